This is an optimization exercise on Yosys and OpenROAD, whose aim is small area, not a production implementation. Where RTL was checked, it was by simulation tests only, not by an equivalence proof against the original. Order is by start time. A run may have started before the one above it ended, and the first run may already hold edits. Not every run is shown, and edits may drop behaviour that the tests do not exercise. Function not checked in run 1: the RTL went through the layout flow alone.

===== design/flow/config.mk =====
export PLATFORM = sky130hd
export DESIGN_NAME = advanced_trace_filter
export DESIGN_NICKNAME = advanced_trace_filter
export VERILOG_FILES = /design/flow/design.v
export SDC_FILE = /design/flow/constraint.sdc
export NUM_CORES = 4
export LEC_CHECK = 0
export CAP_MARGIN = 20
export CORE_MARGIN = 2
export CORE_UTILIZATION = 40
export SLEW_MARGIN = 20

===== design/flow/constraint.sdc =====
create_clock -name core_clock -period 12.0 [get_ports {clk}]
set_input_delay 2.4000 -clock core_clock [delete_from_list [all_inputs] [get_ports {clk}]]
set_output_delay 2.4000 -clock core_clock [all_outputs]
set_load 0.01 [all_outputs]

===== design/flow/design.v =====
`timescale 1ns/10ps
module pos_bit_count #(
    parameter DATA_WIDTH = 1024,
    parameter DATA_WIDTH_LOG2 = 10  
) (
    input clk,
    input rst_n,
    input [DATA_WIDTH-1:0] data_in,
    output reg [DATA_WIDTH_LOG2:0] pos_bit_count
);
    reg [DATA_WIDTH_LOG2:0] temp;
    always @(posedge clk) begin
        if(!rst_n) begin
            pos_bit_count <= 0;
        end
        else begin
            temp = 0;
            for (integer i = 0; i < DATA_WIDTH; i=i+1) begin
                temp = temp + data_in[i];
            end
            pos_bit_count <= temp;
        end
    end
endmodule
`timescale 1ns/10ps
module advanced_trace_filter #(
    parameter DETERMINISTIC_DATA_WIDTH = 256,
    parameter NUM_OF_SEEDS = 4, 
    parameter RANGES_PER_SEED = 4,
    parameter SEEDS_ADDR_WIDTH = 2,
    parameter RANGES_ADDR_WIDTH = 2,
    parameter BIT_COUNTS_WIDTH = 11  
) (
    input wire clk,
    input wire rst_n,
    input wire en,
    input wire [DETERMINISTIC_DATA_WIDTH-1:0] data_pkt_deterministic,
    input wire [DETERMINISTIC_DATA_WIDTH-1:0] seed_input,
    input wire [DETERMINISTIC_DATA_WIDTH-1:0] seed_mask_input,
    input wire [SEEDS_ADDR_WIDTH-1:0] seed_address,
    input wire seed_write_enable,
    input wire [BIT_COUNTS_WIDTH-1:0] lower_bound_input,
    input wire [BIT_COUNTS_WIDTH-1:0] upper_bound_input,
    input wire [RANGES_ADDR_WIDTH-1:0] range_address,
    input wire range_write_enable,
    output reg drop_pkt,
    output reg keep_pkt,
    output wire [BIT_COUNTS_WIDTH-1:0] result_bit_counts_0_probe,
    output wire [BIT_COUNTS_WIDTH-1:0] lower_bound_0_0_probe,
    output wire [BIT_COUNTS_WIDTH-1:0] upper_bound_0_0_probe,
    output wire [NUM_OF_SEEDS*BIT_COUNTS_WIDTH-1:0] bit_counts  
);
    reg [DETERMINISTIC_DATA_WIDTH-1:0] seeds [NUM_OF_SEEDS-1:0];
    reg [DETERMINISTIC_DATA_WIDTH-1:0] seed_masks [NUM_OF_SEEDS-1:0];
    reg [BIT_COUNTS_WIDTH-1:0] lower_bounds [NUM_OF_SEEDS-1:0] [RANGES_PER_SEED-1:0];
    reg [BIT_COUNTS_WIDTH-1:0] upper_bounds [NUM_OF_SEEDS-1:0] [RANGES_PER_SEED-1:0];
    wire [BIT_COUNTS_WIDTH-1:0] result_bit_counts [NUM_OF_SEEDS-1:0];
    assign result_bit_counts_0_probe = result_bit_counts[0];
    assign lower_bound_0_0_probe = lower_bounds[0][0];
    assign upper_bound_0_0_probe = upper_bounds[0][0];
    for (genvar i = 0; i < NUM_OF_SEEDS; i++) begin : g_seed
        assign bit_counts[i*BIT_COUNTS_WIDTH +: BIT_COUNTS_WIDTH] = result_bit_counts[i];
        pos_bit_count #(
            .DATA_WIDTH(DETERMINISTIC_DATA_WIDTH)
        ) pos_bit_count_inst (
            .clk(clk),
            .rst_n(rst_n),
            .data_in(~(data_pkt_deterministic ^ seeds[i]) & seed_masks[i]),  
            .pos_bit_count(result_bit_counts[i])
        );
    end
    always @(posedge clk) begin
        if (rst_n == 1'b0) begin
            for (int i = 0; i < NUM_OF_SEEDS; i++) begin
                seeds[i] <= '0;
                seed_masks[i] <= '0;
            end
        end else begin
            if (seed_write_enable) begin
                seeds[seed_address] <= seed_input;
                seed_masks[seed_address] <= seed_mask_input;
            end
        end
    end
    always @(posedge clk) begin
        if (rst_n == 1'b0) begin
            for (int i = 0; i < NUM_OF_SEEDS; i++) begin
                for (int j = 0; j < RANGES_PER_SEED; j++) begin
                    lower_bounds[i][j] <= '1;
                    upper_bounds[i][j] <= '0;
                end
            end
        end else begin
            if (range_write_enable) begin
                lower_bounds[seed_address][range_address] <= lower_bound_input;
                upper_bounds[seed_address][range_address] <= upper_bound_input;
            end
        end
    end
    reg temp_keep;
    always @(posedge clk) begin
        if (rst_n == 1'b0) begin
            drop_pkt <= 1'b1;
            keep_pkt <= 1'b0;
        end else begin
            if (~en) begin
                drop_pkt <= 1'b1;
                keep_pkt <= 1'b0;
            end else begin
                temp_keep = 0;
                for (int i = 0; i < NUM_OF_SEEDS; i++) begin
                    for (int j = 0; j < RANGES_PER_SEED; j++) begin
                        if (result_bit_counts[i] >= lower_bounds[i][j] && result_bit_counts[i] <= upper_bounds[i][j]) begin
                            temp_keep = 1;
                        end
                    end
                end
                keep_pkt <= temp_keep;
                drop_pkt <= ~temp_keep;
            end
        end
    end
endmodule

===== design/flow/run.sh =====
#!/bin/bash
# synth_recipe.tcl (not shown) runs the flow's synth.tcl, then flattens the netlist and writes it again
# the make line also repeats each setting of config.mk as NAME=value (left out here)
make -C /OpenROAD-flow-scripts/flow DESIGN_CONFIG=/design/flow/config.mk WORK_HOME=/design/flow/orfs CLKGATE_MAP_FILE= SYNTH_SCRIPT=/design/flow/synth_recipe.tcl finish

==> results of run 1 <==
sequential cells by signal, summed over array words and instances, names as in the netlist:
signal and count:
upper_bounds 176, g_seed.pos_bit_count_inst.pos_bit_count 36, keep_pkt 1, seeds 1024
seed_masks 1024, lower_bounds 176, drop_pkt 1
synth_stat cells, types with 5 or more instances:
| master | n |
|---|---|
| a211oi_1 | 19 |
| a2111oi_0 | 16 |
| nor2_1 | 1591 |
| nor4_1 | 6 |
| buf_2 | 77 |
| xor2_1 | 8 |
| o21a_1 | 24 |
| a211o_1 | 7 |
| fa_1 | 968 |
| nand3_1 | 25 |
| a21oi_1 | 80 |
| and2_1 | 632 |
| dfxtp_1 | 38 |
| xnor2_1 | 1036 |
| ha_1 | 448 |
| clkbuf_1 | 492 |
| nand2b_1 | 17 |
| o21ai_0 | 60 |
| nand4_1 | 26 |
| o211ai_1 | 6 |
| o2111ai_1 | 7 |
| o21ai_1 | 21 |
| and3_1 | 35 |
| nor3_1 | 26 |
| inv_1 | 1760 |
| or3_1 | 178 |
| and4_1 | 5 |
| nand2_1 | 1108 |
| a21o_1 | 34 |
| edfxtp_1 | 2400 |
| o21bai_1 | 13 |
| buf_4 | 19 |
| nor2b_1 | 23 |
routing by layer:
layer | global-route usage [%] | vias to the layer above | part of all wire, %
met3 | 5.31 | 685 | 9.1
met5 | 0 | - | 0.12
met1 | 34.2 | 42000 | 40
met4 | 10.2 | 80 | 4.3
met2 | 41.2 | 3401 | 47
li1 | - | 36800 | -
worst paths after layout:
path,endpoint,depth (start not counted)
worst min register to register,drop_pkt,2
worst min-delay path,drop_pkt,2
worst max register to register,g_seed[1].pos_bit_count_inst.pos_bit_count[8],31
worst max-delay path,g_seed[1].pos_bit_count_inst.pos_bit_count[8],32
cell families after synthesis:
logic type	synth area share [%]
AND/OR/NAND/NOR	12.1
flip-flops	54.3
adder cells (fa/ha/maj)	18.6
buffers and inverters	6.70
XOR/XNOR	6.81
other	0.00279
AO/OA/AOI/OAI	1.51
critical path, delay by kind of cell:
family / cells / cell delay (ps)
AO/OA/AOI/OAI: 5 / 760
XOR/XNOR: 1 / 140
adder cells (fa/ha/maj): 13 / 6710
buffers and inverters: 9 / 1190
AND/OR/NAND/NOR: 4 / 410
area by class of cell:
cell class                 count  area [um^2]
clock buffer                 364         7640
antenna                       67          168
clock inverter               144         1440
timing repair buffer         986         9760
inverter                    1760         6610
tap                         4387         5490
multi-input combinational   6462        52500
fill                       29800       177000
sequential                  2438        72800
through the flow:
step	cell area [um^2]	instances	hold slack [ps]	setup WS, ps	utilization [%]
floorplan	134000	11300	615	-2760	-
global placement	147000	16000	816	334	44.1
detailed placement	147000	16000	833	334	44.1
CTS	156000	16500	833	1280	46.8
global route	156000	16600	886	892	46.9
finish	156000	16600	817	1180	46.9
==> out/qor.csv, run 1 <==
metric,value,unit
worst setup path start,data_pkt_deterministic[196],
RSZ-0062 raised after global routing,no,
Finish-stage setup viols,0,
status,finished clean,
Post-CTS Resized,0,
Final #Nets,14100,
Worst Path Max Fanout,4,
"commonest non-fill, non-tap cells in the layout","edfxtp_1, inv_1, nor2_1",
R2R setup slack,2900,ps
Clock Path Buffers,4,
cts bufs inserted,285,
max cap viols,0,
DRC errors left,0,
hold violation count in the final report,0,
initial antenna violation count,152,
"most common cell after layout, fill and taps aside",edfxtp_1,
IO Pins,878,
Die ar.,0.340,mm^2
FF-to-FF Start,seeds[1][196],
slowest cell on the critical path,fa_1,
Tightest Pin Transition,1140,ps
clock-pin slew on the worst setup and hold paths,60,ps
CP arrival,11610,ps
DIE WIDTH,583,um
first-pass GRT wire length,620000,um
Mapped Area,0.134,mm^2
Clock H-tree levels,5,
core area,0.334,mm^2
Tot GR Track Use,25.7,%
wire per inst,26.5,um
Synth cell types,52,
final clock skew,60.3,ps
CTS root buf,clkbuf_16,
residual overflow from global routing,0,
ys flop type,edfxtp_1,
Initial DRC Count,8282,
setup_tns,0,ps
dpl hpwl,329000,um
later-pin clock latency in the skew report,920,ps
pin count of the biggest net entering global routing,150,
layout cell share with drive strength beyond 1,4.44,%
crit path capture type,register,
startpoint type of the worst setup path,input port,
post-synthesis sequential area ratio,54.3,%
GP Congestion,0.933,
# port buffers,867,
synth warn,2,
CTS tree,done,
Routed WL,440000,um
asr flop ratio synth,0,%
Final min period,10820,ps
DR vias/cell,5.00,
top cell type's share of synthesized area,53.7,%
vias in the first global route,86300,
clock sink count,2438,
Syn Inst Count,11200,
Worst path most repeated cell,fa_1,
Slew HR,23.7,%
Synth area leaders,"edfxtp_1, fa_1, xnor2_1",
Tightest Hold Check Type,reg -> reg,
CP required,12790,ps
vias post-DR,83100,
fin crit share,90.2,%
number of synthesized flops with an enable pin,2400,
"FF+latch count, synth",2438,
post-route ant nets,0,
starting density of the core,40.2,%
post-CTS setup buffer count,0,
CP peak stage delay,650,ps
Final Max Slew Viols,0,
area grow syn2layout,16.6,%
chip height,583,um
WS Path Type,in -> reg,
Avg Inst Size Synth,11.9,um^2
"area leader, netlist",edfxtp_1,
CTS hold repair buffers,0,
drt pass-1 iters,6,
cell row count,212,
Max Fclk,92.4,MHz
hold wc startpoint,lower_bounds[3][10],
Power of run 1 is not shown: default switching activity piles up to over one toggle a cycle in this logic, so the estimate is an artifact.
==> run 2: changes to the inputs <==
==> design/flow/design.v (replaced) <==
`timescale 1ns/10ps
module pos_bit_count (
    input  wire [255:0] gn,
    output wire [8:0]   cnt
);
    wire s1;
    wire c2;
    wire s3;
    wire c4;
    wire s5;
    wire c6;
    wire s7;
    wire c8;
    wire s9;
    wire c10;
    wire s11;
    wire c12;
    wire s13;
    wire c14;
    wire s15;
    wire c16;
    wire s17;
    wire c18;
    wire s19;
    wire c20;
    wire s21;
    wire c22;
    wire s23;
    wire c24;
    wire s25;
    wire c26;
    wire s27;
    wire c28;
    wire s29;
    wire c30;
    wire s31;
    wire c32;
    wire s33;
    wire c34;
    wire s35;
    wire c36;
    wire s37;
    wire c38;
    wire s39;
    wire c40;
    wire s41;
    wire c42;
    wire s43;
    wire c44;
    wire s45;
    wire c46;
    wire s47;
    wire c48;
    wire s49;
    wire c50;
    wire s51;
    wire c52;
    wire s53;
    wire c54;
    wire s55;
    wire c56;
    wire s57;
    wire c58;
    wire s59;
    wire c60;
    wire s61;
    wire c62;
    wire s63;
    wire c64;
    wire s65;
    wire c66;
    wire s67;
    wire c68;
    wire s69;
    wire c70;
    wire s71;
    wire c72;
    wire s73;
    wire c74;
    wire s75;
    wire c76;
    wire s77;
    wire c78;
    wire s79;
    wire c80;
    wire s81;
    wire c82;
    wire s83;
    wire c84;
    wire s85;
    wire c86;
    wire s87;
    wire c88;
    wire s89;
    wire c90;
    wire s91;
    wire c92;
    wire s93;
    wire c94;
    wire s95;
    wire c96;
    wire s97;
    wire c98;
    wire s99;
    wire c100;
    wire s101;
    wire c102;
    wire s103;
    wire c104;
    wire s105;
    wire c106;
    wire s107;
    wire c108;
    wire s109;
    wire c110;
    wire s111;
    wire c112;
    wire s113;
    wire c114;
    wire s115;
    wire c116;
    wire s117;
    wire c118;
    wire s119;
    wire c120;
    wire s121;
    wire c122;
    wire s123;
    wire c124;
    wire s125;
    wire c126;
    wire s127;
    wire c128;
    wire s129;
    wire c130;
    wire s131;
    wire c132;
    wire s133;
    wire c134;
    wire s135;
    wire c136;
    wire s137;
    wire c138;
    wire s139;
    wire c140;
    wire s141;
    wire c142;
    wire s143;
    wire c144;
    wire s145;
    wire c146;
    wire s147;
    wire c148;
    wire s149;
    wire c150;
    wire s151;
    wire c152;
    wire s153;
    wire c154;
    wire s155;
    wire c156;
    wire s157;
    wire c158;
    wire s159;
    wire c160;
    wire s161;
    wire c162;
    wire s163;
    wire c164;
    wire s165;
    wire c166;
    wire s167;
    wire c168;
    wire s169;
    wire c170;
    wire s171;
    wire c172;
    wire s173;
    wire c174;
    wire s175;
    wire c176;
    wire s177;
    wire c178;
    wire s179;
    wire c180;
    wire s181;
    wire c182;
    wire s183;
    wire c184;
    wire s185;
    wire c186;
    wire s187;
    wire c188;
    wire s189;
    wire c190;
    wire s191;
    wire c192;
    wire s193;
    wire c194;
    wire s195;
    wire c196;
    wire s197;
    wire c198;
    wire s199;
    wire c200;
    wire s201;
    wire c202;
    wire s203;
    wire c204;
    wire s205;
    wire c206;
    wire s207;
    wire c208;
    wire s209;
    wire c210;
    wire s211;
    wire c212;
    wire s213;
    wire c214;
    wire s215;
    wire c216;
    wire s217;
    wire c218;
    wire s219;
    wire c220;
    wire s221;
    wire c222;
    wire s223;
    wire c224;
    wire s225;
    wire c226;
    wire s227;
    wire c228;
    wire s229;
    wire c230;
    wire s231;
    wire c232;
    wire s233;
    wire c234;
    wire s235;
    wire c236;
    wire s237;
    wire c238;
    wire s239;
    wire c240;
    wire s241;
    wire c242;
    wire s243;
    wire c244;
    wire s245;
    wire c246;
    wire s247;
    wire c248;
    wire s249;
    wire c250;
    wire s251;
    wire c252;
    wire s253;
    wire c254;
    wire h255;
    wire k256;
    wire s257;
    wire c258;
    wire s259;
    wire c260;
    wire s261;
    wire c262;
    wire s263;
    wire c264;
    wire s265;
    wire c266;
    wire s267;
    wire c268;
    wire s269;
    wire c270;
    wire s271;
    wire c272;
    wire s273;
    wire c274;
    wire s275;
    wire c276;
    wire s277;
    wire c278;
    wire s279;
    wire c280;
    wire s281;
    wire c282;
    wire s283;
    wire c284;
    wire s285;
    wire c286;
    wire s287;
    wire c288;
    wire s289;
    wire c290;
    wire s291;
    wire c292;
    wire s293;
    wire c294;
    wire s295;
    wire c296;
    wire s297;
    wire c298;
    wire s299;
    wire c300;
    wire s301;
    wire c302;
    wire s303;
    wire c304;
    wire s305;
    wire c306;
    wire s307;
    wire c308;
    wire s309;
    wire c310;
    wire s311;
    wire c312;
    wire s313;
    wire c314;
    wire s315;
    wire c316;
    wire s317;
    wire c318;
    wire s319;
    wire c320;
    wire s321;
    wire c322;
    wire s323;
    wire c324;
    wire s325;
    wire c326;
    wire s327;
    wire c328;
    wire s329;
    wire c330;
    wire s331;
    wire c332;
    wire s333;
    wire c334;
    wire s335;
    wire c336;
    wire s337;
    wire c338;
    wire s339;
    wire c340;
    wire s341;
    wire c342;
    wire s343;
    wire c344;
    wire s345;
    wire c346;
    wire s347;
    wire c348;
    wire s349;
    wire c350;
    wire s351;
    wire c352;
    wire s353;
    wire c354;
    wire s355;
    wire c356;
    wire s357;
    wire c358;
    wire s359;
    wire c360;
    wire s361;
    wire c362;
    wire s363;
    wire c364;
    wire s365;
    wire c366;
    wire s367;
    wire c368;
    wire s369;
    wire c370;
    wire s371;
    wire c372;
    wire s373;
    wire c374;
    wire s375;
    wire c376;
    wire s377;
    wire c378;
    wire s379;
    wire c380;
    wire s381;
    wire c382;
    wire h383;
    wire k384;
    wire s385;
    wire c386;
    wire s387;
    wire c388;
    wire s389;
    wire c390;
    wire s391;
    wire c392;
    wire s393;
    wire c394;
    wire s395;
    wire c396;
    wire s397;
    wire c398;
    wire s399;
    wire c400;
    wire s401;
    wire c402;
    wire s403;
    wire c404;
    wire s405;
    wire c406;
    wire s407;
    wire c408;
    wire s409;
    wire c410;
    wire s411;
    wire c412;
    wire s413;
    wire c414;
    wire s415;
    wire c416;
    wire s417;
    wire c418;
    wire s419;
    wire c420;
    wire s421;
    wire c422;
    wire s423;
    wire c424;
    wire s425;
    wire c426;
    wire s427;
    wire c428;
    wire s429;
    wire c430;
    wire s431;
    wire c432;
    wire s433;
    wire c434;
    wire s435;
    wire c436;
    wire s437;
    wire c438;
    wire s439;
    wire c440;
    wire s441;
    wire c442;
    wire s443;
    wire c444;
    wire s445;
    wire c446;
    wire h447;
    wire k448;
    wire s449;
    wire c450;
    wire s451;
    wire c452;
    wire s453;
    wire c454;
    wire s455;
    wire c456;
    wire s457;
    wire c458;
    wire s459;
    wire c460;
    wire s461;
    wire c462;
    wire s463;
    wire c464;
    wire s465;
    wire c466;
    wire s467;
    wire c468;
    wire s469;
    wire c470;
    wire s471;
    wire c472;
    wire s473;
    wire c474;
    wire s475;
    wire c476;
    wire s477;
    wire c478;
    wire h479;
    wire k480;
    wire s481;
    wire c482;
    wire s483;
    wire c484;
    wire s485;
    wire c486;
    wire s487;
    wire c488;
    wire s489;
    wire c490;
    wire s491;
    wire c492;
    wire s493;
    wire c494;
    wire h495;
    wire k496;
    wire s497;
    wire c498;
    wire s499;
    wire c500;
    wire s501;
    wire c502;
    wire h503;
    wire k504;
    wire s505;
    wire c506;
    wire h507;
    wire k508;
    wire h509;
    wire k510;
    atf_fa u_s1 (.a(gn[0]), .b(gn[1]), .c(gn[2]), .s(s1), .co(c2));
    atf_fa u_s3 (.a(gn[3]), .b(gn[4]), .c(gn[5]), .s(s3), .co(c4));
    atf_fa u_s5 (.a(gn[6]), .b(gn[7]), .c(gn[8]), .s(s5), .co(c6));
    atf_fa u_s7 (.a(gn[9]), .b(gn[10]), .c(gn[11]), .s(s7), .co(c8));
    atf_fa u_s9 (.a(gn[12]), .b(gn[13]), .c(gn[14]), .s(s9), .co(c10));
    atf_fa u_s11 (.a(gn[15]), .b(gn[16]), .c(gn[17]), .s(s11), .co(c12));
    atf_fa u_s13 (.a(gn[18]), .b(gn[19]), .c(gn[20]), .s(s13), .co(c14));
    atf_fa u_s15 (.a(gn[21]), .b(gn[22]), .c(gn[23]), .s(s15), .co(c16));
    atf_fa u_s17 (.a(gn[24]), .b(gn[25]), .c(gn[26]), .s(s17), .co(c18));
    atf_fa u_s19 (.a(gn[27]), .b(gn[28]), .c(gn[29]), .s(s19), .co(c20));
    atf_fa u_s21 (.a(gn[30]), .b(gn[31]), .c(gn[32]), .s(s21), .co(c22));
    atf_fa u_s23 (.a(gn[33]), .b(gn[34]), .c(gn[35]), .s(s23), .co(c24));
    atf_fa u_s25 (.a(gn[36]), .b(gn[37]), .c(gn[38]), .s(s25), .co(c26));
    atf_fa u_s27 (.a(gn[39]), .b(gn[40]), .c(gn[41]), .s(s27), .co(c28));
    atf_fa u_s29 (.a(gn[42]), .b(gn[43]), .c(gn[44]), .s(s29), .co(c30));
    atf_fa u_s31 (.a(gn[45]), .b(gn[46]), .c(gn[47]), .s(s31), .co(c32));
    atf_fa u_s33 (.a(gn[48]), .b(gn[49]), .c(gn[50]), .s(s33), .co(c34));
    atf_fa u_s35 (.a(gn[51]), .b(gn[52]), .c(gn[53]), .s(s35), .co(c36));
    atf_fa u_s37 (.a(gn[54]), .b(gn[55]), .c(gn[56]), .s(s37), .co(c38));
    atf_fa u_s39 (.a(gn[57]), .b(gn[58]), .c(gn[59]), .s(s39), .co(c40));
    atf_fa u_s41 (.a(gn[60]), .b(gn[61]), .c(gn[62]), .s(s41), .co(c42));
    atf_fa u_s43 (.a(gn[63]), .b(gn[64]), .c(gn[65]), .s(s43), .co(c44));
    atf_fa u_s45 (.a(gn[66]), .b(gn[67]), .c(gn[68]), .s(s45), .co(c46));
    atf_fa u_s47 (.a(gn[69]), .b(gn[70]), .c(gn[71]), .s(s47), .co(c48));
    atf_fa u_s49 (.a(gn[72]), .b(gn[73]), .c(gn[74]), .s(s49), .co(c50));
    atf_fa u_s51 (.a(gn[75]), .b(gn[76]), .c(gn[77]), .s(s51), .co(c52));
    atf_fa u_s53 (.a(gn[78]), .b(gn[79]), .c(gn[80]), .s(s53), .co(c54));
    atf_fa u_s55 (.a(gn[81]), .b(gn[82]), .c(gn[83]), .s(s55), .co(c56));
    atf_fa u_s57 (.a(gn[84]), .b(gn[85]), .c(gn[86]), .s(s57), .co(c58));
    atf_fa u_s59 (.a(gn[87]), .b(gn[88]), .c(gn[89]), .s(s59), .co(c60));
    atf_fa u_s61 (.a(gn[90]), .b(gn[91]), .c(gn[92]), .s(s61), .co(c62));
    atf_fa u_s63 (.a(gn[93]), .b(gn[94]), .c(gn[95]), .s(s63), .co(c64));
    atf_fa u_s65 (.a(gn[96]), .b(gn[97]), .c(gn[98]), .s(s65), .co(c66));
    atf_fa u_s67 (.a(gn[99]), .b(gn[100]), .c(gn[101]), .s(s67), .co(c68));
    atf_fa u_s69 (.a(gn[102]), .b(gn[103]), .c(gn[104]), .s(s69), .co(c70));
    atf_fa u_s71 (.a(gn[105]), .b(gn[106]), .c(gn[107]), .s(s71), .co(c72));
    atf_fa u_s73 (.a(gn[108]), .b(gn[109]), .c(gn[110]), .s(s73), .co(c74));
    atf_fa u_s75 (.a(gn[111]), .b(gn[112]), .c(gn[113]), .s(s75), .co(c76));
    atf_fa u_s77 (.a(gn[114]), .b(gn[115]), .c(gn[116]), .s(s77), .co(c78));
    atf_fa u_s79 (.a(gn[117]), .b(gn[118]), .c(gn[119]), .s(s79), .co(c80));
    atf_fa u_s81 (.a(gn[120]), .b(gn[121]), .c(gn[122]), .s(s81), .co(c82));
    atf_fa u_s83 (.a(gn[123]), .b(gn[124]), .c(gn[125]), .s(s83), .co(c84));
    atf_fa u_s85 (.a(gn[126]), .b(gn[127]), .c(gn[128]), .s(s85), .co(c86));
    atf_fa u_s87 (.a(gn[129]), .b(gn[130]), .c(gn[131]), .s(s87), .co(c88));
    atf_fa u_s89 (.a(gn[132]), .b(gn[133]), .c(gn[134]), .s(s89), .co(c90));
    atf_fa u_s91 (.a(gn[135]), .b(gn[136]), .c(gn[137]), .s(s91), .co(c92));
    atf_fa u_s93 (.a(gn[138]), .b(gn[139]), .c(gn[140]), .s(s93), .co(c94));
    atf_fa u_s95 (.a(gn[141]), .b(gn[142]), .c(gn[143]), .s(s95), .co(c96));
    atf_fa u_s97 (.a(gn[144]), .b(gn[145]), .c(gn[146]), .s(s97), .co(c98));
    atf_fa u_s99 (.a(gn[147]), .b(gn[148]), .c(gn[149]), .s(s99), .co(c100));
    atf_fa u_s101 (.a(gn[150]), .b(gn[151]), .c(gn[152]), .s(s101), .co(c102));
    atf_fa u_s103 (.a(gn[153]), .b(gn[154]), .c(gn[155]), .s(s103), .co(c104));
    atf_fa u_s105 (.a(gn[156]), .b(gn[157]), .c(gn[158]), .s(s105), .co(c106));
    atf_fa u_s107 (.a(gn[159]), .b(gn[160]), .c(gn[161]), .s(s107), .co(c108));
    atf_fa u_s109 (.a(gn[162]), .b(gn[163]), .c(gn[164]), .s(s109), .co(c110));
    atf_fa u_s111 (.a(gn[165]), .b(gn[166]), .c(gn[167]), .s(s111), .co(c112));
    atf_fa u_s113 (.a(gn[168]), .b(gn[169]), .c(gn[170]), .s(s113), .co(c114));
    atf_fa u_s115 (.a(gn[171]), .b(gn[172]), .c(gn[173]), .s(s115), .co(c116));
    atf_fa u_s117 (.a(gn[174]), .b(gn[175]), .c(gn[176]), .s(s117), .co(c118));
    atf_fa u_s119 (.a(gn[177]), .b(gn[178]), .c(gn[179]), .s(s119), .co(c120));
    atf_fa u_s121 (.a(gn[180]), .b(gn[181]), .c(gn[182]), .s(s121), .co(c122));
    atf_fa u_s123 (.a(gn[183]), .b(gn[184]), .c(gn[185]), .s(s123), .co(c124));
    atf_fa u_s125 (.a(gn[186]), .b(gn[187]), .c(gn[188]), .s(s125), .co(c126));
    atf_fa u_s127 (.a(gn[189]), .b(gn[190]), .c(gn[191]), .s(s127), .co(c128));
    atf_fa u_s129 (.a(gn[192]), .b(gn[193]), .c(gn[194]), .s(s129), .co(c130));
    atf_fa u_s131 (.a(gn[195]), .b(gn[196]), .c(gn[197]), .s(s131), .co(c132));
    atf_fa u_s133 (.a(gn[198]), .b(gn[199]), .c(gn[200]), .s(s133), .co(c134));
    atf_fa u_s135 (.a(gn[201]), .b(gn[202]), .c(gn[203]), .s(s135), .co(c136));
    atf_fa u_s137 (.a(gn[204]), .b(gn[205]), .c(gn[206]), .s(s137), .co(c138));
    atf_fa u_s139 (.a(gn[207]), .b(gn[208]), .c(gn[209]), .s(s139), .co(c140));
    atf_fa u_s141 (.a(gn[210]), .b(gn[211]), .c(gn[212]), .s(s141), .co(c142));
    atf_fa u_s143 (.a(gn[213]), .b(gn[214]), .c(gn[215]), .s(s143), .co(c144));
    atf_fa u_s145 (.a(gn[216]), .b(gn[217]), .c(gn[218]), .s(s145), .co(c146));
    atf_fa u_s147 (.a(gn[219]), .b(gn[220]), .c(gn[221]), .s(s147), .co(c148));
    atf_fa u_s149 (.a(gn[222]), .b(gn[223]), .c(gn[224]), .s(s149), .co(c150));
    atf_fa u_s151 (.a(gn[225]), .b(gn[226]), .c(gn[227]), .s(s151), .co(c152));
    atf_fa u_s153 (.a(gn[228]), .b(gn[229]), .c(gn[230]), .s(s153), .co(c154));
    atf_fa u_s155 (.a(gn[231]), .b(gn[232]), .c(gn[233]), .s(s155), .co(c156));
    atf_fa u_s157 (.a(gn[234]), .b(gn[235]), .c(gn[236]), .s(s157), .co(c158));
    atf_fa u_s159 (.a(gn[237]), .b(gn[238]), .c(gn[239]), .s(s159), .co(c160));
    atf_fa u_s161 (.a(gn[240]), .b(gn[241]), .c(gn[242]), .s(s161), .co(c162));
    atf_fa u_s163 (.a(gn[243]), .b(gn[244]), .c(gn[245]), .s(s163), .co(c164));
    atf_fa u_s165 (.a(gn[246]), .b(gn[247]), .c(gn[248]), .s(s165), .co(c166));
    atf_fa u_s167 (.a(gn[249]), .b(gn[250]), .c(gn[251]), .s(s167), .co(c168));
    atf_fa u_s169 (.a(gn[252]), .b(gn[253]), .c(gn[254]), .s(s169), .co(c170));
    atf_fa u_s171 (.a(gn[255]), .b(s1), .c(s3), .s(s171), .co(c172));
    atf_fa u_s173 (.a(s5), .b(s7), .c(s9), .s(s173), .co(c174));
    atf_fa u_s175 (.a(s11), .b(s13), .c(s15), .s(s175), .co(c176));
    atf_fa u_s177 (.a(s17), .b(s19), .c(s21), .s(s177), .co(c178));
    atf_fa u_s179 (.a(s23), .b(s25), .c(s27), .s(s179), .co(c180));
    atf_fa u_s181 (.a(s29), .b(s31), .c(s33), .s(s181), .co(c182));
    atf_fa u_s183 (.a(s35), .b(s37), .c(s39), .s(s183), .co(c184));
    atf_fa u_s185 (.a(s41), .b(s43), .c(s45), .s(s185), .co(c186));
    atf_fa u_s187 (.a(s47), .b(s49), .c(s51), .s(s187), .co(c188));
    atf_fa u_s189 (.a(s53), .b(s55), .c(s57), .s(s189), .co(c190));
    atf_fa u_s191 (.a(s59), .b(s61), .c(s63), .s(s191), .co(c192));
    atf_fa u_s193 (.a(s65), .b(s67), .c(s69), .s(s193), .co(c194));
    atf_fa u_s195 (.a(s71), .b(s73), .c(s75), .s(s195), .co(c196));
    atf_fa u_s197 (.a(s77), .b(s79), .c(s81), .s(s197), .co(c198));
    atf_fa u_s199 (.a(s83), .b(s85), .c(s87), .s(s199), .co(c200));
    atf_fa u_s201 (.a(s89), .b(s91), .c(s93), .s(s201), .co(c202));
    atf_fa u_s203 (.a(s95), .b(s97), .c(s99), .s(s203), .co(c204));
    atf_fa u_s205 (.a(s101), .b(s103), .c(s105), .s(s205), .co(c206));
    atf_fa u_s207 (.a(s107), .b(s109), .c(s111), .s(s207), .co(c208));
    atf_fa u_s209 (.a(s113), .b(s115), .c(s117), .s(s209), .co(c210));
    atf_fa u_s211 (.a(s119), .b(s121), .c(s123), .s(s211), .co(c212));
    atf_fa u_s213 (.a(s125), .b(s127), .c(s129), .s(s213), .co(c214));
    atf_fa u_s215 (.a(s131), .b(s133), .c(s135), .s(s215), .co(c216));
    atf_fa u_s217 (.a(s137), .b(s139), .c(s141), .s(s217), .co(c218));
    atf_fa u_s219 (.a(s143), .b(s145), .c(s147), .s(s219), .co(c220));
    atf_fa u_s221 (.a(s149), .b(s151), .c(s153), .s(s221), .co(c222));
    atf_fa u_s223 (.a(s155), .b(s157), .c(s159), .s(s223), .co(c224));
    atf_fa u_s225 (.a(s161), .b(s163), .c(s165), .s(s225), .co(c226));
    atf_fa u_s227 (.a(s167), .b(s169), .c(s171), .s(s227), .co(c228));
    atf_fa u_s229 (.a(s173), .b(s175), .c(s177), .s(s229), .co(c230));
    atf_fa u_s231 (.a(s179), .b(s181), .c(s183), .s(s231), .co(c232));
    atf_fa u_s233 (.a(s185), .b(s187), .c(s189), .s(s233), .co(c234));
    atf_fa u_s235 (.a(s191), .b(s193), .c(s195), .s(s235), .co(c236));
    atf_fa u_s237 (.a(s197), .b(s199), .c(s201), .s(s237), .co(c238));
    atf_fa u_s239 (.a(s203), .b(s205), .c(s207), .s(s239), .co(c240));
    atf_fa u_s241 (.a(s209), .b(s211), .c(s213), .s(s241), .co(c242));
    atf_fa u_s243 (.a(s215), .b(s217), .c(s219), .s(s243), .co(c244));
    atf_fa u_s245 (.a(s221), .b(s223), .c(s225), .s(s245), .co(c246));
    atf_fa u_s247 (.a(s227), .b(s229), .c(s231), .s(s247), .co(c248));
    atf_fa u_s249 (.a(s233), .b(s235), .c(s237), .s(s249), .co(c250));
    atf_fa u_s251 (.a(s239), .b(s241), .c(s243), .s(s251), .co(c252));
    atf_fa u_s253 (.a(s245), .b(s247), .c(s249), .s(s253), .co(c254));
    assign h255 = s251 ^ s253;
    assign k256 = s251 & s253;
    atf_fa u_s257 (.a(c2), .b(c4), .c(c6), .s(s257), .co(c258));
    atf_fa u_s259 (.a(c8), .b(c10), .c(c12), .s(s259), .co(c260));
    atf_fa u_s261 (.a(c14), .b(c16), .c(c18), .s(s261), .co(c262));
    atf_fa u_s263 (.a(c20), .b(c22), .c(c24), .s(s263), .co(c264));
    atf_fa u_s265 (.a(c26), .b(c28), .c(c30), .s(s265), .co(c266));
    atf_fa u_s267 (.a(c32), .b(c34), .c(c36), .s(s267), .co(c268));
    atf_fa u_s269 (.a(c38), .b(c40), .c(c42), .s(s269), .co(c270));
    atf_fa u_s271 (.a(c44), .b(c46), .c(c48), .s(s271), .co(c272));
    atf_fa u_s273 (.a(c50), .b(c52), .c(c54), .s(s273), .co(c274));
    atf_fa u_s275 (.a(c56), .b(c58), .c(c60), .s(s275), .co(c276));
    atf_fa u_s277 (.a(c62), .b(c64), .c(c66), .s(s277), .co(c278));
    atf_fa u_s279 (.a(c68), .b(c70), .c(c72), .s(s279), .co(c280));
    atf_fa u_s281 (.a(c74), .b(c76), .c(c78), .s(s281), .co(c282));
    atf_fa u_s283 (.a(c80), .b(c82), .c(c84), .s(s283), .co(c284));
    atf_fa u_s285 (.a(c86), .b(c88), .c(c90), .s(s285), .co(c286));
    atf_fa u_s287 (.a(c92), .b(c94), .c(c96), .s(s287), .co(c288));
    atf_fa u_s289 (.a(c98), .b(c100), .c(c102), .s(s289), .co(c290));
    atf_fa u_s291 (.a(c104), .b(c106), .c(c108), .s(s291), .co(c292));
    atf_fa u_s293 (.a(c110), .b(c112), .c(c114), .s(s293), .co(c294));
    atf_fa u_s295 (.a(c116), .b(c118), .c(c120), .s(s295), .co(c296));
    atf_fa u_s297 (.a(c122), .b(c124), .c(c126), .s(s297), .co(c298));
    atf_fa u_s299 (.a(c128), .b(c130), .c(c132), .s(s299), .co(c300));
    atf_fa u_s301 (.a(c134), .b(c136), .c(c138), .s(s301), .co(c302));
    atf_fa u_s303 (.a(c140), .b(c142), .c(c144), .s(s303), .co(c304));
    atf_fa u_s305 (.a(c146), .b(c148), .c(c150), .s(s305), .co(c306));
    atf_fa u_s307 (.a(c152), .b(c154), .c(c156), .s(s307), .co(c308));
    atf_fa u_s309 (.a(c158), .b(c160), .c(c162), .s(s309), .co(c310));
    atf_fa u_s311 (.a(c164), .b(c166), .c(c168), .s(s311), .co(c312));
    atf_fa u_s313 (.a(c170), .b(c172), .c(c174), .s(s313), .co(c314));
    atf_fa u_s315 (.a(c176), .b(c178), .c(c180), .s(s315), .co(c316));
    atf_fa u_s317 (.a(c182), .b(c184), .c(c186), .s(s317), .co(c318));
    atf_fa u_s319 (.a(c188), .b(c190), .c(c192), .s(s319), .co(c320));
    atf_fa u_s321 (.a(c194), .b(c196), .c(c198), .s(s321), .co(c322));
    atf_fa u_s323 (.a(c200), .b(c202), .c(c204), .s(s323), .co(c324));
    atf_fa u_s325 (.a(c206), .b(c208), .c(c210), .s(s325), .co(c326));
    atf_fa u_s327 (.a(c212), .b(c214), .c(c216), .s(s327), .co(c328));
    atf_fa u_s329 (.a(c218), .b(c220), .c(c222), .s(s329), .co(c330));
    atf_fa u_s331 (.a(c224), .b(c226), .c(s257), .s(s331), .co(c332));
    atf_fa u_s333 (.a(s259), .b(s261), .c(s263), .s(s333), .co(c334));
    atf_fa u_s335 (.a(s265), .b(s267), .c(s269), .s(s335), .co(c336));
    atf_fa u_s337 (.a(s271), .b(s273), .c(s275), .s(s337), .co(c338));
    atf_fa u_s339 (.a(s277), .b(s279), .c(s281), .s(s339), .co(c340));
    atf_fa u_s341 (.a(s283), .b(s285), .c(s287), .s(s341), .co(c342));
    atf_fa u_s343 (.a(s289), .b(s291), .c(s293), .s(s343), .co(c344));
    atf_fa u_s345 (.a(s295), .b(s297), .c(s299), .s(s345), .co(c346));
    atf_fa u_s347 (.a(s301), .b(s303), .c(s305), .s(s347), .co(c348));
    atf_fa u_s349 (.a(s307), .b(s309), .c(s311), .s(s349), .co(c350));
    atf_fa u_s351 (.a(c228), .b(c230), .c(c232), .s(s351), .co(c352));
    atf_fa u_s353 (.a(c234), .b(c236), .c(c238), .s(s353), .co(c354));
    atf_fa u_s355 (.a(c240), .b(c242), .c(c244), .s(s355), .co(c356));
    atf_fa u_s357 (.a(c246), .b(s313), .c(s315), .s(s357), .co(c358));
    atf_fa u_s359 (.a(s317), .b(s319), .c(s321), .s(s359), .co(c360));
    atf_fa u_s361 (.a(s323), .b(s325), .c(s327), .s(s361), .co(c362));
    atf_fa u_s363 (.a(s329), .b(s331), .c(s333), .s(s363), .co(c364));
    atf_fa u_s365 (.a(s335), .b(s337), .c(s339), .s(s365), .co(c366));
    atf_fa u_s367 (.a(s341), .b(s343), .c(s345), .s(s367), .co(c368));
    atf_fa u_s369 (.a(s347), .b(s349), .c(c248), .s(s369), .co(c370));
    atf_fa u_s371 (.a(c250), .b(c252), .c(s351), .s(s371), .co(c372));
    atf_fa u_s373 (.a(s353), .b(s355), .c(s357), .s(s373), .co(c374));
    atf_fa u_s375 (.a(s359), .b(s361), .c(s363), .s(s375), .co(c376));
    atf_fa u_s377 (.a(s365), .b(s367), .c(c254), .s(s377), .co(c378));
    atf_fa u_s379 (.a(s369), .b(s371), .c(s373), .s(s379), .co(c380));
    atf_fa u_s381 (.a(s375), .b(k256), .c(s377), .s(s381), .co(c382));
    assign h383 = s379 ^ s381;
    assign k384 = s379 & s381;
    atf_fa u_s385 (.a(c258), .b(c260), .c(c262), .s(s385), .co(c386));
    atf_fa u_s387 (.a(c264), .b(c266), .c(c268), .s(s387), .co(c388));
    atf_fa u_s389 (.a(c270), .b(c272), .c(c274), .s(s389), .co(c390));
    atf_fa u_s391 (.a(c276), .b(c278), .c(c280), .s(s391), .co(c392));
    atf_fa u_s393 (.a(c282), .b(c284), .c(c286), .s(s393), .co(c394));
    atf_fa u_s395 (.a(c288), .b(c290), .c(c292), .s(s395), .co(c396));
    atf_fa u_s397 (.a(c294), .b(c296), .c(c298), .s(s397), .co(c398));
    atf_fa u_s399 (.a(c300), .b(c302), .c(c304), .s(s399), .co(c400));
    atf_fa u_s401 (.a(c306), .b(c308), .c(c310), .s(s401), .co(c402));
    atf_fa u_s403 (.a(c312), .b(c314), .c(c316), .s(s403), .co(c404));
    atf_fa u_s405 (.a(c318), .b(c320), .c(c322), .s(s405), .co(c406));
    atf_fa u_s407 (.a(c324), .b(c326), .c(c328), .s(s407), .co(c408));
    atf_fa u_s409 (.a(c330), .b(c332), .c(c334), .s(s409), .co(c410));
    atf_fa u_s411 (.a(c336), .b(c338), .c(c340), .s(s411), .co(c412));
    atf_fa u_s413 (.a(c342), .b(c344), .c(c346), .s(s413), .co(c414));
    atf_fa u_s415 (.a(c348), .b(c350), .c(s385), .s(s415), .co(c416));
    atf_fa u_s417 (.a(s387), .b(s389), .c(s391), .s(s417), .co(c418));
    atf_fa u_s419 (.a(s393), .b(s395), .c(s397), .s(s419), .co(c420));
    atf_fa u_s421 (.a(s399), .b(s401), .c(c352), .s(s421), .co(c422));
    atf_fa u_s423 (.a(c354), .b(c356), .c(c358), .s(s423), .co(c424));
    atf_fa u_s425 (.a(c360), .b(c362), .c(c364), .s(s425), .co(c426));
    atf_fa u_s427 (.a(c366), .b(c368), .c(s403), .s(s427), .co(c428));
    atf_fa u_s429 (.a(s405), .b(s407), .c(s409), .s(s429), .co(c430));
    atf_fa u_s431 (.a(s411), .b(s413), .c(s415), .s(s431), .co(c432));
    atf_fa u_s433 (.a(s417), .b(s419), .c(c370), .s(s433), .co(c434));
    atf_fa u_s435 (.a(c372), .b(c374), .c(c376), .s(s435), .co(c436));
    atf_fa u_s437 (.a(s421), .b(s423), .c(s425), .s(s437), .co(c438));
    atf_fa u_s439 (.a(s427), .b(s429), .c(s431), .s(s439), .co(c440));
    atf_fa u_s441 (.a(c378), .b(c380), .c(s433), .s(s441), .co(c442));
    atf_fa u_s443 (.a(s435), .b(s437), .c(s439), .s(s443), .co(c444));
    atf_fa u_s445 (.a(c382), .b(s441), .c(s443), .s(s445), .co(c446));
    assign h447 = k384 ^ s445;
    assign k448 = k384 & s445;
    atf_fa u_s449 (.a(c386), .b(c388), .c(c390), .s(s449), .co(c450));
    atf_fa u_s451 (.a(c392), .b(c394), .c(c396), .s(s451), .co(c452));
    atf_fa u_s453 (.a(c398), .b(c400), .c(c402), .s(s453), .co(c454));
    atf_fa u_s455 (.a(c404), .b(c406), .c(c408), .s(s455), .co(c456));
    atf_fa u_s457 (.a(c410), .b(c412), .c(c414), .s(s457), .co(c458));
    atf_fa u_s459 (.a(c416), .b(c418), .c(c420), .s(s459), .co(c460));
    atf_fa u_s461 (.a(s449), .b(s451), .c(s453), .s(s461), .co(c462));
    atf_fa u_s463 (.a(c422), .b(c424), .c(c426), .s(s463), .co(c464));
    atf_fa u_s465 (.a(c428), .b(c430), .c(c432), .s(s465), .co(c466));
    atf_fa u_s467 (.a(s455), .b(s457), .c(s459), .s(s467), .co(c468));
    atf_fa u_s469 (.a(s461), .b(c434), .c(c436), .s(s469), .co(c470));
    atf_fa u_s471 (.a(c438), .b(c440), .c(s463), .s(s471), .co(c472));
    atf_fa u_s473 (.a(s465), .b(s467), .c(c442), .s(s473), .co(c474));
    atf_fa u_s475 (.a(c444), .b(s469), .c(s471), .s(s475), .co(c476));
    atf_fa u_s477 (.a(c446), .b(s473), .c(s475), .s(s477), .co(c478));
    assign h479 = k448 ^ s477;
    assign k480 = k448 & s477;
    atf_fa u_s481 (.a(c450), .b(c452), .c(c454), .s(s481), .co(c482));
    atf_fa u_s483 (.a(c456), .b(c458), .c(c460), .s(s483), .co(c484));
    atf_fa u_s485 (.a(c462), .b(s481), .c(c464), .s(s485), .co(c486));
    atf_fa u_s487 (.a(c466), .b(c468), .c(s483), .s(s487), .co(c488));
    atf_fa u_s489 (.a(c470), .b(c472), .c(s485), .s(s489), .co(c490));
    atf_fa u_s491 (.a(s487), .b(c474), .c(c476), .s(s491), .co(c492));
    atf_fa u_s493 (.a(s489), .b(c478), .c(s491), .s(s493), .co(c494));
    assign h495 = k480 ^ s493;
    assign k496 = k480 & s493;
    atf_fa u_s497 (.a(c482), .b(c484), .c(c486), .s(s497), .co(c498));
    atf_fa u_s499 (.a(c488), .b(c490), .c(s497), .s(s499), .co(c500));
    atf_fa u_s501 (.a(c492), .b(s499), .c(c494), .s(s501), .co(c502));
    assign h503 = k496 ^ s501;
    assign k504 = k496 & s501;
    atf_fa u_s505 (.a(c498), .b(c500), .c(c502), .s(s505), .co(c506));
    assign h507 = k504 ^ s505;
    assign k508 = k504 & s505;
    assign h509 = c506 ^ k508;
    assign k510 = c506 & k508;
    assign cnt[0] = h255;
    assign cnt[1] = h383;
    assign cnt[2] = h447;
    assign cnt[3] = h479;
    assign cnt[4] = h495;
    assign cnt[5] = h503;
    assign cnt[6] = h507;
    assign cnt[7] = h509;
    assign cnt[8] = k510;
endmodule
module atf_fa (
    input  wire a,
    input  wire b,
    input  wire c,
    output wire s,
    output wire co
);
    assign s = a ^ b ^ c;
    assign co = (a & b) | (a & c) | (b & c);
endmodule
`timescale 1ns/10ps
module advanced_trace_filter #(
    parameter DETERMINISTIC_DATA_WIDTH = 256,
    parameter NUM_OF_SEEDS = 4,
    parameter RANGES_PER_SEED = 4,
    parameter SEEDS_ADDR_WIDTH = 2,
    parameter RANGES_ADDR_WIDTH = 2,
    parameter BIT_COUNTS_WIDTH = 11
) (
    input wire clk,
    input wire rst_n,
    input wire en,
    input wire [DETERMINISTIC_DATA_WIDTH-1:0] data_pkt_deterministic,
    input wire [DETERMINISTIC_DATA_WIDTH-1:0] seed_input,
    input wire [DETERMINISTIC_DATA_WIDTH-1:0] seed_mask_input,
    input wire [SEEDS_ADDR_WIDTH-1:0] seed_address,
    input wire seed_write_enable,
    input wire [BIT_COUNTS_WIDTH-1:0] lower_bound_input,
    input wire [BIT_COUNTS_WIDTH-1:0] upper_bound_input,
    input wire [RANGES_ADDR_WIDTH-1:0] range_address,
    input wire range_write_enable,
    output wire drop_pkt,
    output wire keep_pkt,
    output wire [BIT_COUNTS_WIDTH-1:0] result_bit_counts_0_probe,
    output wire [BIT_COUNTS_WIDTH-1:0] lower_bound_0_0_probe,
    output wire [BIT_COUNTS_WIDTH-1:0] upper_bound_0_0_probe,
    output wire [NUM_OF_SEEDS*BIT_COUNTS_WIDTH-1:0] bit_counts
);
    localparam W = 256;
    localparam NS = 4;
    localparam NR = 4;
    reg [W-1:0] match_one_n [NS-1:0];    
    reg [W-1:0] match_zero_n [NS-1:0];   
    reg [NS-1:0] seed_valid;           
    wire [W-1:0] enc_one_n = ~(seed_input & seed_mask_input);
    wire [W-1:0] enc_zero_n = ~(~seed_input & seed_mask_input);
    always @(posedge clk) begin
        for (int i = 0; i < NS; i++) begin
            if (seed_write_enable && seed_address == i) begin
                match_one_n[i] <= enc_one_n;
                match_zero_n[i] <= enc_zero_n;
            end
        end
    end
    always @(posedge clk) begin
        if (!rst_n) begin
            seed_valid <= '0;
        end else if (seed_write_enable) begin
            seed_valid[seed_address] <= 1'b1;
        end
    end
    reg [8:0] counts [NS-1:0];
    for (genvar i = 0; i < NS; i++) begin : g_seed
        wire [W-1:0] agree;
        wire [8:0] pc;
        for (genvar k = 0; k < W; k++) begin : g_bit
            assign agree[k] = ~(data_pkt_deterministic[k] ? match_one_n[i][k] : match_zero_n[i][k]);
        end
        pos_bit_count pos_bit_count_inst (
            .gn(agree),
            .cnt(pc)
        );
        always @(posedge clk) begin
            counts[i] <= (rst_n && seed_valid[i]) ? pc : 9'd0;
        end
        assign bit_counts[i*BIT_COUNTS_WIDTH +: BIT_COUNTS_WIDTH] = {2'b00, counts[i]};
    end
    assign result_bit_counts_0_probe = {2'b00, counts[0]};
    reg [10:0] lower_0_0;
    reg [10:0] upper_0_0;
    reg [8:0] lower_sat [1:NS*NR-1];
    reg [8:0] upper_sat [1:NS*NR-1];
    wire [8:0] lower_in_sat = (|lower_bound_input[10:9]) ? 9'h1ff : lower_bound_input[8:0];
    wire [8:0] upper_in_sat = (|upper_bound_input[10:9]) ? 9'h1ff : upper_bound_input[8:0];
    wire [3:0] range_index = {seed_address, range_address};
    wire [10:0] lower_load = rst_n ? lower_bound_input : 11'h7ff;
    wire [10:0] upper_load = rst_n ? upper_bound_input : 11'h000;
    wire [8:0] lower_sat_load = rst_n ? lower_in_sat : 9'h1ff;
    wire [8:0] upper_sat_load = rst_n ? upper_in_sat : 9'h000;
    wire [NS*NR-1:0] range_load;
    for (genvar k = 0; k < NS*NR; k++) begin : g_rload
        assign range_load[k] = !rst_n || (range_write_enable && range_index == k);
    end
    always @(posedge clk) begin
        if (range_load[0]) begin
            lower_0_0 <= lower_load;
            upper_0_0 <= upper_load;
        end
    end
    always @(posedge clk) begin
        for (int k = 1; k < NS*NR; k++) begin
            if (range_load[k]) begin
                lower_sat[k] <= lower_sat_load;
                upper_sat[k] <= upper_sat_load;
            end
        end
    end
    assign lower_bound_0_0_probe = lower_0_0;
    assign upper_bound_0_0_probe = upper_0_0;
    function automatic ge9;
        input [8:0] a;
        input [8:0] b;
        integer n;
        begin
            ge9 = 1'b1;
            for (n = 0; n < 9; n = n + 1) ge9 = (a[n] ^ b[n]) ? a[n] : ge9;
        end
    endfunction
    reg hit;
    always @(*) begin
        hit = ~|lower_0_0[10:9] && ge9(counts[0], lower_0_0[8:0]) &&
              (|upper_0_0[10:9] || ge9(upper_0_0[8:0], counts[0]));
        for (int k = 1; k < NS*NR; k++) begin
            if (ge9(counts[k/NR], lower_sat[k]) && ge9(upper_sat[k], counts[k/NR]))
                hit = 1'b1;
        end
    end
    reg keep;
    always @(posedge clk) begin
        keep <= rst_n && en && hit;
    end
    assign keep_pkt = keep;
    assign drop_pkt = ~keep;
endmodule
--- a/design/flow/config.mk
+++ b/design/flow/config.mk
@@ -9,3 +9,5 @@
 export CORE_MARGIN = 2
 export CORE_UTILIZATION = 40
 export SLEW_MARGIN = 20
+export SYNTH_HIERARCHICAL = 1
+export SYNTH_MINIMUM_KEEP_SIZE = 0
==> out/qor.csv, run 2 <==
metric,value,unit,change
clock-pin slew on the worst setup and hold paths,60,ps,about the same
most frequent cell after synthesis,edfxtp_1,,unchanged
DR vias/cell,5.18,,was 5.00
synth warn,12,,was 2
clock sink count,2381,,was 2438
fin crit share,78.0,%,was 90.2%
"area leader, netlist",edfxtp_1,,unchanged
core area,0.276,mm^2,was 0.334 mm^2
later-pin clock latency in the skew report,920,ps,about the same
max cap viols,0,,unchanged
R2R setup slack,4460,ps,was 2900 ps
setup_tns,0,ps,unchanged
hold wc startpoint,seed_valid[1],,was lower_bounds[3][10]
Avg Inst Size Synth,18.3,um^2,was 11.9 um^2
Min-Delay Endpoint,counts[1][7],,was drop_pkt
worst setup margin,2640,ps,was 1180 ps
CP Cell Sequence,"clkdlybuf4s50_1, mux2i_1, fa_1, fa_1, fa_1, fa_1, fa_1, fa_1, fa_1, fa_1, fa_1, fa_1, fa_1, fa_1, ha_1, ha_1, and3_1",,
CTS root buf,clkbuf_16,,unchanged
Syn Inst Count,6054,,was 11200
CTS tree,done,,unchanged
Post-synth top cells,"edfxtp_1, mux2i_1, fa_1",,"was edfxtp_1, inv_1, nor2_1"
Clock H-tree levels,4,,was 5
vias post-DR,56100,,was 83100
"commonest non-fill, non-tap cells in the layout","edfxtp_1, mux2i_1, fa_1",,"was edfxtp_1, inv_1, nor2_1"
Final #Nets,8699,,was 14100
Tightest Hold Check Type,reg -> reg,,unchanged
slowest cell on the critical path,fa_1,,unchanged
DRC errors left,0,,unchanged
Slew HR,22.4,%,was 23.7%
WS Path Type,in -> reg,,unchanged
cell family with most CP delay,adder cells,,unchanged
RSZ-0062 raised after global routing,no,,unchanged
layout cell share with drive strength beyond 1,6.31,%,was 4.44%
startpoint type of the worst setup path,input port,,unchanged
Final Max Slew Viols,0,,unchanged
area grow syn2layout,18.4,%,was 16.6%
Die ar.,0.281,mm^2,was 0.340 mm^2
post-route insts no fill,10800,,was 16600
Routed WL,330000,um,was 440000 um
first-pass GRT wire length,450000,um,was 620000 um
post-route ant nets,0,,unchanged
chip height,530,um,was 583 um
Finish-stage setup viols,0,,unchanged
CP arrival,10150,ps,was 11610 ps
IO Pins,878,,unchanged
Clock Path Buffers,4,,unchanged
wire per inst,30.5,um,was 26.5 um
cell row count,193,,was 212
"FF+latch count, synth",2381,,was 2438
Worst path most repeated cell,fa_1,,unchanged
DIE WIDTH,530,um,was 583 um
initial antenna violation count,120,,was 152
depth of the worst register-to-register path,16,,was 31
dpl hpwl,264000,um,was 329000 um
Initial DRC Count,5558,,was 8282
Post-CTS Resized,0,,unchanged
crit path capture type,register,,unchanged
pin count of the biggest net entering global routing,155,,was 150
"most common cell after layout, fill and taps aside",edfxtp_1,,unchanged
Tot GR Track Use,23.4,%,was 25.7%
cts bufs inserted,248,,was 285
Max Fclk,107,MHz,was 92.4 MHz
starting density of the core,40.1,%,was 40.2%
asr flop ratio synth,0,%,unchanged
status,finished clean,,unchanged
GP Congestion,0.894,,was 0.933
post-synthesis sequential area ratio,64.3,%,was 54.3%
worst hold path depth,1,,was 2
final clock skew,80.6,ps,was 60.3 ps
hold violation count in the final report,0,,unchanged
Tightest Pin Transition,1160,ps,was 1140 ps
worst r2r dst,counts[0][7],,was g_seed[1].pos_bit_count_inst.pos_bit_count[8]
top cell type's share of synthesized area,63.5,%,was 53.7%
Mapped Area,0.111,mm^2,was 0.134 mm^2
Largest regs,"match_one_n: 1024 flops, match_zero_n: 1024 flops",,"was seed_masks: 1024 flops, seeds: 1024 flops"
CTS hold repair buffers,0,,unchanged
Synth area leaders,"edfxtp_1, fa_1, mux2i_1",,"was edfxtp_1, fa_1, xnor2_1"
CP required,12790,ps,about the same
Final min period,9360,ps,was 10820 ps
number of synthesized flops with an enable pin,2340,,was 2400
ys flop type,edfxtp_1,,unchanged
fin util,47.5,%,was 46.9%
CP peak stage delay,740,ps,was 650 ps
Synth cell types,82,,was 52
dpl ws,1770,ps,was 334 ps
# port buffers,867,,unchanged
Cells after DPL,10300,,was 16000
post-CTS setup buffer count,0,,unchanged
drt pass-1 iters,8,,was 6
Buf/Inv on CP,1,,was 9
FF-to-FF Start,match_one_n[0][52],,was seeds[1][196]
Worst Path Max Fanout,4,,unchanged
residual overflow from global routing,0,,unchanged
vias in the first global route,58300,,was 86300
[run 2: cell types whose count changed after synthesis, sizes merged, moves of 83 or more]
cell / before / now
or3: 178 / 24
and2: 632 / 11
nand2b: 17 / 322
ha: 448 / 32
maj3: 0 / 83
mux2i: 0 / 1025
inv: 1760 / 75
clkbuf: 492 / 277
xnor2: 1036 / 0
nand2: 1108 / 303
nor2: 1591 / 41
[run 2: per-module statistics from Yosys (local to each module, per instance)]
module | cells inside | flops+latches | area, um^2 | copies in the design
atf_fa | 1 | 0 | 20.0 | 988
advanced_trace_filter | 4998 | 2381 | 90200 | 1
pos_bit_count | 17 | 0 | 168 | 4
[run 2: worst max path at each step]
stage	from	endpoint	slack (ps)	cells after the start
floorplan	seed_write_enable	match_one_n[3][0]	-4430	2
global route	data_pkt_deterministic[54]	counts[0][7]	2540	17
CTS	data_pkt_deterministic[206]	counts[0][7]	2750	17
global placement	data_pkt_deterministic[55]	counts[0][7]	1740	17
detailed placement	data_pkt_deterministic[206]	counts[0][7]	1770	17
finish	data_pkt_deterministic[54]	counts[0][7]	2640	17
[run 2: per-layer routing]
| metal | wire length (um) | vias up | GRT usage [%] | share of wire [%] |
|---|---|---|---|---|
| li1 | - | 23900 | - | - |
| met1 | 134000 | 29300 | 31.5 | 41 |
| met2 | 158000 | 2281 | 37.9 | 48 |
| met3 | 26100 | 515 | 5.17 | 7.9 |
| met4 | 10600 | 68 | 7.68 | 3.2 |
| met5 | 431 | - | 0 | 0.13 |
[run 2: cell type report]
class	instances	area [um^2]
Fill cell	23100	145000
Sequential cell	2381	71100
Multi-Input combinational cell	3263	37900
Timing Repair Buffer	901	9060
Clock buffer	295	6400
Tap cell	3705	4640
Clock inverter	155	1520
Inverter	85	319
Antenna cell	43	108
[run 2: metrics by stage]
stage / hold slack [ps] / instance area [um^2]
floorplan: 526 / 111000
global placement: 573 / 123000
detailed placement: 568 / 123000
CTS: 572 / 131000
global route: 591 / 131000
finish: 574 / 131000
[run 2: worst register-to-register path, cell delays in order (launching register included)]
cell and delay, ps:
edfxtp_1 360, mux2i_1 270, fa_1 500, fa_1 590, fa_1 530, fa_1 740, fa_1 510, fa_1 440
fa_1 490, fa_1 440, fa_1 460, fa_1 420, fa_1 390, fa_1 510, ha_1 240, ha_1 270
and3_1 190
[run 2: cell families (layout without fill, tap and decap cells)]
logic type               count (synthesis)  in the layout  synth area share, %
AO/OA/AOI/OAI                          258            258                 1.68
adder cells (fa/ha/maj)               1103           1103                 19.0
buffers and inverters                  419           1436                 1.61
flip-flops                            2381           2381                 64.3
multiplexers                          1025           1025                 9.28
other                                    1             53              0.00339
AND/OR/NAND/NOR                        867            867                 4.14
Power of run 2 is not shown: the default activity estimate is doubtful for this run.
==> run 3: changes to the inputs <==
--- a/design/flow/design.v
+++ b/design/flow/design.v
@@ -866,15 +866,15 @@
     assign result_bit_counts_0_probe = {2'b00, counts[0]};
     reg [10:0] lower_0_0;
     reg [10:0] upper_0_0;
-    reg [8:0] lower_sat [1:NS*NR-1];
-    reg [8:0] upper_sat [1:NS*NR-1];
-    wire [8:0] lower_in_sat = (|lower_bound_input[10:9]) ? 9'h1ff : lower_bound_input[8:0];
-    wire [8:0] upper_in_sat = (|upper_bound_input[10:9]) ? 9'h1ff : upper_bound_input[8:0];
+    reg [8:0] lower_n [1:NS*NR-1];
+    reg [8:0] upper_n [1:NS*NR-1];
+    wire [8:0] lower_in_n = (|lower_bound_input[10:9]) ? 9'h000 : ~lower_bound_input[8:0];
+    wire [8:0] upper_in_n = (|upper_bound_input[10:9]) ? 9'h000 : ~upper_bound_input[8:0];
     wire [3:0] range_index = {seed_address, range_address};
     wire [10:0] lower_load = rst_n ? lower_bound_input : 11'h7ff;
     wire [10:0] upper_load = rst_n ? upper_bound_input : 11'h000;
-    wire [8:0] lower_sat_load = rst_n ? lower_in_sat : 9'h1ff;
-    wire [8:0] upper_sat_load = rst_n ? upper_in_sat : 9'h000;
+    wire [8:0] lower_n_load = rst_n ? lower_in_n : 9'h000;
+    wire [8:0] upper_n_load = rst_n ? upper_in_n : 9'h1ff;
     wire [NS*NR-1:0] range_load;
     for (genvar k = 0; k < NS*NR; k++) begin : g_rload
         assign range_load[k] = !rst_n || (range_write_enable && range_index == k);
@@ -888,31 +888,44 @@
     always @(posedge clk) begin
         for (int k = 1; k < NS*NR; k++) begin
             if (range_load[k]) begin
-                lower_sat[k] <= lower_sat_load;
-                upper_sat[k] <= upper_sat_load;
+                lower_n[k] <= lower_n_load;
+                upper_n[k] <= upper_n_load;
             end
         end
     end
     assign lower_bound_0_0_probe = lower_0_0;
     assign upper_bound_0_0_probe = upper_0_0;
-    function automatic ge9;
-        input [8:0] a;
-        input [8:0] b;
-        integer n;
-        begin
-            ge9 = 1'b1;
-            for (n = 0; n < 9; n = n + 1) ge9 = (a[n] ^ b[n]) ? a[n] : ge9;
+    wire [NS*NR-1:0] in_range;
+    for (genvar k = 0; k < NS*NR; k++) begin : g_cmp
+        wire [8:0] c = counts[k/NR];
+        wire [8:0] ln;
+        wire [8:0] un;
+        wire [9:0] ge_c;
+        wire [9:0] gt_c;
+        wire lower_ok;
+        wire upper_ok;
+        if (k == 0) begin : g_exact
+            assign ln = ~lower_0_0[8:0];
+            assign un = ~upper_0_0[8:0];
+            assign lower_ok = ~|lower_0_0[10:9] & ge_c[9];
+            assign upper_ok = |upper_0_0[10:9] | ~gt_c[9];
+        end else begin : g_sat
+            assign ln = lower_n[k];
+            assign un = upper_n[k];
+            assign lower_ok = ge_c[9];
+            assign upper_ok = ~gt_c[9];
         end
-    endfunction
-    reg hit;
-    always @(*) begin
-        hit = ~|lower_0_0[10:9] && ge9(counts[0], lower_0_0[8:0]) &&
-              (|upper_0_0[10:9] || ge9(upper_0_0[8:0], counts[0]));
-        for (int k = 1; k < NS*NR; k++) begin
-            if (ge9(counts[k/NR], lower_sat[k]) && ge9(upper_sat[k], counts[k/NR]))
-                hit = 1'b1;
+        assign ge_c[0] = 1'b1;
+        assign gt_c[0] = 1'b0;
+        assign ge_c[1] = c[0] | ln[0];
+        assign gt_c[1] = c[0] & un[0];
+        for (genvar n = 1; n < 9; n++) begin : g_bit
+            atf_maj3 u_ge (.a(c[n]), .b(ln[n]), .c(ge_c[n]), .y(ge_c[n+1]));
+            atf_maj3 u_gt (.a(c[n]), .b(un[n]), .c(gt_c[n]), .y(gt_c[n+1]));
         end
+        assign in_range[k] = lower_ok & upper_ok;
     end
+    wire hit = |in_range;
     reg keep;
     always @(posedge clk) begin
         keep <= rst_n && en && hit;
@@ -920,3 +933,11 @@
     assign keep_pkt = keep;
     assign drop_pkt = ~keep;
 endmodule
+module atf_maj3 (
+    input  wire a,
+    input  wire b,
+    input  wire c,
+    output wire y
+);
+    assign y = (a & b) | (a & c) | (b & c);
+endmodule
==> design/flow/flow/run.sh (new file) <==
#!/bin/bash
# Layout flow: the standard flow (standard.sh, unchanged synthesis) with
# two layout settings changed:
#  - input and output ports are buffered with the smallest buffer
#    (sky130_fd_sc_hd__buf_1) instead of the default delay buffer;
#  - clock tree synthesis builds the tree from sky130_fd_sc_hd__clkbuf_2 and
#    adds no dummy loads.
# standard.sh's output goes to standard.log; ORFS keeps each step's log in orfs/logs/.
export BUFFER_PORTS_ARGS="-buffer_cell sky130_fd_sc_hd__buf_1"
export CTS_ARGS="-sink_clustering_enable -repair_clock_nets -dont_use_dummy_load -buf_list sky130_fd_sc_hd__clkbuf_2"
bash standard.sh > standard.log 2>&1
==> design/flow/standard.sh (new file) <==
#!/bin/bash
# synth_recipe.tcl (not shown) runs the flow's synth.tcl, then flattens the netlist and writes it again
# the make line also repeats each setting of config.mk as NAME=value (left out here)
make -C /OpenROAD-flow-scripts/flow DESIGN_CONFIG=/design/flow/config.mk WORK_HOME=/design/flow/orfs CLKGATE_MAP_FILE= SYNTH_SCRIPT=/design/flow/synth_recipe.tcl "${@:-finish}"
removed: design/flow/run.sh
==> out/qor.csv, run 3 <==
metric,value,unit,change
Worst path depth,17,,unchanged
cts bufs inserted,616,,was 248
first-pass GRT wire length,440000,um,was 450000 um
fin crit share,67.3,%,was 78.0%
hold violation count in the final report,0,,unchanged
Max Fclk,124,MHz,was 107 MHz
CTS root buf,clkbuf_2,,was clkbuf_16
clock-pin slew on the worst setup and hold paths,100,ps,was 60 ps
Worst Path Max Fanout,4,,unchanged
starting density of the core,40.1,%,about the same
FF-to-FF Start,match_one_n[2][17],,was match_one_n[0][52]
number of synthesized flops with an enable pin,2340,,unchanged
CP Cell Sequence,"buf_1, mux2i_1, fa_1, fa_1, fa_1, fa_1, fa_1, fa_1, fa_1, fa_1, fa_1, fa_1, fa_1, fa_1, ha_1, ha_1, and3_1",,"was clkdlybuf4s50_1, mux2i_1, fa_1, fa_1, fa_1, fa_1, fa_1, fa_1, fa_1, fa_1, fa_1, fa_1, fa_1, fa_1, ha_1, ha_1, and3_1"
vias in the first global route,58200,,was 58300
initial antenna violation count,216,,was 120
final clock skew,295,ps,was 80.6 ps
dpl hpwl,257000,um,was 264000 um
setup_tns,0,ps,unchanged
Final min period,8080,ps,was 9360 ps
ys flop type,edfxtp_1,,unchanged
CP arrival,9760,ps,was 10150 ps
Clock H-tree levels,6,,was 4
max cap viols,0,,unchanged
area grow syn2layout,9.27,%,was 18.4%
fin util,43.8,%,was 47.5%
startpoint type of the worst setup path,input port,,unchanged
DR vias/cell,5.15,,was 5.18
Tot GR Track Use,23.1,%,was 23.4%
complex-gate fraction of the synthesized area,0.154,%,was 1.68%
"FF+latch count, synth",2381,,unchanged
Filler cells,24100,,was 23100
Synth cell types,34,,was 82
RSZ-0062 raised after global routing,no,,unchanged
core area,0.273,mm^2,was 0.276 mm^2
pin count of the biggest net entering global routing,141,,was 155
Post-Synth XOR/XNOR Area,0,%,unchanged
"most common cell after layout, fill and taps aside",edfxtp_1,,unchanged
Largest regs,"match_one_n: 1024 flops, match_zero_n: 1024 flops",,unchanged
multiplexer area fraction after synthesis,9.36,%,was 9.28%
Routed WL,322000,um,was 330000 um
CP endpoint,counts[2][7],,was counts[0][7]
chip height,527,um,was 530 um
drt pass-1 iters,5,,was 8
Avg Inst Size Synth,19.2,um^2,was 18.3 um^2
cell row count,192,,was 193
GP Congestion,0.888,,was 0.894
Worst path most repeated cell,fa_1,,unchanged
depth of the worst register-to-register path,16,,unchanged
Die ar.,0.278,mm^2,was 0.281 mm^2
highest routed layer,met5,,unchanged
Synth Area in Simple Gates,3.04,%,was 4.14%
combinational family with the most area after synthesis,adder cells,,unchanged
residual overflow from global routing,0,,unchanged
slowest cell on the critical path,fa_1,,unchanged
post-synthesis sequential area ratio,64.9,%,was 64.3%
met3 wire length,27000,um,was 26100 um
worst r2r dst,counts[2][7],,was counts[0][7]
post-CTS setup buffer count,0,,unchanged
Slew HR,22.6,%,was 22.4%
synth warn,12,,unchanged
top cell type's share of synthesized area,64.2,%,was 63.5%
Initial DRC Count,4657,,was 5558
CTS hold repair buffers,0,,unchanged
most frequent cell after synthesis,edfxtp_1,,unchanged
Buf/Inv on CP,1,,unchanged
R2R setup slack,4270,ps,was 4460 ps
Final Max Slew Viols,0,,unchanged
"commonest non-fill, non-tap cells in the layout","edfxtp_1, mux2i_1, fa_1",,unchanged
Post-CTS Resized,0,,unchanged
asr flop ratio synth,0,%,unchanged
wl on met1,129000,um,was 134000 um
cell family with most CP delay,adder cells,,unchanged
Clock Path Buffers,4,,unchanged
IO Pins,878,,unchanged
Synth area leaders,"edfxtp_1, fa_1, mux2i_1",,unchanged
crit path capture type,register,,unchanged
CP peak stage delay,710,ps,was 740 ps
status,finished clean,,unchanged
Post-synth top cells,"edfxtp_1, mux2i_1, fa_1",,unchanged
vias post-DR,54600,,was 56100
met2 routed WL,154000,um,was 158000 um
Mapped Area,0.109,mm^2,was 0.111 mm^2
Tightest Hold Check Type,reg -> reg,,unchanged
post-route ant nets,0,,unchanged
CP required,13690,ps,was 12790 ps
wire per inst,30.4,um,was 30.5 um
Finish-stage setup viols,0,,unchanged
clock sink count,2381,,unchanged
layout cell share with drive strength beyond 1,14.0,%,was 6.31%
Adder-Cell Fraction of Synth Area,21.1,%,was 19.0%
later-pin clock latency in the skew report,2040,ps,was 920 ps
worst setup path start,data_pkt_deterministic[53],,was data_pkt_deterministic[54]
# port buffers,867,,unchanged
Tightest Pin Transition,1160,ps,about the same
WS Path Type,in -> reg,,unchanged
"area leader, netlist",edfxtp_1,,unchanged
Syn Inst Count,5705,,was 6054
DIE WIDTH,527,um,was 530 um
CTS tree,done,,unchanged
DRC errors left,0,,unchanged
Final #Nets,8744,,was 8699
## run 3: changes by cell type after synthesis, moves of 30 or more
cell and change:
maj3_2 +231, nor2b_1 -60, maj3_1 -58, nand2b_1 -52
nand2_1 -44, a21oi_1 -42, inv_1 -37, o21ai_0 -30
## run 3: kinds of logic (layout without fill, tap and decap cells)
family / Yosys count / count (layout)
flops: 2381 / 2381
fa+ha+maj: 1276 / 1276
mux: 1024 / 1024
simple gates: 640 / 640
buf+inv: 354 / 1563
compound gates: 29 / 29
other cells: 1 / 85
## run 3: worst min path at each step
stage / cells after the start / from / to
final: 1 / seed_valid[3] / counts[3][4]
after global routing: 3 / en / keep
after CTS: 3 / en / keep
after detailed placement: 1 / seed_valid[3] / counts[3][7]
after global placement: 1 / seed_valid[1] / counts[1][8]
after floorplan: 1 / seed_valid[0] / counts[0][0]
## run 3: per-stage QoR
stage	hold WS (ps)	instance area, um^2	setup slack [ps]	instances
3_5_place_dp	579	116000	2120	9895
5_1_grt	452	120000	3990	10600
2_1_floorplan	526	110000	-4420	5714
3_3_place_gp	564	116000	2060	9895
4_1_cts	259	119000	4290	10500
6_report	485	120000	3920	10600
## run 3: layout make-up
type	instances	area, um^2	area share [%]
diodes	75	188	0.157
clock buffers	616	3080	2.58
inverters	33	124	0.104
multi-input cells	2979	36900	30.9
flip-flops and latches	2381	71100	59.4
well taps	3589	4490	3.75
repair buffers	914	3670	3.07
## run 3: Yosys stat by module, one instance, submodules excluded
module / area [um^2] / times used / cells
advanced_trace_filter: 86100 / 1 / 4393
atf_maj3: 11.3 / 256 / 1
pos_bit_count: 168 / 4 / 17
atf_fa: 20.0 / 988 / 1
## run 3: metal layers
metal / GRT usage [%] / vias to the layer above
met2: 36.9 / 2205
met5: 0 / -
met3: 7.15 / 715
li1: - / 23300
met4: 9.04 / 162
met1: 29.5 / 28200
Power of run 3 is not shown: the default activity estimate is doubtful for this run.
==> run 4: changes to the inputs <==
--- a/design/flow/design.v
+++ b/design/flow/design.v
@@ -830,8 +830,12 @@
     reg [W-1:0] match_one_n [NS-1:0];    
     reg [W-1:0] match_zero_n [NS-1:0];   
     reg [NS-1:0] seed_valid;           
-    wire [W-1:0] enc_one_n = ~(seed_input & seed_mask_input);
-    wire [W-1:0] enc_zero_n = ~(~seed_input & seed_mask_input);
+    wire [W-1:0] enc_one_n;
+    wire [W-1:0] enc_zero_n;
+    for (genvar k = 0; k < W; k++) begin : g_enc
+        atf_nand2 u_one (.a(seed_input[k]), .b(seed_mask_input[k]), .y(enc_one_n[k]));
+        atf_nand2 u_zero (.a(seed_mask_input[k]), .b(enc_one_n[k]), .y(enc_zero_n[k]));
+    end
     always @(posedge clk) begin
         for (int i = 0; i < NS; i++) begin
             if (seed_write_enable && seed_address == i) begin
@@ -933,6 +937,13 @@
     assign keep_pkt = keep;
     assign drop_pkt = ~keep;
 endmodule
+module atf_nand2 (
+    input  wire a,
+    input  wire b,
+    output wire y
+);
+    assign y = ~(a & b);
+endmodule
 module atf_maj3 (
     input  wire a,
     input  wire b,
==> design/flow/flow/run.sh (replaced) <==
#!/bin/bash
# Layout flow: the standard flow (standard.sh, unchanged synthesis) with
# two layout settings changed:
#  - input and output ports are buffered with the smallest buffer
#    (sky130_fd_sc_hd__buf_1) instead of the default delay buffer;
#  - clock tree synthesis builds the tree from sky130_fd_sc_hd__clkbuf_4 (clusters of at most 10 flip-flops within 40 um) and
#    adds no dummy loads.
# standard.sh's output goes to standard.log; ORFS keeps each step's log in orfs/logs/.
export BUFFER_PORTS_ARGS="-buffer_cell sky130_fd_sc_hd__buf_1"
export CTS_ARGS="-sink_clustering_enable -repair_clock_nets -dont_use_dummy_load -buf_list sky130_fd_sc_hd__clkbuf_4 -sink_clustering_size 10 -sink_clustering_max_diameter 40"
bash standard.sh > standard.log 2>&1
--- a/design/flow/config.mk
+++ b/design/flow/config.mk
@@ -7,7 +7,7 @@
 export LEC_CHECK = 0
 export CAP_MARGIN = 20
 export CORE_MARGIN = 2
-export CORE_UTILIZATION = 40
+export CORE_UTILIZATION = 65
 export SLEW_MARGIN = 20
 export SYNTH_HIERARCHICAL = 1
 export SYNTH_MINIMUM_KEEP_SIZE = 0
==> out/qor.csv, run 4 <==
metric,value,unit,change
slowest cell on the critical path,fa_1,,unchanged
startpoint type of the worst setup path,input port,,unchanged
drt pass-1 iters,6,,was 5
max cap viols,0,,unchanged
Post-CTS Resized,0,,unchanged
CTS root buf,clkbuf_4,,was clkbuf_2
dpl hpwl,225000,um,was 257000 um
post-CTS setup buffer count,0,,unchanged
fin util,69.9,%,was 43.8%
wire per inst,32.1,um,was 30.4 um
synth warn,12,,unchanged
residual overflow from global routing,0,,unchanged
Routed WL,286000,um,was 322000 um
post-synthesis sequential area ratio,65.3,%,was 64.9%
# port buffers,867,,unchanged
Worst Path Max Fanout,4,,unchanged
post-route ant nets,0,,unchanged
Final Max Slew Viols,0,,unchanged
initial antenna violation count,71,,was 216
Final #Nets,8469,,was 8744
Post-synth top cells,"edfxtp_1, mux2i_1, fa_1",,unchanged
CP Cell Sequence,"buf_1, mux2i_1, fa_1, fa_1, fa_1, fa_1, fa_1, fa_1, fa_1, fa_1, fa_1, fa_1, fa_1, fa_1, ha_1, ha_1, and3_1",,unchanged
area grow syn2layout,7.16,%,was 9.27%
clock-pin slew on the worst setup and hold paths,70,ps,was 100 ps
Tightest Hold Check Type,reg -> reg,,unchanged
Finish-stage setup viols,0,,unchanged
GP Congestion,0.954,,was 0.888
Avg Inst Size Synth,19.1,um^2,was 19.2 um^2
CP required,13240,ps,was 13690 ps
final clock skew,107,ps,was 295 ps
fin crit share,70.2,%,was 67.3%
Clock H-tree levels,5,,was 6
DRC errors left,0,,unchanged
"area leader, netlist",edfxtp_1,,unchanged
starting density of the core,65.3,%,was 40.1%
core area,0.167,mm^2,was 0.273 mm^2
Worst path most repeated cell,fa_1,,unchanged
Clock Path Buffers,4,,unchanged
Tot GR Track Use,34.2,%,was 23.1%
WS Path Type,in -> reg,,unchanged
worst setup path start,data_pkt_deterministic[133],,was data_pkt_deterministic[53]
hold wc startpoint,seed_valid[2],,was seed_valid[3]
number of synthesized flops with an enable pin,2340,,unchanged
Synth area leaders,"edfxtp_1, fa_1, mux2i_1",,unchanged
Initial DRC Count,5802,,was 4657
Tightest Pin Transition,1110,ps,was 1160 ps
DIE WIDTH,413,um,was 527 um
most frequent cell after synthesis,edfxtp_1,,unchanged
hold violation count in the final report,0,,unchanged
cell row count,150,,was 192
RSZ-0062 raised after global routing,no,,unchanged
Synth cell types,32,,was 34
Largest regs,"match_one_n: 1024 flops, match_zero_n: 1024 flops",,unchanged
first-pass GRT wire length,396000,um,was 440000 um
IO Pins,878,,unchanged
crit path capture type,register,,unchanged
Mapped Area,0.109,mm^2,about the same
layout cell share with drive strength beyond 1,10.3,%,was 14.0%
cell family with most CP delay,adder cells,,unchanged
DR vias/cell,6.06,,was 5.15
FF-to-FF Start,match_one_n[3][133],,was match_one_n[2][17]
Buf/Inv on CP,1,,unchanged
cts bufs inserted,333,,was 616
"commonest non-fill, non-tap cells in the layout","edfxtp_1, mux2i_1, fa_1",,unchanged
Die ar.,0.171,mm^2,was 0.278 mm^2
top cell type's share of synthesized area,64.6,%,was 64.2%
clock sink count,2381,,unchanged
asr flop ratio synth,0,%,unchanged
vias post-DR,53900,,was 54600
Syn Inst Count,5704,,was 5705
setup_tns,0,ps,unchanged
CTS tree,done,,unchanged
"FF+latch count, synth",2381,,unchanged
CP peak stage delay,750,ps,was 710 ps
"most common cell after layout, fill and taps aside",edfxtp_1,,unchanged
status,finished clean,,unchanged
Slew HR,26.3,%,was 22.6%
ys flop type,edfxtp_1,,unchanged
CTS hold repair buffers,0,,unchanged
vias in the first global route,55500,,was 58200
later-pin clock latency in the skew report,1420,ps,was 2040 ps
pin count of the biggest net entering global routing,152,,was 141
Final min period,8420,ps,was 8080 ps
chip height,413,um,was 527 um
Max Fclk,119,MHz,was 124 MHz
CP arrival,9660,ps,was 9760 ps
==> run 4: cells by family (layout without fill, tap and decap cells) <==
kind of cell,Yosys count,in the layout,synth area share [%]
flip-flops,2381,2381,65.3
adder cells (fa/ha/maj),1276,1276,21.2
multiplexers,1024,1024,9.42
AND/OR/NAND/NOR,640,640,2.45
buffers and inverters,354,1289,1.43
AO/OA/AOI/OAI,28,28,0.155
other,1,47,0.00345
==> run 4: stage by stage <==
step                hold WS, ps  worst slack, ps  instances  area (um^2)
detailed placement          573             2240       8519       114000
global route                620             3450       8873       117000
floorplan                   526            -4430       5713       109000
global placement            563             2310       8519       114000
CTS                         587             3750       8852       116000
finish                      597             3580       8889       117000
==> run 4: layer usage <==
| layer | global-route usage (%) | routed length (um) | vias to the layer above |
|---|---|---|---|
| met5 | 0 | 343 | - |
| met4 | 12.0 | 10100 | 54 |
| met3 | 8.03 | 27500 | 502 |
| met2 | 55.1 | 140000 | 2769 |
| met1 | 46.5 | 108000 | 27900 |
| li1 | - | - | 22600 |
==> run 4: path summary, 6_finish.rpt <==
| path | end | slack (ps) | cells after the start |
|---|---|---|---|
| worst min register to register | counts[2][7] | 600 | 1 |
| worst min-delay path | counts[2][7] | 600 | 1 |
| worst max register to register | counts[3][7] | 4480 | 16 |
| worst max-delay path | counts[3][7] | 3580 | 17 |
==> run 4: modules after synthesis (local to each module, per instance) <==
module / cells inside / flip-flops and latches / area (um^2) / times used
advanced_trace_filter: 3880 / 2381 / 83500 / 1
atf_fa: 1 / 0 / 20.0 / 988
atf_maj3: 1 / 0 / 11.3 / 256
atf_nand2: 1 / 0 / 3.75 / 512
pos_bit_count: 17 / 0 / 168 / 4
==> run 4: final cells by class <==
class | instances | area, um^2
timing repair buffer | 923 | 3760
antenna | 37 | 92.6
sequential | 2381 | 71100
tap | 2204 | 2760
fill | 11000 | 50100
inverter | 33 | 124
multi-input combinational | 2978 | 36300
clock buffer | 333 | 2500
Power of run 4 is left out: the tool's default activity adds up to more than one toggle a clock period on the data nets, which glitch-free logic cannot reach.
==> run 5: changes to the inputs <==
--- a/design/flow/design.v
+++ b/design/flow/design.v
@@ -851,12 +851,17 @@
             seed_valid[seed_address] <= 1'b1;
         end
     end
+    wire [W-1:0] data_n = ~data_pkt_deterministic;
     reg [8:0] counts [NS-1:0];
     for (genvar i = 0; i < NS; i++) begin : g_seed
         wire [W-1:0] agree;
         wire [8:0] pc;
         for (genvar k = 0; k < W; k++) begin : g_bit
-            assign agree[k] = ~(data_pkt_deterministic[k] ? match_one_n[i][k] : match_zero_n[i][k]);
+            atf_oai22 u_agree (
+                .a1(data_pkt_deterministic[k]), .a2(match_zero_n[i][k]),
+                .b1(data_n[k]), .b2(match_one_n[i][k]),
+                .y(agree[k])
+            );
         end
         pos_bit_count pos_bit_count_inst (
             .gn(agree),
@@ -944,6 +949,15 @@
 );
     assign y = ~(a & b);
 endmodule
+module atf_oai22 (
+    input  wire a1,
+    input  wire a2,
+    input  wire b1,
+    input  wire b2,
+    output wire y
+);
+    assign y = ~((a1 | a2) & (b1 | b2));
+endmodule
 module atf_maj3 (
     input  wire a,
     input  wire b,
==> out/qor.csv, run 5 <==
metric,value,unit,change
status,finished clean,,unchanged
CTS root buf,clkbuf_4,,unchanged
"most common cell after layout, fill and taps aside",edfxtp_1,,unchanged
# port buffers,867,,unchanged
Final #Nets,8730,,was 8469
crit path capture type,register,,unchanged
DRC errors left,0,,unchanged
Routed WL,288000,um,was 286000 um
"commonest non-fill, non-tap cells in the layout","edfxtp_1, o22ai_1, fa_1",,"was edfxtp_1, mux2i_1, fa_1"
first-pass GRT wire length,403000,um,was 396000 um
synth warn,17,,was 12
Die ar.,0.165,mm^2,was 0.171 mm^2
Worst path most repeated cell,fa_1,,unchanged
asr flop ratio synth,0,%,unchanged
highest routed layer,met5,,unchanged
wire per inst,31.6,um,was 32.1 um
Tightest Hold Check Type,reg -> reg,,unchanged
initial antenna violation count,63,,was 71
Mapped Area,0.105,mm^2,was 0.109 mm^2
Final Max Slew Viols,0,,unchanged
Syn Inst Count,5710,,was 5704
Largest regs,"match_one_n: 1024 flops, match_zero_n: 1024 flops",,unchanged
dpl hpwl,224000,um,was 225000 um
chip height,406,um,was 413 um
Initial DRC Count,6877,,was 5802
setup_tns,0,ps,unchanged
final clock skew,99.2,ps,was 107 ps
slowest cell on the critical path,fa_1,,unchanged
post-route insts no fill,9100,,was 8889
worst hold slack,552,ps,was 597 ps
later-pin clock latency in the skew report,1350,ps,was 1420 ps
IO Pins,878,,unchanged
Avg Inst Size Synth,18.4,um^2,was 19.1 um^2
clock-pin slew on the worst setup and hold paths,90,ps,was 70 ps
post-route ant nets,0,,unchanged
layout cell share with drive strength beyond 1,9.91,%,was 10.3%
met3 wire length,32000,um,was 27500 um
Finish-stage setup viols,0,,unchanged
Max Fclk,118,MHz,was 119 MHz
DR vias/cell,6.32,,was 6.06
most frequent cell after synthesis,edfxtp_1,,unchanged
Synth cell types,32,,unchanged
Worst Path Max Fanout,5,,was 4
CP Cell Sequence,"buf_1, inv_1, o22ai_1, fa_1, fa_1, fa_1, fa_1, fa_1, fa_1, fa_1, fa_1, fa_1, fa_1, fa_1, fa_1, ha_1, ha_1, and3_1",,"was buf_1, mux2i_1, fa_1, fa_1, fa_1, fa_1, fa_1, fa_1, fa_1, fa_1, fa_1, fa_1, fa_1, fa_1, ha_1, ha_1, and3_1"
starting density of the core,65.4,%,was 65.3%
clock sink count,2381,,unchanged
GP Congestion,0.992,,was 0.954
Clock Path Buffers,4,,unchanged
wl on met1,105000,um,was 108000 um
CP arrival,9620,ps,was 9660 ps
Cells after DPL,8734,,was 8519
cts bufs inserted,335,,was 333
Tot GR Track Use,35.6,%,was 34.2%
vias in the first global route,58700,,was 55500
top cell type's share of synthesized area,66.9,%,was 64.6%
CP peak stage delay,770,ps,was 750 ps
pin count of the biggest net entering global routing,148,,was 152
Tightest Pin Transition,1120,ps,was 1110 ps
Clock H-tree levels,5,,unchanged
WS Path Type,in -> reg,,unchanged
cell row count,147,,was 150
core area,0.161,mm^2,was 0.167 mm^2
CTS tree,done,,unchanged
Final min period,8440,ps,was 8420 ps
CP required,13180,ps,was 13240 ps
Post-synth top cells,"edfxtp_1, o22ai_1, fa_1",,"was edfxtp_1, mux2i_1, fa_1"
Synth area leaders,"edfxtp_1, fa_1, o22ai_1",,"was edfxtp_1, fa_1, mux2i_1"
max cap viols,0,,unchanged
Slew HR,25.5,%,was 26.3%
ys flop type,edfxtp_1,,unchanged
number of synthesized flops with an enable pin,2340,,unchanged
DIE WIDTH,406,um,was 413 um
post-synthesis sequential area ratio,67.7,%,was 65.3%
RSZ-0062 raised after global routing,no,,unchanged
vias post-DR,57500,,was 53900
area grow syn2layout,8.30,%,was 7.16%
fin util,70.8,%,was 69.9%
met2 routed WL,137000,um,was 140000 um
drt pass-1 iters,6,,unchanged
startpoint type of the worst setup path,input port,,unchanged
Post-CTS Resized,0,,unchanged
fin crit share,70.4,%,was 70.2%
CTS hold repair buffers,0,,unchanged
hold violation count in the final report,0,,unchanged
residual overflow from global routing,0,,unchanged
post-CTS setup buffer count,0,,unchanged
"area leader, netlist",edfxtp_1,,unchanged
"FF+latch count, synth",2381,,unchanged
## run 5: cell types whose count changed after synthesis, sizes merged, moves of 2 or more
cell	delta
o21ai	-10
mux2i	-1024
o41ai	+2
nor2	-3
nand3b	-2
inv	+255
nand2	+4
o31ai	+8
clkbuf	-254
o22ai	+1026
## run 5: layer usage
layer	track usage [%]	up-vias
met1	48.1	29300
met5	0.357	-
met2	55.2	3279
met4	16.6	74
met3	9.36	633
li1	-	24200
## run 5: through the flow
step	worst slack [ps]	cell area [um^2]
finish	3560	114000
CTS	3730	114000
global route	3430	114000
detailed placement	2290	111000
global placement	2380	111000
floorplan	-3830	105000
## run 5: final cells by class
| type | count | area, um^2 |
|---|---|---|
| Antenna cell | 31 | 77.6 |
| Clock buffer | 335 | 2510 |
| Fill cell | 10600 | 46900 |
| Inverter | 288 | 1080 |
| Multi-Input combinational cell | 2982 | 32500 |
| Sequential cell | 2381 | 71100 |
| Tap cell | 2160 | 2700 |
| Timing Repair Buffer | 923 | 3780 |
## run 5: worst max-delay path: cells and delay by family
family	cells	cell delay, ps
and+or+nand+nor	1	180
AOI/OAI and AO/OA	1	220
buffers and inverters	2	300
adders and majority gates	14	6490
## run 5: cell families (layout without fill, tap and decap cells)
group	count (synthesis)	in the layout	synth area share (%)
buffers and inverters	356	1546	1.49
other	1	41	0.00357
adders and majority gates	1276	1276	22.0
and+or+nand+nor	643	643	2.55
AOI/OAI and AO/OA	1053	1053	6.29
DFF	2381	2381	67.7
## run 5: worst paths after layout
path,startpoint,to,slack (ps),cells past startpoint
setup reg to reg,match_zero_n[3][5],counts[3][7],4530,16
hold / removal,seed_valid[2],counts[2][6],550,1
hold reg to reg,seed_valid[2],counts[2][6],550,1
setup / recovery,data_pkt_deterministic[5],counts[3][7],3560,18
## run 5: Yosys stat by module (local to each module, per instance)
module | cell area [um^2] | copies in the design
pos_bit_count | 168 | 4
atf_nand2 | 3.75 | 512
atf_oai22 | 6.26 | 1024
atf_maj3 | 11.3 | 256
advanced_trace_filter | 73300 | 1
atf_fa | 20.0 | 988
Power of run 5 is left out for the same reason.
==> run 6: changes to the inputs <==
==> design/flow/flow/run.sh (replaced) <==
#!/bin/bash
# Layout flow: the standard flow (standard.sh, unchanged synthesis) with
# these layout changes:
#  - after floorplanning, every combinational cell is swapped to the smallest
#    drive strength of the same cell (flow/downsize.tcl); the later placement
#    repair steps re-buffer or re-size wherever slew, capacitance or timing
#    need it;
#  - input and output ports are buffered with the smallest buffer
#    (sky130_fd_sc_hd__buf_1) instead of the default delay buffer;
#  - clock tree synthesis builds the tree from sky130_fd_sc_hd__clkbuf_4
#    (clusters of at most 10 flip-flops within 40 um) and adds no dummy loads.
# Each tool's output goes to its own log here: standard_floorplan.log,
# downsize.log, standard.log (and ORFS keeps each step's log in orfs/logs/).
set -e
export BUFFER_PORTS_ARGS="-buffer_cell sky130_fd_sc_hd__buf_1"
export CTS_ARGS="-sink_clustering_enable -repair_clock_nets -dont_use_dummy_load -buf_list sky130_fd_sc_hd__clkbuf_4 -sink_clustering_size 10 -sink_clustering_max_diameter 40"
bash standard.sh floorplan > standard_floorplan.log 2>&1
R=orfs/results/sky130hd/advanced_trace_filter/base
cp $R/2_floorplan.odb $R/2_floorplan_orig.odb
IN_ODB=$R/2_floorplan_orig.odb OUT_ODB=$R/2_floorplan.odb openroad -no_init -exit flow/downsize.tcl > downsize.log 2>&1
bash standard.sh > standard.log 2>&1
==> design/flow/flow/downsize.tcl (new file) <==
# Swap every combinational cell to the smallest-area variant of the same cell
# (same function and pins, smaller drive strength). Registers are left as they are.
read_liberty $::env(FLOW_HOME)/platforms/sky130hd/lib/sky130_fd_sc_hd__tt_025C_1v80.lib
read_db $::env(IN_ODB)
set lib [lindex [get_libs *] 0]
array set best {}
foreach lc [get_lib_cells */*] {
  set name [get_property $lc name]
  if {![regexp {^(sky130_fd_sc_hd__[a-z0-9]+)_([0-9]+)$} $name -> base drive]} continue
  set a [get_property $lc area]
  if {[regexp {__(df|edf|sdf|sedf|dl|tap|fill|decap|conb|lpflow|probe|clk)} $name]} continue
  if {![info exists best($base)] || $a < [lindex $best($base) 1]} { set best($base) [list $name $a] }
}
set n 0; set saved 0
foreach inst [get_cells *] {
  set m [get_property $inst ref_name]
  if {![regexp {^(sky130_fd_sc_hd__[a-z0-9]+)_([0-9]+)$} $m -> base drive]} continue
  if {![info exists best($base)]} continue
  if {[regexp {__(df|edf|sdf|sedf|dl|tap|fill|decap|conb|lpflow|probe|clk)} $m]} continue
  set lc [get_lib_cells */$m]
  set b [lindex $best($base) 0]
  if {$b == $m} continue
  set a0 [get_property $lc area]
  set a1 [lindex $best($base) 1]
  if {$a1 < $a0} {
    replace_cell $inst $b
    incr n
    set saved [expr {$saved + $a0 - $a1}]
  }
}
puts "downsized $n cells, saved $saved um2"
write_db $::env(OUT_ODB)
==> out/qor.csv, run 6 <==
metric,value,unit,change
# port buffers,867,,unchanged
Routed WL,290000,um,was 288000 um
Final min period,8420,ps,was 8440 ps
Tot GR Track Use,35.7,%,was 35.6%
"area leader, netlist",edfxtp_1,,unchanged
Min-Delay Endpoint,counts[3][8],,was counts[2][6]
drt pass-1 iters,6,,unchanged
Post-synth top cells,"edfxtp_1, o22ai_1, fa_1",,unchanged
vias in the first global route,58600,,was 58700
synth warn,17,,unchanged
Largest regs,"match_one_n: 1024 flops, match_zero_n: 1024 flops",,unchanged
worst hold path depth,1,,unchanged
post-route ant nets,0,,unchanged
initial antenna violation count,82,,was 63
Clock H-tree levels,5,,unchanged
"commonest non-fill, non-tap cells in the layout","edfxtp_1, o22ai_1, fa_1",,unchanged
hold violation count in the final report,0,,unchanged
WS Path Type,in -> reg,,unchanged
Mapped Area,0.105,mm^2,unchanged
core area,0.161,mm^2,unchanged
Worst path most repeated cell,fa_1,,unchanged
status,finished clean,,unchanged
Synth cell types,32,,unchanged
RSZ-0062 raised after global routing,no,,unchanged
hold wc startpoint,seed_valid[3],,was seed_valid[2]
clock-pin slew on the worst setup and hold paths,100,ps,was 90 ps
max cap viols,0,,unchanged
residual overflow from global routing,0,,unchanged
vias post-DR,57700,,was 57500
cell family with most CP delay,adder cells,,unchanged
Die ar.,0.165,mm^2,unchanged
CTS root buf,clkbuf_4,,unchanged
CP arrival,9640,ps,was 9620 ps
FF-to-FF Start,match_zero_n[0][142],,was match_zero_n[3][5]
placed inst area,0.111,mm^2,about the same
top cell type's share of synthesized area,66.9,%,unchanged
CP required,13230,ps,was 13180 ps
Worst Path Max Fanout,5,,unchanged
cell row count,147,,unchanged
DR vias/cell,6.33,,was 6.32
Tightest Pin Transition,1180,ps,was 1120 ps
depth of the worst register-to-register path,16,,unchanged
Final #Nets,8735,,was 8730
first-pass GRT wire length,404000,um,was 403000 um
number of synthesized flops with an enable pin,2340,,unchanged
DRC errors left,0,,unchanged
GP Congestion,0.979,,was 0.992
Synth area leaders,"edfxtp_1, fa_1, o22ai_1",,unchanged
chip height,406,um,unchanged
CTS hold repair buffers,0,,unchanged
crit path capture type,register,,unchanged
Post-CTS Resized,0,,unchanged
Initial DRC Count,7041,,was 6877
starting density of the core,65.4,%,unchanged
Buf/Inv on CP,2,,unchanged
"most common cell after layout, fill and taps aside",edfxtp_1,,unchanged
IO Pins,878,,unchanged
area grow syn2layout,8.02,%,was 8.30%
dpl hpwl,225000,um,was 224000 um
Final Max Slew Viols,0,,unchanged
CTS tree,done,,unchanged
"FF+latch count, synth",2381,,unchanged
asr flop ratio synth,0,%,unchanged
DIE WIDTH,406,um,unchanged
final clock skew,134,ps,was 99.2 ps
post-CTS setup buffer count,0,,unchanged
post-synthesis sequential area ratio,67.7,%,unchanged
layout cell share with drive strength beyond 1,6.19,%,was 9.91%
slowest cell on the critical path,fa_1,,unchanged
most frequent cell after synthesis,edfxtp_1,,unchanged
CP Cell Sequence,"buf_1, inv_1, o22ai_1, fa_1, fa_1, fa_1, fa_1, fa_1, fa_1, fa_1, fa_1, fa_1, fa_1, fa_1, fa_1, ha_1, ha_1, and3_1",,unchanged
later-pin clock latency in the skew report,1370,ps,was 1350 ps
R2R setup slack,4530,ps,about the same
fin crit share,70.2,%,was 70.4%
post-route insts no fill,9114,,was 9100
clock sink count,2381,,unchanged
Avg Inst Size Synth,18.4,um^2,unchanged
Clock Path Buffers,4,,unchanged
fin area,0.113,mm^2,was 0.114 mm^2
Finish-stage setup viols,0,,unchanged
worst r2r dst,counts[0][7],,was counts[3][7]
ys flop type,edfxtp_1,,unchanged
pin count of the biggest net entering global routing,165,,was 148
CP peak stage delay,680,ps,was 770 ps
cts bufs inserted,335,,unchanged
Syn Inst Count,5710,,unchanged
Cells after DPL,8739,,was 8734
Max Fclk,119,MHz,was 118 MHz
startpoint type of the worst setup path,input port,,unchanged
Slew HR,21.4,%,was 25.5%
Tightest Hold Check Type,reg -> reg,,unchanged
wire per inst,31.8,um,was 31.6 um
-- run 6: cell counts after synthesis --
Identical to the previous run, type by type.
-- run 6: kinds of logic (layout without fill, tap and decap cells) --
group,Yosys count,in the layout,synth area share [%]
AOI/OAI and AO/OA,1053,1053,6.29
adders and majority gates,1276,1276,22.0
buffers and inverters,356,1551,1.49
DFF,2381,2381,67.7
other,1,50,0.00357
and+or+nand+nor,643,643,2.55
-- run 6: worst max path at each step --
stage,cells after the start,slack [ps],to,start
after global routing,18,3480,counts[1][7],data_pkt_deterministic[63]
after floorplan,2,-3830,match_one_n[0][0],seed_address[1]
after CTS,18,3720,counts[1][7],data_pkt_deterministic[63]
final,18,3580,counts[3][7],data_pkt_deterministic[63]
after detailed placement,18,2220,counts[1][7],data_pkt_deterministic[63]
after global placement,18,2360,counts[3][7],data_pkt_deterministic[63]
-- run 6: metrics by stage --
stage               setup TNS (ps)  hold WS (ps)  setup slack, ps  utilization (%)
global placement                 0           558             2360             69.0
CTS                              0           540             3720             70.6
finish                           0           545             3580             70.6
detailed placement               0           560             2220             69.0
floorplan                 -3556120           526            -3830                -
global route                     0           565             3480             70.6
-- run 6: modules after synthesis (local to each module, per instance) --
| module | cell area [um^2] | flops+latches | cells inside | copies in the design |
|---|---|---|---|---|
| pos_bit_count | 168 | 0 | 17 | 4 |
| advanced_trace_filter | 73300 | 2381 | 2862 | 1 |
| atf_maj3 | 11.3 | 0 | 1 | 256 |
| atf_fa | 20.0 | 0 | 1 | 988 |
| atf_nand2 | 3.75 | 0 | 1 | 512 |
| atf_oai22 | 6.26 | 0 | 1 | 1024 |
-- run 6: final cells by class --
type	count	area, um^2
Antenna cell	40	100
Clock buffer	335	2510
Fill cell	10500	47100
Inverter	288	1080
Multi-Input combinational cell	2982	32100
Sequential cell	2381	71100
Tap cell	2160	2700
Timing Repair Buffer	928	3800
-- run 6: per-layer routing --
metal | vias to the layer above | global-route usage (%) | routed length (um)
met5 | - | 0 | 458
met4 | 72 | 15.0 | 12800
met3 | 625 | 9.66 | 32300
met2 | 3205 | 55.4 | 137000
met1 | 29600 | 48.9 | 107000
li1 | 24300 | - | -
Power of run 6 is left out for the same reason.

## what the ideal ports hide
Ports are ideal in the flow. The routed layouts listed here were re-timed in OpenROAD. Step 1, drivers: a clkbuf_16 drives clk and a buf_2 each remaining input, both assumed. Step 2 also shifts input and output timing later by t, the mid clock arrival at the registers, as if the neighbouring blocks saw the same clock. Slacks: ideal / step 1 / step 2; pairs: ideal / step 1.
run	t (ns)	slack for setup (ns)	pins driven straight from the clock port
run 1	1.004	1.176 / 1.260 / 0.256	1
run 2	1.008	2.645 / 2.709 / 1.701	1
run 3	1.999	3.923 / 3.952 / 1.953	1
run 4	1.459	3.579 / 3.561 / 2.102	1
run 5	1.380	3.558 / 3.581 / 2.201	1
run 6	1.389	3.582 / 3.598 / 2.208	1
After both steps every run listed still meets setup and hold. For run 3, which loses most, drivers alone change the setup slack by +0.029 ns; drivers and shift together by -1.970 ns.
